This design comes from an exercise in tuning for small area on the open sky130 flow, not from production work. The RTL was checked by simulation tests, not by an equivalence proof against the original design. Order is by start time. A run may have started before the one above it ended, and the first run may already hold edits. The series may have gaps, and a smaller design here may also do less where the tests do not look. Power and IR drop assume default switching activity.

==> design.v <==
package qspa_pkg;
  parameter INSTRUCTION_WIDTH = 32;
  parameter DATA_WIDTH = 32;
  parameter S0_IDX  = 4'd0;   
  parameter S13_IDX = 4'd13;  
  parameter S14_IDX = 4'd14;  
  parameter S15_IDX = 4'd15;  
  parameter FLAG_ZERO  = 0;
  parameter FLAG_OVF   = 1;
  parameter FLAG_CARRY = 2;
  parameter FLAG_IQ_EMPTY    = 3;
  parameter FLAG_DQ_EMPTY    = 4;
  parameter FLAG_SPARSE_MODE = 5;
  parameter FLAG_LOOP_ACTIVE = 6;
  parameter FLAG_STALL       = 7;
  typedef enum logic [5:0] { 
    NOP     = 6'h00,
    BRANCH  = 6'h01,
    LOOP    = 6'h02,
    HALT    = 6'h03,
    YIELD   = 6'h04,
    ADD_IMM     = 6'h11,
    SUB_IMM     = 6'h12,
    AND_IMM     = 6'h13,
    OR_IMM      = 6'h14,
    CMP_IMM     = 6'h15,
    MOV_IMM     = 6'h16,
    ADD_REG     = 6'h17,
    SUB_REG     = 6'h18,
    AND_REG     = 6'h19,
    OR_REG      = 6'h1A,
    CMP_REG     = 6'h1B,
    MOV_REG     = 6'h1C,
    SHL_IMM     = 6'h1D,
    SHL_REG     = 6'h1E,
    SHR_IMM     = 6'h1F,
    SHR_REG     = 6'h20,
    LCSET_IMM   = 6'h21,
    LCSET_REG   = 6'h22
  } op_t;
  typedef struct packed {
    logic [5:0]  opcode;
    logic [3:0]  vd;
    logic [3:0]  vs1;
    logic [3:0]  vs2;
    logic [13:0] imm14;
  } instr_v_t;
  typedef struct packed {
    logic [5:0]  opcode;
    logic [3:0]  sd;
    logic [3:0]  ss1;
    logic [17:0] imm18;
  } instr_si_t;
  typedef struct packed {
    logic [5:0]  opcode;
    logic [3:0]  sd;
    logic [3:0]  ss1;
    logic [3:0]  ss2;
    logic [13:0] reserved;
  } instr_sr_t;
  typedef struct packed {
    logic [5:0]  opcode;
    logic [3:0]  reserved_qid;
    logic [3:0]  ss1;
    logic [17:0] imm18;
  } instr_c_t;
endpackage
import qspa_pkg::*;
module qsp_regfile (
    input  logic                  clk,
    input  logic                  rst_n,
    input  logic [3:0]            rs1_addr,
    output logic [DATA_WIDTH-1:0] rs1_data,
    input  logic [3:0]            rs2_addr,
    output logic [DATA_WIDTH-1:0] rs2_data,
    input  logic                  we,       
    input  logic [3:0]            rd_addr,  
    input  logic [DATA_WIDTH-1:0] rd_data,  
    input  logic                  flag_zero,
    input  logic                  flag_carry,
    input  logic                  flag_ovf,
    input  logic                  flag_we,   
    output logic [DATA_WIDTH-1:0] status_reg_out
);
    logic [DATA_WIDTH-1:0]  regfile [15:0];  
    always_ff @(posedge clk) begin : write
        if (!rst_n) begin
            for (int i = 0; i < 16; i++) begin
                regfile[i] <= 'b0;
            end
        end else begin
            if (we && rd_addr != S0_IDX) begin
                regfile[rd_addr] <= rd_data;
            end
            if (flag_we) begin
                regfile[S15_IDX][FLAG_ZERO]  <= flag_zero;
                regfile[S15_IDX][FLAG_OVF]   <= flag_ovf;
                regfile[S15_IDX][FLAG_CARRY] <= flag_carry;
            end
        end
    end
    always_comb begin : read
        status_reg_out = regfile[S15_IDX];  
        rs1_data = (rs1_addr == S0_IDX) ? 'b0 : regfile[rs1_addr];
        rs2_data = (rs2_addr == S0_IDX) ? 'b0 : regfile[rs2_addr];
    end
endmodule
import qspa_pkg::*;
module qsp_decode (
    input  logic [INSTRUCTION_WIDTH-1:0] instruction,
    output logic [3:0]                   rs1_addr,
    output logic [3:0]                   rs2_addr,
    output logic [3:0]                   rd_addr,
    output logic                         we,        
    output logic [5:0]                          alu_op,       
    output logic [DATA_WIDTH-1:0]        imm_ext,   
    output logic                         use_imm,    
    output logic                         illegal    
);
    qspa_pkg::instr_v_t  instr_v;
    qspa_pkg::instr_si_t instr_si;
    qspa_pkg::instr_sr_t instr_sr;
    qspa_pkg::instr_c_t  instr_c;
    always_comb begin
        instr_v  = instruction;
        instr_si = instruction;
        instr_sr = instruction;
        instr_c  = instruction;
        alu_op = instruction[31:26]; 
        rs1_addr = 4'b0;
        rs2_addr = 4'b0;
        rd_addr  = 4'b0;
        imm_ext  = 'b0;
        use_imm  = 1'b0;
        we       = 1'b0;
        illegal  = 1'b0;
        case (alu_op)
            ADD_IMM, SHL_IMM, SHR_IMM, LCSET_IMM, SUB_IMM, CMP_IMM, MOV_IMM: begin
                rs1_addr = instr_si.ss1;
                rd_addr  = instr_si.sd;
                imm_ext = $signed(instr_si.imm18);
                use_imm = 1'b1;            
                we = (alu_op != CMP_IMM) && (alu_op != LCSET_IMM);
            end
            ADD_REG, SHL_REG, SHR_REG, LCSET_REG,  SUB_REG, CMP_REG, MOV_REG: begin
                rs1_addr = instr_sr.ss1;
                rs2_addr = instr_sr.ss2;
                rd_addr  = instr_sr.sd;
                use_imm = 1'b0;            
                we = (alu_op != CMP_REG) && (alu_op != LCSET_REG);
            end
            BRANCH, LOOP, HALT, YIELD, NOP: begin
                rs1_addr = instr_c.ss1;
                imm_ext = $signed(instr_c.imm18);  
                use_imm = 1'b1;  
                we      = 1'b0;  
            end
            default: begin
                illegal = 1'b1;  
            end
        endcase
    end
endmodule
import qspa_pkg::*;
module qsp_alu (
    input  logic [5:0]                alu_op,  
    input  logic [DATA_WIDTH-1:0] op1,     
    input  logic [DATA_WIDTH-1:0] op2,     
    output logic [DATA_WIDTH-1:0] result,
    output logic                  flag_zero,
    output logic                  flag_carry,
    output logic                  flag_ovf
);
  logic [DATA_WIDTH-1:0] cmp_result;
  always_comb begin : alu_case
    cmp_result = 'b0;
    case (alu_op)
      ADD_IMM, ADD_REG: begin
        {flag_carry, result} = op1 + op2;  
        flag_ovf = ((op1[DATA_WIDTH-1] == op2[DATA_WIDTH-1]) && (result[DATA_WIDTH-1] != op1[DATA_WIDTH-1]));
        flag_zero = (result == 0);
      end
      SUB_IMM, SUB_REG: begin
        {flag_carry, result} = op1 - op2;  
        flag_ovf = ((op1[DATA_WIDTH-1] != op2[DATA_WIDTH-1]) && (result[DATA_WIDTH-1] != op1[DATA_WIDTH-1]));
        flag_zero = (result == 0);
      end
      AND_IMM, AND_REG: begin
        result = op1 & op2;
        flag_zero = (result == 0);
        flag_carry = 0;  
        flag_ovf = 0;    
      end
      OR_IMM, OR_REG: begin
        result = op1 | op2;
        flag_zero = (result == 0);
        flag_carry = 0;  
        flag_ovf = 0;    
      end
      CMP_IMM, CMP_REG: begin
        {flag_carry, cmp_result} = op1 - op2;  
        flag_ovf = ((op1[DATA_WIDTH-1] != op2[DATA_WIDTH-1]) && (cmp_result[DATA_WIDTH-1] != op1[DATA_WIDTH-1]));
        flag_zero = (cmp_result == 0);
        result = 'b0;  
      end
      MOV_IMM, MOV_REG: begin
        result = op2;  
        flag_zero = (result == 0);
        flag_carry = 0;  
        flag_ovf = 0;    
      end
      SHL_IMM, SHL_REG: begin
        result = op1 << op2[$clog2(DATA_WIDTH)-1:0];  
        flag_zero = (result == 0);
        flag_carry = 0;
        flag_ovf = 0;
      end
      SHR_IMM, SHR_REG: begin
        result = $signed(op1) >>> op2[$clog2(DATA_WIDTH)-1:0]; 
        flag_zero = (result == 0);
        flag_carry = 0;
        flag_ovf = 0;
      end
      LCSET_IMM, LCSET_REG: begin
        result = op1; 
        flag_zero = 0;
        flag_carry = 0;
        flag_ovf = 0;
      end
      default: begin
        result = 'b0;
        flag_zero = 1'b0;
        flag_carry = 1'b0;
        flag_ovf = 1'b0;
      end
    endcase
  end
endmodule
import qspa_pkg::*;
module pipe_reg_dec_iss (
    input  logic                  clk,
    input  logic                  rst,
    input  logic                  stall,  
    input  logic                  flush,  
    input  logic [5:0]                   dec_alu_op,
    input  logic [3:0]            dec_rd_addr,
    input  logic                  dec_we,
    input  logic [DATA_WIDTH-1:0] dec_imm_ext,
    input  logic                  dec_use_imm,
    input  logic [DATA_WIDTH-1:0] dec_rs1_data,
    input  logic [DATA_WIDTH-1:0] dec_rs2_data,
    input  logic [3:0]            dec_rs1_addr,
    input  logic [3:0]            dec_rs2_addr,
    output logic [5:0]                   iss_alu_op,
    output logic [3:0]            iss_rd_addr,
    output logic                  iss_we,
    output logic [DATA_WIDTH-1:0] iss_imm_ext,
    output logic                  iss_use_imm,
    output logic [3:0] iss_rs1_addr,
    output logic [3:0] iss_rs2_addr,
    output logic [DATA_WIDTH-1:0] iss_rs1_data,
    output logic [DATA_WIDTH-1:0] iss_rs2_data
);
    always @(posedge clk) begin
        if (rst) begin
            iss_alu_op    <= NOP;
            iss_rd_addr   <= 'b0;
            iss_we        <= 1'b0;
            iss_imm_ext   <= 'b0;
            iss_use_imm   <= 1'b0;
            iss_rs1_data  <= 'b0;
            iss_rs2_data  <= 'b0;
            iss_rs1_addr  <= 'b0;
            iss_rs2_addr  <= 'b0;
        end else if (flush) begin
            iss_alu_op    <= NOP;
            iss_rd_addr   <= 'b0;
            iss_we        <= 1'b0;
            iss_imm_ext   <= 'b0;
            iss_use_imm   <= 1'b0;
            iss_rs1_data  <= 'b0;
            iss_rs2_data  <= 'b0;
            iss_rs1_addr  <= 'b0;
            iss_rs2_addr  <= 'b0;
        end else if (stall) begin
        end else begin
            iss_alu_op    <= dec_alu_op;
            iss_rd_addr   <= dec_rd_addr;
            iss_we        <= dec_we;
            iss_imm_ext   <= dec_imm_ext;
            iss_use_imm   <= dec_use_imm;
            iss_rs1_data  <= dec_rs1_data;
            iss_rs2_data  <= dec_rs2_data;
            iss_rs1_addr  <= dec_rs1_addr;
            iss_rs2_addr  <= dec_rs2_addr;
        end
    end
endmodule
import qspa_pkg::*;
module pipe_reg_iss_ex (
    input  logic                  clk,
    input  logic                  rst,
    input  logic                  stall,
    input  logic                  flush,
    input  logic [5:0]                   iss_alu_op,
    input  logic [3:0]            iss_rd_addr,
    input  logic                  iss_we,
    input  logic [DATA_WIDTH-1:0] iss_imm_ext,
    input  logic                  iss_use_imm,
    input  logic [DATA_WIDTH-1:0] iss_rs1_data,
    input  logic [DATA_WIDTH-1:0] iss_rs2_data,
    input  logic [3:0]            iss_rs1_addr,
    input  logic [3:0]            iss_rs2_addr,
    output logic [5:0]                   ex_alu_op,
    output logic [3:0]            ex_rd_addr,
    output logic                  ex_we,
    output logic [DATA_WIDTH-1:0] ex_imm_ext,
    output logic                  ex_use_imm,
    output logic [DATA_WIDTH-1:0] ex_rs1_data,
    output logic [DATA_WIDTH-1:0] ex_rs2_data,
    output logic [3:0]            ex_rs1_addr,
    output logic [3:0]            ex_rs2_addr
);
    always @(posedge clk) begin
        if (rst) begin
            ex_alu_op    <= NOP;
            ex_rd_addr   <= 'b0;
            ex_we        <= 1'b0;
            ex_imm_ext   <= 'b0;
            ex_use_imm   <= 1'b0;
            ex_rs1_data  <= 'b0;
            ex_rs2_data  <= 'b0;
            ex_rs1_addr  <= 'b0;
            ex_rs2_addr  <= 'b0;
        end else if (flush) begin
            ex_alu_op    <= NOP;
            ex_rd_addr   <= 'b0;
            ex_we        <= 1'b0;
            ex_imm_ext   <= 'b0;
            ex_use_imm   <= 1'b0;
            ex_rs1_data  <= 'b0;
            ex_rs2_data  <= 'b0;
            ex_rs1_addr  <= 'b0;
            ex_rs2_addr  <= 'b0;
        end else if (stall) begin
        end else begin
            ex_alu_op    <= iss_alu_op;
            ex_rd_addr   <= iss_rd_addr;
            ex_we        <= iss_we;
            ex_imm_ext   <= iss_imm_ext;
            ex_use_imm   <= iss_use_imm;
            ex_rs1_data  <= iss_rs1_data;
            ex_rs2_data  <= iss_rs2_data;
            ex_rs1_addr  <= iss_rs1_addr;
            ex_rs2_addr  <= iss_rs2_addr;
        end
    end
endmodule
import qspa_pkg::*;
module pipe_reg_ex_wb (
    input  logic                  clk,
    input  logic                  rst,
    input  logic                  stall,
    input  logic                  flush,
    input  logic [DATA_WIDTH-1:0] ex_alu_result,
    input  logic [3:0]            ex_rd_addr,
    input  logic                  ex_we,
    input  logic                  ex_flag_zero,
    input  logic                  ex_flag_carry,
    input  logic                  ex_flag_ovf,
    output logic [DATA_WIDTH-1:0] wb_alu_result,
    output logic [3:0]            wb_rd_addr,
    output logic                  wb_we,
    output logic                  wb_flag_zero,
    output logic                  wb_flag_carry,
    output logic                  wb_flag_ovf
);
    always @(posedge clk) begin
        if (rst) begin
            wb_alu_result <= 'b0;
            wb_rd_addr    <= 'b0;
            wb_we         <= 1'b0;
            wb_flag_zero  <= 1'b0;
            wb_flag_carry <= 1'b0;
            wb_flag_ovf   <= 1'b0;
        end else if (flush) begin
            wb_alu_result <= 'b0;
            wb_rd_addr    <= 'b0;
            wb_we         <= 1'b0;
            wb_flag_zero  <= 1'b0;
            wb_flag_carry <= 1'b0;
            wb_flag_ovf   <= 1'b0;
        end else if (stall) begin
        end else begin
            wb_alu_result <= ex_alu_result;
            wb_rd_addr    <= ex_rd_addr;
            wb_we         <= ex_we;
            wb_flag_zero  <= ex_flag_zero;
            wb_flag_carry <= ex_flag_carry;
            wb_flag_ovf   <= ex_flag_ovf;
        end
    end
endmodule
import qspa_pkg::*;
module qsp_core (
    input  logic         clk,
    input  logic         rst_n,
    input  logic [31:0]  instruction,
    output logic [31:0]  status_out,
    output logic         illegal  
);
    logic [5:0]                   dec_alu_op;
    logic [3:0]            dec_rs1_addr, dec_rs2_addr, dec_rd_addr;
    logic [DATA_WIDTH-1:0] dec_imm_ext;
    logic                  dec_we, dec_use_imm;
    logic [DATA_WIDTH-1:0] reg_rs1_data, reg_rs2_data;  
    logic [5:0]                   iss_alu_op;
    logic [3:0]            iss_rs1_addr, iss_rs2_addr, iss_rd_addr;
    logic [DATA_WIDTH-1:0] iss_imm_ext;
    logic                  iss_we, iss_use_imm;
    logic [DATA_WIDTH-1:0] iss_rs1_data, iss_rs2_data;
    logic [5:0]                   ex_alu_op;
    logic [3:0]            ex_rs1_addr, ex_rs2_addr, ex_rd_addr;
    logic [DATA_WIDTH-1:0] ex_imm_ext;
    logic                  ex_we, ex_use_imm;
    logic [DATA_WIDTH-1:0] ex_rs1_data, ex_rs2_data;
    logic [DATA_WIDTH-1:0] alu_result;
    logic [DATA_WIDTH-1:0] alu_op2_final;
    logic                  f_zero, f_carry, f_ovf;
    logic [DATA_WIDTH-1:0] wb_alu_result;
    logic [3:0]            wb_rd_addr;
    logic                  wb_we;
    logic                  wb_flag_zero, wb_flag_carry, wb_flag_ovf;
    logic                  ex_flag_zero, ex_flag_carry, ex_flag_ovf;
    logic [DATA_WIDTH-1:0] fwd_rs1_data;
    logic [DATA_WIDTH-1:0] fwd_rs2_data;
    assign alu_op2_final = ex_use_imm ? ex_imm_ext : fwd_rs2_data;
    qsp_regfile regfile_inst (
        .clk            (clk),
        .rst_n          (rst_n),
        .rs1_addr       (dec_rs1_addr),
        .rs2_addr       (dec_rs2_addr),
        .rs1_data       (reg_rs1_data),
        .rs2_data       (reg_rs2_data),
        .we             (wb_we),
        .rd_addr        (wb_rd_addr),
        .rd_data        (wb_alu_result),
        .flag_zero      (wb_flag_zero),
        .flag_carry     (wb_flag_carry),
        .flag_ovf       (wb_flag_ovf),
        .flag_we        (wb_we),   
        .status_reg_out (status_out)
    );
    qsp_decode decode_inst (
        .instruction (instruction),
        .rs1_addr    (dec_rs1_addr),
        .rs2_addr    (dec_rs2_addr),
        .rd_addr     (dec_rd_addr),
        .we          (dec_we),
        .alu_op      (dec_alu_op),
        .imm_ext     (dec_imm_ext),
        .use_imm     (dec_use_imm),
        .illegal     (illegal)  
    );
    pipe_reg_dec_iss pr_dec_iss (
        .clk          (clk),
        .rst          (!rst_n),
        .stall        (1'b0),  
        .flush        (1'b0),  
        .dec_alu_op   (dec_alu_op),
        .dec_rd_addr  (dec_rd_addr),
        .dec_we       (dec_we),
        .dec_imm_ext  (dec_imm_ext),
        .dec_use_imm  (dec_use_imm),
        .dec_rs1_data (reg_rs1_data),
        .dec_rs2_data (reg_rs2_data),
        .dec_rs1_addr (dec_rs1_addr),
        .dec_rs2_addr (dec_rs2_addr),
        .iss_alu_op   (iss_alu_op),
        .iss_rd_addr  (iss_rd_addr),
        .iss_we       (iss_we),
        .iss_imm_ext  (iss_imm_ext),
        .iss_use_imm  (iss_use_imm),
        .iss_rs1_data (iss_rs1_data),
        .iss_rs2_data (iss_rs2_data),
        .iss_rs1_addr (iss_rs1_addr),
        .iss_rs2_addr (iss_rs2_addr)
    );
    pipe_reg_iss_ex pr_iss_ex (
        .clk          (clk),
        .rst          (!rst_n),
        .stall        (1'b0),  
        .flush        (1'b0),  
        .iss_alu_op   (iss_alu_op),
        .iss_rd_addr  (iss_rd_addr),
        .iss_we       (iss_we),
        .iss_imm_ext  (iss_imm_ext),
        .iss_use_imm  (iss_use_imm),
        .iss_rs1_data (iss_rs1_data),
        .iss_rs2_data (iss_rs2_data),
        .iss_rs1_addr (iss_rs1_addr),
        .iss_rs2_addr (iss_rs2_addr),
        .ex_alu_op    (ex_alu_op),
        .ex_rd_addr   (ex_rd_addr),
        .ex_we        (ex_we),
        .ex_imm_ext   (ex_imm_ext),
        .ex_use_imm   (ex_use_imm),
        .ex_rs1_data  (ex_rs1_data),
        .ex_rs2_data  (ex_rs2_data),
        .ex_rs1_addr  (ex_rs1_addr),
        .ex_rs2_addr  (ex_rs2_addr)
    );
    qsp_alu alu_inst (
        .alu_op       (ex_alu_op),
        .op1      (fwd_rs1_data),
        .op2      (alu_op2_final),
        .result   (alu_result),
        .flag_zero   (f_zero),
        .flag_carry  (f_carry),
        .flag_ovf    (f_ovf)
    );
    pipe_reg_ex_wb pr_ex_wb (
        .clk             (clk),
        .rst             (!rst_n),
        .stall           (1'b0),  
        .flush           (1'b0),  
        .ex_alu_result   (alu_result),
        .ex_rd_addr      (ex_rd_addr),
        .ex_we           (ex_we),
        .ex_flag_zero    (f_zero),
        .ex_flag_carry   (f_carry),
        .ex_flag_ovf     (f_ovf),
        .wb_alu_result   (wb_alu_result),
        .wb_rd_addr      (wb_rd_addr),
        .wb_we           (wb_we),
        .wb_flag_zero    (wb_flag_zero),
        .wb_flag_carry   (wb_flag_carry),
        .wb_flag_ovf     (wb_flag_ovf)
    );
    always_comb begin : forwarding_logic
        fwd_rs1_data = ex_rs1_data;
        fwd_rs2_data = ex_rs2_data;
        if (wb_we && (wb_rd_addr != S0_IDX) && (wb_rd_addr == ex_rs1_addr)) begin
            fwd_rs1_data = wb_alu_result;
        end
        if (wb_we && (wb_rd_addr != S0_IDX) && (wb_rd_addr == ex_rs2_addr)) begin
            fwd_rs2_data = wb_alu_result;
        end
    end
endmodule
==> run.sh <==
#!/bin/bash
# synth_recipe.tcl (not shown) runs the flow's synth.tcl, then flattens the netlist and writes it again
# the make line also repeats each setting of config.mk as NAME=value (left out here)
make -C /OpenROAD-flow-scripts/flow DESIGN_CONFIG=/design/flow/config.mk WORK_HOME=/design/flow/orfs CLKGATE_MAP_FILE= SYNTH_SCRIPT=/design/flow/synth_recipe.tcl finish
==> config.mk <==
export PLATFORM = sky130hd
export DESIGN_NAME = qsp_core
export DESIGN_NICKNAME = qsp_core
export VERILOG_FILES = /design/flow/design.v
export SDC_FILE = /design/flow/constraint.sdc
export NUM_CORES = 4
export LEC_CHECK = 0
export CAP_MARGIN = 20
export CORE_MARGIN = 2
export CORE_UTILIZATION = 40
export SLEW_MARGIN = 20
==> constraint.sdc <==
create_clock -name core_clock -period 7.0 [get_ports {clk}]
set_input_delay 1.4000 -clock core_clock [delete_from_list [all_inputs] [get_ports {clk}]]
set_output_delay 1.4000 -clock core_clock [all_outputs]
set_load 0.01 [all_outputs]
==> metrics.md, run 1 <==
| Metric | Value |
|---|---|
| Outcome | finished clean |
| Worst hold stages | 1 |
| Clk Latency, worst-skew pair | 0.68 ns |
| Synthesis-stage register bit count | 756 |
| DRC | 0 |
| Avg Inst Size Synth | 9.80 µm² |
| Fillers | 10,715 |
| Detail Placement HPWL | 123,000 µm |
| Static leakage | 19.2 nW |
| Adder and majority cell fraction of the synthesized area | 2.98% |
| Top post-synthesis cells by area | edfxtp_1, dfxtp_1, and2_1 |
| Die area | 115,000 µm² |
| Post-route ant nets | 0 |
| CP Launch Type | register |
| Area post-placement | 47,800 µm² |
| Hold Fails Final Rpt | 0 |
| Hold Startpoint | pr_dec_iss.iss_rd_addr[3] |
| Part of the cycle the worst path needs | 94.1% |
| Relative max-transition margin | 20.3% |
| Min Clock Period, post-route | 6.58 ns |
| Fin Setup TNS | 0 ns |
| CTS Buffer Depth | 3 |
| FFs w/ async S/R, synth | 0% |
| Setup Buffers After CTS | 0 |
| Die Height | 339 µm |
| CP Class | register to register |
| Post-synthesis cell area | 45,000 µm² |
| Clock Pin Slew Worst Setup and Hold Paths | 0.07 ns |
| Post-Synth XOR/XNOR Area | 1.32% |
| Max Fclk | 0.152 GHz |
| Sequential power share | 44.1% |
| Synth-to-Final Area Change | 12.7% |
| Core region area | 112,000 µm² |
| First-pass GRT wire length | 262,000 µm |
| Simple-Gate Fraction of Synth Area | 19.2% |
| Final nets | 4,677 |
| Final setup vio count | 0 |
| IO buf count | 66 |
| GRT overflow | 0 |
| Top cell type's share of synthesized area | 34.2% |
| YS warnings | 7 |
| Htree depth | 3 |
| Crit. End Element | register |
| Biggest area consumer among synthesized cells | edfxtp_1 |
| Main synth FF type | edfxtp_1 |
| Final Max Slew Viols | 0 |
| Die X | 339 µm |
| Switching power share of the total | 28.1% |
| Internal power | 8.19 mW |
| Clock Sinks | 756 |
| Combinational share of power | 15.5% |
| FF-to-FF End | pr_ex_wb.wb_flag_zero |
| Worst-Margin Slew | 1.19 ns |
| Routability cong. | 1.02 |
| Share of cells above drive strength 1 | 10.0% |
| Hold Path Class | register to register |
| FF-to-FF setup slack | 0.42 ns |
| Most frequent cells in the layout | and2_1, edfxtp_1, nand2_1 |
| Row count | 123 |
| Final Cell Area | 50,700 µm² |
| Commonest non-fill, non-tap cell in the layout | and2_1 |
| CTS Buf Count | 86 |
| CP required | 7.60 ns |
| Arrival time worst endpoint | 7.18 ns |
| Vias per cell | 6.32 |
| Final clock skew | 0.0353 ns |
| Main combinational cell family by area after synthesis | simple AND/OR/NAND/NOR gates |
| Clock power frac | 40.4% |
| Initial DRC count | 4,903 |
| Reg2reg path depth | 18 |
| EDFF count, synth | 512 |
| Synth Area in Compound Gates | 17.4% |
| Post-Syn Instances | 4,594 |
| NetSw | 3.20 mW |
| Vias in the first global route | 37,411 |
| Mux contribution to synthesized area | 9.56% |
| Final core occ | 45.3% |
| PD cells | 225 nW/µm² |
| VDD IR-drop max | 0.208 mV |
| Cts hold-fix bufs | 0 |
| Initial antenna violation count | 5 |
| Yosys cell types | 94 |
| Critical Path Fanout Max | 8 |
| Worst r2r src | pr_ex_wb.wb_rd_addr[2] |
| Total of max-cap violations | 0 |
| Initial Util | 40.2% |
| IO Count | 67 |
| Largest net degree at the start of global routing | 84 |
| Hold Path Sink | pr_iss_ex.ex_rd_addr[3] |
| Total track usage | 30.7% |
| RSZ-0062 raised after global routing | no |
| # resized after CTS | 0 |
| Seq/Total Area, Yosys | 45.0% |
| CTS tree | built |
| Drt pass-1 iters | 6 |
| Vias | 38,626 |
| Root Buffer | clkbuf_16 |
| Detailed Route WL | 182,000 µm |
| Wire per inst | 29.8 µm |
==> layout make-up <==
cell class | count | area [µm²] | share of cell area [%]
Timing Repair Buffer | 243 | 2140 | 4.22
Inverter | 101 | 382 | 0.752
Tap cell | 1500 | 1880 | 3.70
Clock buffer | 132 | 2540 | 5.01
Antenna cell | 3 | 7.51 | 0.0148
Multi-Input combinational cell | 3349 | 23200 | 45.7
Sequential cell | 756 | 20300 | 39.9
Clock inverter | 28 | 323 | 0.637
==> worst max-delay path, stage by stage (launching register included) <==
cell and delay (ns):
dfxtp_1 0.34, xor2_1 0.19, nor4_4 0.41, and2_2 0.40, mux2i_1 0.12, o21ai_0 0.45, ha_1 0.42, a211oi_1 0.23
o21ai_1 0.12, a221oi_1 0.44, a311o_1 0.42, xor2_1 0.27, nand4_1 0.17, or4b_1 0.56, or4_1 0.50, or4_1 0.47
or4_1 0.39, or4_1 0.41, a31oi_1 0.17
==> Yosys cell counts, drive strengths merged, types with 15 or more instances <==
cell type,number
a31oi,19
xor2,15
o22ai,127
nand3,83
a21o,18
nand4,23
a221oi,48
nand2b,31
a22oi,15
dfxtp,244
a21oi,201
o21a,17
o21bai,17
ha,104
mux2i,305
edfxtp,512
inv,100
nor4,35
o211ai,24
and2,592
nor2b,78
clkbuf,347
a311oi,64
and3,93
nand2,412
a211oi,253
xnor2,53
nor3,39
o221ai,75
o21ai,139
mux4,34
mux2,43
buf,72
nor2,199
==> per-layer routing <==
metal | routed length (µm) | vias up | global-route usage, %
li1 | - | 16861 | -
met1 | 72600 | 19121 | 40.2
met2 | 83600 | 2186 | 49.5
met3 | 16000 | 458 | 4.79
met4 | 9680 | 0 | 15.0
met5 | 0 | - | 0
==> sequential cells by signal (all words and copies together), names as in the netlist, 18 cells and up <==
| signal | flops |
|---|---|
| regfile_inst.regfile | 512 |
| pr_dec_iss.iss_rs1_data | 32 |
| pr_dec_iss.iss_rs2_data | 32 |
| pr_ex_wb.wb_alu_result | 32 |
| pr_iss_ex.ex_rs1_data | 32 |
| pr_iss_ex.ex_rs2_data | 32 |
| pr_dec_iss.iss_imm_ext | 18 |
| pr_iss_ex.ex_imm_ext | 18 |
==> cell families (layout without fill, tap and decap cells) <==
logic type	after synthesis	in the layout
AOI/OAI and AO/OA	1126	1126
xor gates and xnor gates	68	68
adders and majority gates	106	106
buffers and inverters	520	504
DFF	756	756
muxes	382	382
other	1	35
and+or+nand+nor	1635	1635
==> through the flow <==
step	cells	power, mW	setup WS (ns)	hold slack [ns]
after floorplan	4625	6.16	0.296	0.412
after global placement	5948	6.83	0.636	0.414
after detailed placement	5948	6.82	0.596	0.418
after CTS	6108	11.4	0.560	0.429
after global routing	6110	11.7	0.0810	0.438
final	6112	11.4	0.415	0.429
==> worst max-delay path by stage <==
stage                                       from               endpoint  slack (ns)  depth (start not counted)
after floorplan           pr_ex_wb.wb_rd_addr[2]  pr_ex_wb.wb_flag_zero        0.30                         26
after global placement    pr_ex_wb.wb_rd_addr[0]  pr_ex_wb.wb_flag_zero        0.64                         20
after detailed placement  pr_ex_wb.wb_rd_addr[2]  pr_ex_wb.wb_flag_zero        0.60                         18
after CTS                 pr_ex_wb.wb_rd_addr[2]  pr_ex_wb.wb_flag_zero        0.56                         18
after global routing      pr_ex_wb.wb_rd_addr[1]  pr_ex_wb.wb_flag_zero        0.08                         20
final                     pr_ex_wb.wb_rd_addr[2]  pr_ex_wb.wb_flag_zero        0.42                         18
==> power by group through the flow <==
stage | sequential, mW | clock [mW] | combinational [mW]
4_1_cts | 5.02 | 4.64 | 1.72
6_report | 5.02 | 4.61 | 1.77
5_1_grt | 5.03 | 4.80 | 1.86
2_1_floorplan | 5.08 | 0 | 1.08
3_5_place_dp | 5.11 | 0 | 1.71
3_3_place_gp | 5.11 | 0 | 1.72
==> run 2: changes to the inputs <==
==> design.v (replaced) <==
module qsp_regfile (
    input  logic         clk,
    input  logic         rst_n,
    input  logic         we,         
    input  logic [3:0]   rd,
    input  logic [31:0]  wdata,
    input  logic [2:0]   flags,      
    output logic [479:0] regs        
);
    wire [31:0] d = wdata & {32{rst_n}};
    genvar i;
    generate
        for (i = 1; i < 15; i++) begin : g_r
            always_ff @(posedge clk)
                if (!rst_n || (we && rd == i)) regs[32*i-32 +: 32] <= d;
        end
    endgenerate
    always_ff @(posedge clk)
        if (!rst_n || (we && rd == 4'd15)) regs[479:451] <= d[31:3];
    always_ff @(posedge clk)
        if (!rst_n || we) regs[450:448] <= flags & {3{rst_n}};
endmodule
module qsp_core (
    input  logic         clk,
    input  logic         rst_n,
    input  logic [31:0]  instruction,
    output logic [31:0]  status_out,
    output logic         illegal
);
    wire [5:0]  opc = instruction[31:26];
    wire [3:0]  rd  = instruction[25:22];
    wire [3:0]  rs1 = instruction[21:18];
    wire [3:0]  rs2 = instruction[17:14];
    wire [31:0] imm = {{14{instruction[17]}}, instruction[17:0]};
    logic op_add, op_sub, op_mov, op_shl, op_shr, op2_reg;
    always_comb begin
        op_add = 1'b0; op_sub = 1'b0; op_mov = 1'b0; op_shl = 1'b0; op_shr = 1'b0;
        op2_reg = 1'b0; illegal = 1'b0;
        case (opc)
            6'h00, 6'h01, 6'h02, 6'h03, 6'h04,
            6'h15, 6'h1B, 6'h21, 6'h22: ;
            6'h11: op_add = 1'b1;
            6'h17: begin op_add = 1'b1; op2_reg = 1'b1; end
            6'h12: op_sub = 1'b1;
            6'h18: begin op_sub = 1'b1; op2_reg = 1'b1; end
            6'h16: op_mov = 1'b1;
            6'h1C: begin op_mov = 1'b1; op2_reg = 1'b1; end
            6'h1D: op_shl = 1'b1;
            6'h1E: begin op_shl = 1'b1; op2_reg = 1'b1; end
            6'h1F: op_shr = 1'b1;
            6'h20: begin op_shr = 1'b1; op2_reg = 1'b1; end
            default: illegal = 1'b1;
        endcase
    end
    wire we = op_add | op_sub | op_mov | op_shl | op_shr;
    logic        v1, v2, v3;
    logic [3:0]  rd1, rd2, rd3;
    logic [31:0] res1, res2, res3;
    logic        c2, c3, o2, o3;
    logic [479:0] regs;
    qsp_regfile regfile_inst (
        .clk   (clk),
        .rst_n (rst_n),
        .we    (v3),
        .rd    (rd3),
        .wdata (res3),
        .flags ({c3, o3, ~|res3}),
        .regs  (regs)
    );
    assign status_out = regs[479:448];
    wire fwd1 = v1 && (rd1 != 4'd0) && (rd1 == rs1);
    wire fwd2 = v1 && (rd1 != 4'd0) && (rd1 == rs2);
    logic [31:0] rf1, rf2;
    always_comb begin
        rf1 = '0;
        rf2 = '0;
        for (int i = 1; i < 16; i++) begin
            rf1 = rf1 | ({32{rs1 == i}} & regs[32*i-32 +: 32]);
            rf2 = rf2 | ({32{rs2 == i}} & regs[32*i-32 +: 32]);
        end
    end
    wire [31:0] op1  = fwd1 ? res1 : rf1;
    wire [31:0] rv2  = fwd2 ? res1 : rf2;
    wire [31:0] op2  = op2_reg ? rv2 : imm;
    wire [31:0] b = op_sub ? ~op2 : op2;
    wire [32:0] sum = {1'b0, op1} + {1'b0, b} + {32'd0, op_sub};
    logic [31:0] op1_rev, sh_rev;
    always_comb for (int i = 0; i < 32; i++) op1_rev[i] = op1[31-i];
    wire [31:0] shin = op_shl ? op1_rev : op1;
    wire        fill = op_shr & op1[31];
    wire [32:0] shx  = $signed({fill, shin}) >>> op2[4:0];
    wire [31:0] sh   = shx[31:0];
    always_comb for (int i = 0; i < 32; i++) sh_rev[i] = sh[31-i];
    wire [31:0] result = ({32{op_add | op_sub}} & sum[31:0])
                       | ({32{op_mov}} & op2)
                       | ({32{op_shr}} & sh)
                       | ({32{op_shl}} & sh_rev);
    logic as1, sub1, eq1, a1;
    wire  s1  = res1[31];
    wire  co1 = eq1 ? a1 : ~s1;             
    always_ff @(posedge clk) begin
        v1 <= rst_n & we;
        v2 <= rst_n & v1;
        v3 <= rst_n & v2;
        rd1 <= rd;  rd2 <= rd1;  rd3 <= rd2;
        res1 <= result; res2 <= res1; res3 <= res2;
        as1  <= op_add | op_sub;
        sub1 <= op_sub;
        eq1  <= op1[31] == b[31];
        a1   <= op1[31];
        c2 <= as1 & (co1 ^ sub1);
        o2 <= as1 & eq1 & (s1 != a1);
        c3 <= c2;
        o3 <= o2;
    end
endmodule
==> flow/run.sh (new file) <==
#!/bin/bash
# Layout flow: the standard flow (standard.sh) with these changes:
#  - synthesis runs the standard script, except that ABC maps with map.abc,
#    a delay-constrained mapping with area recovery, in place of ORFS's
#    speed script (the flip-flops are mapped before ABC, as in the standard
#    synthesis);
#  - global placement is not timing driven;
#  - ports are buffered with buf_2;
#  - CTS uses clkbuf_16 in clusters of up to 20 sinks, without dummy loads.
# Each step's full log is in orfs/logs/; make's output is in make.log.
set -euo pipefail
W=$(pwd)
sed -e "s|log_cmd abc {\*}\$abc_args|log_cmd abc -script $W/flow/map.abc {*}[lrange \$abc_args 2 end]|" \
  "$FLOW_HOME/scripts/synth.tcl" > "$W/synth_map.tcl"
grep -q "flow/map.abc" "$W/synth_map.tcl"
sed -e "s|source \$::env(SCRIPTS_DIR)/synth.tcl|source $W/synth_map.tcl|" \
  "$W/synth_recipe.tcl" > "$W/synth_recipe_map.tcl"
grep -q "synth_map.tcl" "$W/synth_recipe_map.tcl"
bash standard.sh \
  SYNTH_SCRIPT="$W/synth_recipe_map.tcl" \
  GPL_TIMING_DRIVEN=0 \
  BUFFER_PORTS_ARGS="-buffer_cell sky130_fd_sc_hd__buf_2" \
  CTS_ARGS="-sink_clustering_enable -repair_clock_nets -sink_clustering_size 20 -sink_clustering_max_diameter 100 -buf_list sky130_fd_sc_hd__clkbuf_16 -dont_use_dummy_load" \
  finish > "$W/make.log" 2>&1
==> flow/map.abc (new file) <==
strash
dch
map -D 4000
topo
stime -c
buffer -c
upsize -c -D 4000
dnsize -c -D 4000
==> standard.sh (new file) <==
#!/bin/bash
# synth_recipe.tcl (not shown) runs the flow's synth.tcl, then flattens the netlist and writes it again
# the make line also repeats each setting of config.mk as NAME=value (left out here)
make -C /OpenROAD-flow-scripts/flow DESIGN_CONFIG=/design/flow/config.mk WORK_HOME=/design/flow/orfs CLKGATE_MAP_FILE= SYNTH_SCRIPT=/design/flow/synth_recipe.tcl "${@:-finish}"
--- a/config.mk
+++ b/config.mk
@@ -7,5 +7,6 @@
 export LEC_CHECK = 0
 export CAP_MARGIN = 20
 export CORE_MARGIN = 2
-export CORE_UTILIZATION = 40
+export CORE_UTILIZATION = 55
+export PLACE_DENSITY = 0.65
 export SLEW_MARGIN = 20
removed: run.sh
==> metrics.md, run 2 <==
| Metric | Value |
|---|---|
| Outcome | complete, but fails checks |
| Violated checks | setup timing |
| Htree depth | 2 (-1) |
| DRC | 0 (unchanged) |
| CTS Buf Count | 35 (-59%) |
| Vias | 26,905 (-30%) |
| Count leader, synth | edfxtp_1 |
| Reg2reg path depth | 18 (unchanged) |
| Top cell type's share of synthesized area | 50.0% (+16 points) |
| Synth-to-Final Area Change | 12.7% (about the same) |
| Avg Inst Size Synth | 10.1 µm² (+2.9%) |
| Final clock skew | 0.0461 ns (+0.0109 ns) |
| Cts hold-fix bufs | 0 (unchanged) |
| Post-route ant nets | 0 (unchanged) |
| Worst-Margin Slew | 1.38 ns (+0.194 ns) |
| PnR worst setup slack | -0.00787 ns (-0.423 ns) |
| Post-synth top cells | edfxtp_1, nand2_1, inv_1 |
| Root Buffer | clkbuf_16 |
| IO Count | 67 (unchanged) |
| FF-to-FF setup slack | 0.55 ns (+0.13 ns) |
| CP Class | input pin to register |
| Initial antenna violation count | 5 (unchanged) |
| Vias per cell | 7.26 (+15%) |
| Total of max-cap violations | 0 (unchanged) |
| Clock Sinks | 599 (-21%) |
| CTS tree | built |
| Largest Register | regfile_inst.regs |
| Sequential standard cell area | 16,800 µm² (-17%) |
| Commonest non-fill, non-tap cell in the layout | edfxtp_1 |
| Seq/Total Area, Yosys | 58.2% (+13 points) |
| Part of the cycle the worst path needs | 100% (+6.0 points) |
| Post-Syn Instances | 2,862 (-38%) |
| Detail Placement HPWL | 93,300 µm (-24%) |
| Crit. End Element | register |
| Relative max-transition margin | 6.50% (-14 points) |
| Most frequent cells in the layout | edfxtp_1, nand2_1, inv_1 |
| Final non-filler cell total | 3,706 (-39%) |
| Max reg flops | 480 (-6.3%) |
| Synthesis-stage register bit count | 599 (-21%) |
| Final setup vio count | 2 (+2) |
| Final Cell Area | 32,500 µm² (-36%) |
| Final nets | 3,095 (-34%) |
| Static leakage | 12.2 nW (-37%) |
| IO buf count | 66 (unchanged) |
| CP required | 7.41 ns (-0.19 ns) |
| Biggest area consumer among synthesized cells | edfxtp_1 |
| Initial Util | 55.9% (+16 points) |
| Die area | 54,300 µm² (-53%) |
| Yosys cell types | 48 (-49%) |
| GRT overflow | 0 (unchanged) |
| Total track usage | 45.3% (+15 points) |
| Initial DRC count | 6,141 (+25%) |
| Wire per inst | 33.9 µm (+14%) |
| Die Height | 233 µm (-31%) |
| Clk Latency, worst-skew pair | 0.59 ns (-0.09 ns) |
| Main synth FF type | edfxtp_1 |
| Core region area | 51,600 µm² (-54%) |
| VDD IR-drop max | 0.267 mV (+28%) |
| Final Max Slew Viols | 0 (unchanged) |
| Multi-input logic area | 10,500 µm² (-55%) |
| Worst hold stages | 0 (-1) |
| Fillers | 4,135 (-61%) |
| Hold Path Class | register to register |
| FFs w/ async S/R, synth | 0% (unchanged) |
| Drt pass-1 iters | 7 (+1) |
| Routability cong. | 1.02 (+0.75%) |
| Hold Fails Final Rpt | 0 (unchanged) |
| Top post-synthesis cells by area | edfxtp_1, dfxtp_1, nand2_1 |
| Detailed Route WL | 125,000 µm (-31%) |
| First-pass GRT wire length | 173,000 µm (-34%) |
| Area post-placement | 30,900 µm² (-35%) |
| Max Fclk | 0.143 GHz (-6.0%) |
| CTS Buffer Depth | 3 (unchanged) |
| Min Clock Period, post-route | 7.01 ns (+0.423 ns) |
| PD cells | 244 nW/µm² (+8.6%) |
| YS warnings | 2 (-5) |
| Row count | 83 (-33%) |
| Vias in the first global route | 24,742 (-34%) |
| Share of cells above drive strength 1 | 11.1% (+1.1 points) |
| Post-synthesis cell area | 28,900 µm² (-36%) |
| EDFF count, synth | 480 (-6.3%) |
| Final core occ | 63.0% (+18 points) |
| Die X | 233 µm (-31%) |
| Arrival time worst endpoint | 7.42 ns (+0.24 ns) |
| Largest net degree at the start of global routing | 21 (-75%) |
| Clock Pin Slew Worst Setup and Hold Paths | 0.08 ns (about the same) |
| CP Launch Type | input pin |
| Critical Path Fanout Max | 10 (+2) |
| Post-Place Cells | 3,636 (-39%) |
## run 2: changes by cell type in the layout (fill, tap and decap cells not counted), moves of 74 or more
cell / change
a22oi_1: +83
o22ai_1: -80
o21ai_0: +74
buf_4: -95
mux2i_1: -293
a221oi_1: +96
inv_1: +214
a211oi_1: -243
nor2b_1: -78
and2_1: -589
dfxtp_1: -125
and3_1: -93
## run 2: through the flow
stage	hold WS [ns]	power [mW]	setup TNS, ns	setup slack [ns]
after floorplan	0.310	5.10	0	0.670
after global placement	0.311	5.73	-47.38	-2.54
after detailed placement	0.312	5.78	-44.45	-2.55
after CTS	0.332	7.72	0	0.0117
after global routing	0.339	8.06	-0.246	-0.132
final	0.332	7.93	-0.0111	-0.00787
## run 2: final cells by class
type,instances,area share [%]
buffer,168,2.58
multi-input combinational,1756,32.4
sequential,599,51.7
clock buffer,35,2.69
tap,680,2.62
timing repair buffer,129,3.89
inverter,337,4.09
antenna,2,0.0154
## run 2: power by group
part | internal [mW] | switching [mW] | total [mW]
Clock | 0.895 | 1.16 | 2.05
Combinational | 0.443 | 1.18 | 1.62
Sequential | 4.11 | 0.150 | 4.26
Total | 5.44 | 2.49 | 7.93
## run 2: worst paths after layout
kind | start | endpoint
setup / recovery | instruction[18] | res1[23]
hold / removal | res2[15] | res3[15]
setup reg to reg | rd1[0] | res1[23]
hold reg to reg | res2[15] | res3[15]
## run 2: cell families (layout without fill, tap and decap cells)
group           Yosys count  count (layout)  share of synthesized area (%)
buf+inv                 507             669                           7.01
fa+ha+maj                35              35                           1.54
compound gates          877             877                           20.4
xor+xnor                 48              48                           1.46
mux                      12              12                          0.416
flops                   599             599                           58.2
other cells               0               2                              0
simple gates            784             784                           11.0
## run 2: critical path, stage by stage
cell and delay, ns:
buf_2 0.13, inv_1 0.09, nor2_1 0.07, nand2_2 0.19, clkinvlp_4 0.21, buf_4 0.18
buf_2 0.28, a22oi_1 0.22, nand2_1 0.08, a221oi_1 0.46, nand4_1 0.16, a2111oi_1 1.10
nor2_1 0.52, nand2_1 0.22, nand2_1 0.06, o21ai_0 0.30, mux2i_1 0.17, o21ai_0 0.27
nand2_1 0.17, o211ai_1 0.13, o21ai_0 0.26, a22oi_1 0.46, o221ai_1 0.25
## run 2: per-layer routing
metal	vias to the layer above	part of all wire, %	track usage, %	routed length (µm)
li1	10811	-	-	-
met1	12711	36	62.7	45300
met2	2826	39	62.6	49500
met3	551	18	17.1	22500
met4	6	6.5	21.4	8120
met5	-	0.032	0	40
## run 2: timing repair
action | CTS | global route
setup endpoints to repair | 31 | 15
pin swaps | 3 | 8
gates resized for setup | 100 | 84
setup buffers | 8 | 24
==> run 3: changes to the inputs <==
--- a/design.v
+++ b/design.v
@@ -56,7 +56,7 @@
     logic        v1, v2, v3;
     logic [3:0]  rd1, rd2, rd3;
     logic [31:0] res1, res2, res3;
-    logic        c2, c3, o2, o3;
+    logic        c1, c2, c3, o1, o2, o3;
     logic [479:0] regs;
     qsp_regfile regfile_inst (
         .clk   (clk),
@@ -84,6 +84,7 @@
     wire [31:0] op2  = op2_reg ? rv2 : imm;
     wire [31:0] b = op_sub ? ~op2 : op2;
     wire [32:0] sum = {1'b0, op1} + {1'b0, b} + {32'd0, op_sub};
+    wire        ovf = (op1[31] == b[31]) && (sum[31] != op1[31]);
     logic [31:0] op1_rev, sh_rev;
     always_comb for (int i = 0; i < 32; i++) op1_rev[i] = op1[31-i];
     wire [31:0] shin = op_shl ? op1_rev : op1;
@@ -95,22 +96,15 @@
                        | ({32{op_mov}} & op2)
                        | ({32{op_shr}} & sh)
                        | ({32{op_shl}} & sh_rev);
-    logic as1, sub1, eq1, a1;
-    wire  s1  = res1[31];
-    wire  co1 = eq1 ? a1 : ~s1;             
     always_ff @(posedge clk) begin
         v1 <= rst_n & we;
         v2 <= rst_n & v1;
         v3 <= rst_n & v2;
         rd1 <= rd;  rd2 <= rd1;  rd3 <= rd2;
         res1 <= result; res2 <= res1; res3 <= res2;
-        as1  <= op_add | op_sub;
-        sub1 <= op_sub;
-        eq1  <= op1[31] == b[31];
-        a1   <= op1[31];
-        c2 <= as1 & (co1 ^ sub1);
-        o2 <= as1 & eq1 & (s1 != a1);
-        c3 <= c2;
-        o3 <= o2;
+        c1 <= (op_add & sum[32]) | (op_sub & ~sum[32]);
+        o1 <= (op_add | op_sub) & ovf;
+        c2 <= c1; c3 <= c2;
+        o2 <= o1; o3 <= o2;
     end
 endmodule
==> run.sh (new file) <==
#!/bin/bash
# synth_recipe.tcl (not shown) runs the flow's synth.tcl, then flattens the netlist and writes it again
# the make line also repeats each setting of config.mk as NAME=value (left out here)
make -C /OpenROAD-flow-scripts/flow DESIGN_CONFIG=/design/flow/config.mk WORK_HOME=/design/flow/orfs CLKGATE_MAP_FILE= SYNTH_SCRIPT=/design/flow/synth_recipe.tcl finish
--- a/config.mk
+++ b/config.mk
@@ -7,6 +7,5 @@
 export LEC_CHECK = 0
 export CAP_MARGIN = 20
 export CORE_MARGIN = 2
-export CORE_UTILIZATION = 55
-export PLACE_DENSITY = 0.65
+export CORE_UTILIZATION = 40
 export SLEW_MARGIN = 20
removed: flow/run.sh
removed: flow/map.abc
removed: standard.sh
==> metrics.md, run 3 <==
| Metric | Value |
|---|---|
| First-pass GRT wire length | 217,000 µm (+25%) |
| Commonest non-fill, non-tap cell in the layout | edfxtp_1 |
| FFs w/ async S/R, synth | 0% (unchanged) |
| Area post-placement | 35,100 µm² (+14%) |
| Final core occ | 48.1% (-15 points) |
| Worst hold stages | 0 (unchanged) |
| Hold Startpoint | res2[29] |
| Post-Syn Instances | 2,741 (-4.2%) |
| Post-Place Cells | 3,938 (+8.3%) |
| Vias | 28,873 (+7.3%) |
| GRT overflow | 0 (unchanged) |
| Synth-to-Final Area Change | 19.0% |
| CP max stage delay | 0.45 ns (-0.65 ns) |
| FF-to-FF setup slack | 1.24 ns (+0.69 ns) |
| YS warnings | 2 (unchanged) |
| Initial antenna violation count | 14 (+9) |
| Wire per inst | 38.8 µm (+15%) |
| CP required | 7.53 ns (+0.12 ns) |
| Vias per cell | 7.11 (-2.1%) |
| Final Cell Area | 37,300 µm² (+15%) |
| Avg Inst Size Synth | 11.4 µm² (+13%) |
| Tot Pwr | 9.79 mW (+23%) |
| Simple-Gate Fraction of Synth Area | 10.5% (-0.42 points) |
| Worst r2r src | rd1[1] |
| Post-route ant nets | 0 (unchanged) |
| Synthesis-stage register bit count | 597 (-0.33%) |
| Post-synthesis cell area | 31,300 µm² (+8.5%) |
| PnR worst setup slack | 0.220 ns (+0.227 ns) |
| Relative max-transition margin | 22.1% (+16 points) |
| Clock Pin Slew Worst Setup and Hold Paths | 0.06 ns (-0.02 ns) |
| Slowest cell on the critical path | clkdlybuf4s50_1 |
| Drt pass-1 iters | 8 (+1) |
| Root Buffer | clkbuf_16 |
| Post-Synth XOR/XNOR Area | 1.79% (+0.33 points) |
| Final Max Slew Viols | 0 (unchanged) |
| Htree depth | 3 (+1) |
| Part of the cycle the worst path needs | 96.9% (-3.2 points) |
| Core region area | 77,500 µm² (+50%) |
| Total of max-cap violations | 0 (unchanged) |
| Die Height | 284 µm (+22%) |
| PD cells | 263 nW/µm² (+7.7%) |
| Vias in the first global route | 28,079 (+13%) |
| Final nets | 3,037 (-1.9%) |
| Worst-Margin Slew | 1.16 ns (-0.227 ns) |
| Hold Path Class | register to register |
| Arrival time worst endpoint | 7.31 ns (-0.11 ns) |
| Routability cong. | 1.07 (+4.1%) |
| Static leakage | 13.6 nW (+11%) |
| Main synth FF type | edfxtp_1 |
| Seq/Total Area, Yosys | 53.5% (-4.7 points) |
| DP Worst Slack | -0.425 ns (+2.12 ns) |
| Post-synth top cells | edfxtp_1, a22oi_1, nor2_1 |
| Main combinational cell family by area after synthesis | compound AO/OA/AOI/OAI gates |
| Hold Fails Final Rpt | 0 (unchanged) |
| Final setup vio count | 0 (-2) |
| Max reg flops | 480 (unchanged) |
| CTS Buffer Depth | 3 (unchanged) |
| Clock Sinks | 597 (-0.33%) |
| Biggest area consumer among synthesized cells | edfxtp_1 |
| Total track usage | 38.0% (-7.4 points) |
| Largest net degree at the start of global routing | 47 (+120%) |
| Yosys cell types | 95 (+98%) |
| Share of cells above drive strength 1 | 19.2% (+8.0 points) |
| Max Fclk | 0.147 GHz (+3.4%) |
| Critical Path Fanout Max | 13 (+3) |
| IO buf count | 66 (unchanged) |
| Final non-filler cell total | 4,062 (+9.6%) |
| FF-to-FF End | res1[30] |
| Detail Placement HPWL | 109,000 µm (+17%) |
| VDD IR-drop max | 0.192 mV (-28%) |
| Final clock skew | 0.0314 ns (-0.0147 ns) |
| Clk Latency, worst-skew pair | 0.62 ns (+0.03 ns) |
| CTS Buf Count | 66 (+89%) |
| Largest Register | regfile_inst.regs |
| Row count | 102 (+23%) |
| Adder and majority cell fraction of the synthesized area | 1.46% (-0.081 points) |
| Initial Util | 40.4% (-15 points) |
| Count leader, synth | edfxtp_1 |
| RSZ-0062 raised after global routing | no |
| Crit. End Element | register |
| EDFF count, synth | 480 (unchanged) |
| Outcome | finished clean |
| Hold Path Sink | res3[29] |
| IO Count | 67 (unchanged) |
| Die X | 284 µm (+22%) |
| Mux contribution to synthesized area | 5.56% (+5.1 points) |
| CP Class | input pin to register |
| Most frequent cells in the layout | edfxtp_1, buf_4, a22oi_1 |
| Synth Area in Compound Gates | 22.9% (+2.5 points) |
| CP Launch Type | input pin |
| CTS tree | built |
| DRC | 0 (unchanged) |
| Initial DRC count | 5,537 (-9.8%) |
| Detailed Route WL | 158,000 µm (+26%) |
| Top cell type's share of synthesized area | 46.0% (-3.9 points) |
| Most common cell on crit path | buf_4 |
| Top post-synthesis cells by area | edfxtp_1, dfxtp_1, a22oi_1 |
| Die area | 80,500 µm² (+48%) |
| Reg2reg path depth | 22 (+4) |
| Min Clock Period, post-route | 6.78 ns (-0.227 ns) |
-- run 3: cell types whose count changed in the layout (fill, tap and decap cells not counted), sizes merged, moves of 83 or more --
cell,change
a221oi,-84
buf,+160
inv,-255
mux2i,+85
nand2,-323
nor2,-85
o21ai,-83
-- run 3: per-layer routing --
metal  track usage [%]  wire, µm
met3              12.8     22000
met2              55.8     66400
met5                 0       158
met4              24.4     11900
met1              47.7     57200
-- run 3: cells by family after synthesis --
kind of cell / count (synthesis)
mux: 162
simple gates: 625
buf+inv: 292
compound gates: 965
fa+ha+maj: 36
xor+xnor: 64
flops: 597
-- run 3: worst max-delay path by stage --
stage	start	to	slack [ns]
final	instruction[15]	res1[30]	0.22
after global routing	instruction[15]	res1[30]	0.03
after CTS	instruction[15]	res1[30]	0.14
after detailed placement	instruction[15]	res1[30]	-0.43
after global placement	instruction[15]	res1[30]	-0.39
after floorplan	instruction[15]	res1[29]	0.33
-- run 3: cell type report --
cell class | count | area, µm²
Fill cell | 7014 | 40200
Clock inverter | 32 | 262
Sequential cell | 597 | 16800
Multi-Input combinational cell | 1852 | 13500
Clock buffer | 87 | 1890
Tap cell | 1040 | 1300
Antenna cell | 4 | 10.0
Timing Repair Buffer | 394 | 3310
Inverter | 56 | 210
-- run 3: critical path, delay by kind of cell --
| kind | cells | cell delay (ns) |
|---|---|---|
| AO/OA/AOI/OAI | 14 | 3.44 |
| XOR/XNOR | 1 | 0.12 |
| adder cells (fa/ha/maj) | 1 | 0.23 |
| buffers and inverters | 6 | 1.36 |
| AND/OR/NAND/NOR | 4 | 0.74 |
-- run 3: what timing repair did --
item,4_1_cts,5_1_grt
endpoints found under the setup margin,0,5
hold endpoints to repair,0,0
resized for setup,0,4
hold buffers,0,0
buffers inserted,0,1
-- run 3: report_power, final --
group,leakage [nW],total [mW],internal [mW],switching (mW)
sequential,5.90,4.27,4.08,0.187
combinational,6.68,2.05,0.715,1.33
clock,1.04,3.47,1.99,1.48
-- run 3: through the flow --
step	hold WS [ns]	TNS [ns]
6_report	0.324	0
5_1_grt	0.324	0
4_1_cts	0.321	0
3_5_place_dp	0.312	-1.63
3_3_place_gp	0.310	-1.69
2_1_floorplan	0.310	0
==> run 4: changes to the inputs <==
--- a/design.v
+++ b/design.v
@@ -19,6 +19,33 @@
         if (!rst_n || (we && rd == 4'd15)) regs[479:451] <= d[31:3];
     always_ff @(posedge clk)
         if (!rst_n || we) regs[450:448] <= flags & {3{rst_n}};
+endmodule
+module qsp_aoi222 (
+    input  logic a1, a2, b1, b2, c1, c2,
+    output logic y
+);
+    assign y = ~((a1 & a2) | (b1 & b2) | (c1 & c2));
+endmodule
+module qsp_rdport (
+    input  logic [479:0] regs,      
+    input  logic [14:0]  sel,       
+    output logic [31:0]  q
+);
+    genvar b, g;
+    generate
+        for (b = 0; b < 32; b++) begin : g_bit
+            logic [4:0] y;
+            for (g = 0; g < 5; g++) begin : g_grp
+                qsp_aoi222 u_aoi (
+                    .a1 (sel[3*g]),     .a2 (regs[32*(3*g) + b]),
+                    .b1 (sel[3*g + 1]), .b2 (regs[32*(3*g + 1) + b]),
+                    .c1 (sel[3*g + 2]), .c2 (regs[32*(3*g + 2) + b]),
+                    .y  (y[g])
+                );
+            end
+            assign q[b] = ~&y;
+        end
+    endgenerate
 endmodule
 module qsp_core (
     input  logic         clk,
@@ -56,7 +83,7 @@
     logic        v1, v2, v3;
     logic [3:0]  rd1, rd2, rd3;
     logic [31:0] res1, res2, res3;
-    logic        c1, c2, c3, o1, o2, o3;
+    logic        c2, c3, o2, o3;
     logic [479:0] regs;
     qsp_regfile regfile_inst (
         .clk   (clk),
@@ -70,41 +97,75 @@
     assign status_out = regs[479:448];
     wire fwd1 = v1 && (rd1 != 4'd0) && (rd1 == rs1);
     wire fwd2 = v1 && (rd1 != 4'd0) && (rd1 == rs2);
+    logic [14:0] sel1, sel2;
+    always_comb
+        for (int i = 1; i < 16; i++) begin
+            sel1[i-1] = rs1 == i;
+            sel2[i-1] = rs2 == i;
+        end
     logic [31:0] rf1, rf2;
-    always_comb begin
-        rf1 = '0;
-        rf2 = '0;
-        for (int i = 1; i < 16; i++) begin
-            rf1 = rf1 | ({32{rs1 == i}} & regs[32*i-32 +: 32]);
-            rf2 = rf2 | ({32{rs2 == i}} & regs[32*i-32 +: 32]);
-        end
-    end
+    qsp_rdport rp1 (.regs(regs), .sel(sel1), .q(rf1));
+    qsp_rdport rp2 (.regs(regs), .sel(sel2), .q(rf2));
     wire [31:0] op1  = fwd1 ? res1 : rf1;
     wire [31:0] rv2  = fwd2 ? res1 : rf2;
     wire [31:0] op2  = op2_reg ? rv2 : imm;
     wire [31:0] b = op_sub ? ~op2 : op2;
-    wire [32:0] sum = {1'b0, op1} + {1'b0, b} + {32'd0, op_sub};
-    wire        ovf = (op1[31] == b[31]) && (sum[31] != op1[31]);
+    logic [32:0] sum;
+    logic [31:0] g0, p0;
+    logic [31:0] G, P;
+    logic [32:0] cy;
+    always_comb begin
+        g0 = op1 & b;
+        p0 = op1 ^ b;
+        G = g0; P = p0;
+        for (int d = 1; d < 32; d = d * 2)
+            for (int i = 2*d - 1; i < 32; i += 2*d) begin
+                G[i] = G[i] | (P[i] & G[i-d]);
+                P[i] = P[i] & P[i-d];
+            end
+        for (int d = 8; d >= 1; d = d / 2)
+            for (int i = 3*d - 1; i < 32; i += 2*d) begin
+                G[i] = G[i] | (P[i] & G[i-d]);
+                P[i] = P[i] & P[i-d];
+            end
+        cy[0] = op_sub;
+        for (int i = 0; i < 32; i++) cy[i+1] = G[i] | (P[i] & op_sub);
+        for (int i = 0; i < 32; i++) sum[i] = p0[i] ^ cy[i];
+        sum[32] = cy[32];
+    end
     logic [31:0] op1_rev, sh_rev;
     always_comb for (int i = 0; i < 32; i++) op1_rev[i] = op1[31-i];
     wire [31:0] shin = op_shl ? op1_rev : op1;
     wire        fill = op_shr & op1[31];
-    wire [32:0] shx  = $signed({fill, shin}) >>> op2[4:0];
-    wire [31:0] sh   = shx[31:0];
+    logic [31:0] t1, t2, t3, t4, sh;
+    always_comb begin
+        t4 = op2[4] ? {{16{fill}}, shin[31:16]} : shin;
+        t3 = op2[3] ? {{8{fill}}, t4[31:8]} : t4;
+        t2 = op2[2] ? {{4{fill}}, t3[31:4]} : t3;
+        t1 = op2[1] ? {{2{fill}}, t2[31:2]} : t2;
+        sh = op2[0] ? {fill, t1[31:1]} : t1;
+    end
     always_comb for (int i = 0; i < 32; i++) sh_rev[i] = sh[31-i];
     wire [31:0] result = ({32{op_add | op_sub}} & sum[31:0])
                        | ({32{op_mov}} & op2)
                        | ({32{op_shr}} & sh)
                        | ({32{op_shl}} & sh_rev);
+    logic as1, sub1, eq1, a1;
+    wire  s1  = res1[31];
+    wire  co1 = eq1 ? a1 : ~s1;             
     always_ff @(posedge clk) begin
         v1 <= rst_n & we;
         v2 <= rst_n & v1;
         v3 <= rst_n & v2;
         rd1 <= rd;  rd2 <= rd1;  rd3 <= rd2;
         res1 <= result; res2 <= res1; res3 <= res2;
-        c1 <= (op_add & sum[32]) | (op_sub & ~sum[32]);
-        o1 <= (op_add | op_sub) & ovf;
-        c2 <= c1; c3 <= c2;
-        o2 <= o1; o3 <= o2;
+        as1  <= op_add | op_sub;
+        sub1 <= op_sub;
+        eq1  <= op1[31] == b[31];
+        a1   <= op1[31];
+        c2 <= as1 & (co1 ^ sub1);
+        o2 <= as1 & eq1 & (s1 != a1);
+        c3 <= c2;
+        o3 <= o2;
     end
 endmodule
--- a/config.mk
+++ b/config.mk
@@ -7,5 +7,10 @@
 export LEC_CHECK = 0
 export CAP_MARGIN = 20
 export CORE_MARGIN = 2
-export CORE_UTILIZATION = 40
+export CORE_UTILIZATION = 55
+export CTS_BUF_LIST = sky130_fd_sc_hd__clkbuf_8
+export CTS_CLUSTER_DIAMETER = 60
+export CTS_CLUSTER_SIZE = 15
+export PLACE_DENSITY = 0.65
 export SLEW_MARGIN = 20
+export SYNTH_HIERARCHICAL = 1
==> metrics.md, run 4 <==
| Metric | Value |
|---|---|
| Static leakage | 10.7 nW (-21%) |
| VDD IR-drop max | 0.185 mV (-3.5%) |
| Top post-synthesis cells by area | edfxtp_1, a222oi_1, dfxtp_1 |
| Crit-path cells | clkdlybuf4s50_1 > nand2b_1 > nor2_4 > a222oi_1 > and3_1 > nand3_1 > mux2_2 > ha_1 > nand4_1 > o41ai_1 > o21ai_1 > a31oi_2 > a32oi_1 > buf_4 > o31ai_1 > o21a_1 > or3_1 > a21boi_1 > a211o_1 |
| Area post-placement | 30,400 µm² (-13%) |
| CP required | 7.62 ns (+0.09 ns) |
| Relative max-transition margin | 22.1% (+0.035 points) |
| Detailed Route WL | 104,000 µm (-34%) |
| Max Fclk | 0.157 GHz (+6.7%) |
| Clock Pin Slew Worst Setup and Hold Paths | 0.11 ns (+0.05 ns) |
| Setup Buffers After CTS | 0 (unchanged) |
| Root Buffer | clkbuf_8 |
| FF-to-FF End | res1[31] |
| Seq/Total Area, Yosys | 60.2% (+6.7 points) |
| Final nets | 2,274 (-25%) |
| Wire per inst | 35.8 µm (-7.7%) |
| Outcome | finished clean |
| Tot Pwr | 7.51 mW (-23%) |
| EDFF count, synth | 480 (unchanged) |
| First-pass GRT wire length | 148,000 µm (-32%) |
| Crit. End Element | register |
| Core region area | 50,100 µm² (-35%) |
| Clk Latency, worst-skew pair | 0.72 ns (+0.10 ns) |
| CTS Buf Count | 50 (-24%) |
| Largest Register | regfile_inst.regs |
| Row count | 82 (-20%) |
| Final Max Slew Viols | 0 (unchanged) |
| CP Capture Point | res1[31] |
| Count leader, synth | edfxtp_1 |
| CP Class | input pin to register |
| Hold Fails Final Rpt | 0 (unchanged) |
| Worst path depth | 19 (-27%) |
| Vias per cell | 7.71 (+8.5%) |
| Initial antenna violation count | 0 (-14) |
| Final setup vio count | 0 (unchanged) |
| RSZ-0062 raised after global routing | no |
| Max reg flops | 480 (unchanged) |
| Yosys cell types | 68 (-28%) |
| Drt pass-1 iters | 14 (+6) |
| CTS Buffer Depth | 3 (unchanged) |
| Vias | 22,364 (-23%) |
| Initial DRC count | 5,277 (-4.7%) |
| Die X | 229 µm (-19%) |
| GRT overflow | 0 (unchanged) |
| CTS tree | built |
| # resized after CTS | 0 (unchanged) |
| Cell family with most CP delay | compound AO/OA/AOI/OAI gates |
| Reg2reg path depth | 19 (-14%) |
| Part of the cycle the worst path needs | 90.8% (-6.1 points) |
| Post-synth top cells | edfxtp_1, a222oi_1, mux2i_1 |
| FFs w/ async S/R, synth | 0% (unchanged) |
| Hold Path Class | register to register |
| Final clock skew | 0.0386 ns (+0.00712 ns) |
| Worst r2r src | rd1[1] |
| DP Worst Slack | 0.112 ns (+0.537 ns) |
| Biggest area consumer among synthesized cells | edfxtp_1 |
| Main synth FF type | edfxtp_1 |
| Total track usage | 38.6% (+0.66 points) |
| IO Count | 67 (unchanged) |
| Cts hold-fix bufs | 0 (unchanged) |
| Critical Path Fanout Max | 23 (+10) |
| Share of cells above drive strength 1 | 14.1% (-5.1 points) |
| Critical Path Source | instruction[21] |
| N_diodes | 0 (-4) |
| YS warnings | 8 (+6) |
| Synth-to-Final Area Change | 12.2% |
| CP Launch Type | input pin |
| Routability cong. | 0.953 (-11%) |
| Top cell type's share of synthesized area | 51.7% (+5.6 points) |
| Initial Util | 55.7% (+15 points) |
| Slowest cell on the critical path | nor2_4 |
| DRC | 0 (unchanged) |
| Die Height | 229 µm (-19%) |
| Worst-Margin Slew | 1.17 ns (+0.00894 ns) |
| Commonest non-fill, non-tap cell in the layout | edfxtp_1 |
| Htree depth | 2 (-1) |
| Synthesis-stage register bit count | 599 (+0.34%) |
| Clock Sinks | 599 (+0.34%) |
| Post-route ant nets | 0 (unchanged) |
| Worst hold stages | 0 (unchanged) |
| Fillers | 3,936 (-44%) |
| Largest net degree at the start of global routing | 55 (+17%) |
| Total of max-cap violations | 0 (unchanged) |
| Min Clock Period, post-route | 6.35 ns (-0.428 ns) |
| Post-Syn Instances | 2,056 (-25%) |
| PD cells | 240 nW/µm² (-8.6%) |
| Arrival time worst endpoint | 6.97 ns (-0.34 ns) |
| FF-to-FF setup slack | 1.89 ns (+0.65 ns) |
| Avg Inst Size Synth | 13.6 µm² (+19%) |
| Most frequent cells in the layout | edfxtp_1, a222oi_1, mux2i_1 |
| Vias in the first global route | 21,482 (-23%) |
| Post-synthesis cell area | 27,900 µm² (-11%) |
| IO buf count | 66 (unchanged) |
| Final Cell Area | 31,300 µm² (-16%) |
| PnR worst setup slack | 0.647 ns (+0.428 ns) |
| Crit path buf inv count | 2 (-4) |
| Fin Setup TNS | 0 ns (unchanged) |
| CP max stage delay | 0.89 ns (+0.44 ns) |
| Die area | 52,500 µm² (-35%) |
| Detail Placement HPWL | 68,700 µm (-37%) |
==> run 4: worst min-delay path by stage <==
stage                     startpoint  endpoint
after floorplan                   c2        c3
after global placement        rd2[0]    rd3[0]
after detailed placement      rd2[1]    rd3[1]
after CTS                     rd2[1]    rd3[1]
after global routing          rd2[1]    rd3[1]
final                         rd2[1]    rd3[1]
==> run 4: Yosys stat by module, one instance, submodules excluded <==
| module | area, µm² | cells | flops+latches | copies in the design |
|---|---|---|---|---|
| qsp_regfile | 14800 | 544 | 480 | 1 |
| qsp_core | 9180 | 1064 | 119 | 1 |
| qsp_rdport | 360 | 64 | 0 | 2 |
| qsp_aoi222 | 10.0 | 1 | 0 | 320 |
==> run 4: per-layer routing <==
| metal | track usage (%) | part of all wire, % | up-vias | routed length (µm) |
|---|---|---|---|---|
| li1 | - | - | 9157 | - |
| met5 | 0 | 0 | - | 0 |
| met1 | 51.3 | 36 | 10979 | 37700 |
| met3 | 9.04 | 13 | 370 | 13600 |
| met4 | 22.7 | 7.0 | 0 | 7280 |
| met2 | 58.2 | 44 | 1858 | 45300 |
==> run 4: worst register-to-register path, delay by kind of cell (launching register included) <==
family                     cells  cell delay (ns)
AOI/OAI and AO/OA             10             2.62
xor gates and xnor gates       1             0.13
adders and majority gates      1             0.34
buffers and inverters          2             0.46
DFF                            1             0.44
and+or+nand+nor                5             1.03
==> run 4: kinds of logic after synthesis <==
group / Yosys count / synth area share (%)
compound gates: 588 / 18.0
fa+ha+maj: 35 / 1.57
xor+xnor: 72 / 2.26
buf+inv: 91 / 1.53
simple gates: 454 / 8.25
flops: 599 / 60.2
mux: 217 / 8.17
==> run 4: per-stage QoR <==
stage | hold WS, ns | std cells | utilization [%]
after global routing | 0.322 | 2901 | 62.5
after CTS | 0.326 | 2901 | 62.5
after floorplan | 0.310 | 2056 | -
after detailed placement | 0.312 | 2825 | 60.7
after global placement | 0.311 | 2825 | 60.7
final | 0.319 | 2901 | 62.5
==> run 4: cell type report <==
type | instances | area (µm²) | area share (%)
repair buffers | 175 | 1640 | 5.23
inverters | 13 | 48.8 | 0.156
flip-flops and latches | 599 | 16800 | 53.7
clock buffers | 50 | 688 | 2.20
multi-input cells | 1366 | 11100 | 35.4
clock inverters | 26 | 200 | 0.640
well taps | 672 | 841 | 2.69
==> run 4: report_power, final <==
part / total (mW) / switching (mW) / internal, mW / leakage [nW]
Combinational: 1.36 / 0.877 / 0.478 / 4.30
Clock: 1.93 / 1.21 / 0.722 / 0.496
Sequential: 4.23 / 0.150 / 4.08 / 5.92
Total: 7.51 / 2.23 / 5.28 / 10.7
==> run 5: changes to the inputs <==
==> flow/run.sh (new file) <==
#!/bin/bash
# Layout flow: the standard flow (standard.sh) with these changes:
#  - synthesis runs the standard script, except that ABC maps with map.abc
#    (ABC's &nf mapper with a 4 ns delay target and area recovery) in place
#    of ORFS's speed script; the flip-flops are mapped before ABC, as in the
#    standard synthesis;
#  - ports are buffered with buf_2;
#  - CTS uses clkbuf_8 in clusters of up to 15 sinks, without dummy loads.
# Each step's full log is in orfs/logs/; make's output is in make.log.
set -euo pipefail
W=$(pwd)
sed -e "s|log_cmd abc {\*}\$abc_args|log_cmd abc -script $W/flow/map.abc {*}[lrange \$abc_args 2 end]|" \
  "$FLOW_HOME/scripts/synth.tcl" > "$W/synth_map.tcl"
grep -q "flow/map.abc" "$W/synth_map.tcl"
sed -e "s|source \$::env(SCRIPTS_DIR)/synth.tcl|source $W/synth_map.tcl|" \
  "$W/synth_recipe.tcl" > "$W/synth_recipe_map.tcl"
grep -q "synth_map.tcl" "$W/synth_recipe_map.tcl"
bash standard.sh \
  SYNTH_SCRIPT="$W/synth_recipe_map.tcl" \
  BUFFER_PORTS_ARGS="-buffer_cell sky130_fd_sc_hd__buf_2" \
  CTS_ARGS="-sink_clustering_enable -repair_clock_nets -sink_clustering_size 15 -sink_clustering_max_diameter 60 -buf_list sky130_fd_sc_hd__clkbuf_8 -dont_use_dummy_load" \
  finish > "$W/make.log" 2>&1
==> flow/map.abc (new file) <==
strash
&get -n
&st
&dch
&nf -D 4000
&put
topo
stime -c
buffer -c
upsize -c -D 4000
dnsize -c -D 4000
==> standard.sh (new file) <==
#!/bin/bash
# synth_recipe.tcl (not shown) runs the flow's synth.tcl, then flattens the netlist and writes it again
# the make line also repeats each setting of config.mk as NAME=value (left out here)
make -C /OpenROAD-flow-scripts/flow DESIGN_CONFIG=/design/flow/config.mk WORK_HOME=/design/flow/orfs CLKGATE_MAP_FILE= SYNTH_SCRIPT=/design/flow/synth_recipe.tcl "${@:-finish}"
--- a/config.mk
+++ b/config.mk
@@ -8,9 +8,7 @@
 export CAP_MARGIN = 20
 export CORE_MARGIN = 2
 export CORE_UTILIZATION = 55
-export CTS_BUF_LIST = sky130_fd_sc_hd__clkbuf_8
-export CTS_CLUSTER_DIAMETER = 60
-export CTS_CLUSTER_SIZE = 15
 export PLACE_DENSITY = 0.65
+export SETUP_SLACK_MARGIN = 0.1
 export SLEW_MARGIN = 20
 export SYNTH_HIERARCHICAL = 1
removed: run.sh
==> metrics.md, run 5 <==
| Metric | Value |
|---|---|
| Fin Setup TNS | 0 ns (unchanged) |
| PD cells | 245 nW/µm² (+2.0%) |
| First-pass GRT wire length | 141,000 µm (-4.6%) |
| Total track usage | 38.7% (+0.055 points) |
| Top post-synthesis cells by area | edfxtp_1, a222oi_1, dfxtp_1 |
| Htree depth | 2 (unchanged) |
| Die area | 50,800 µm² (-3.4%) |
| Top cell type's share of synthesized area | 53.5% (+1.8 points) |
| Outcome | finished clean |
| CP required | 7.48 ns (-0.14 ns) |
| Vias | 21,669 (-3.1%) |
| Clk Latency, worst-skew pair | 0.70 ns (-0.02 ns) |
| Initial antenna violation count | 0 (unchanged) |
| Arrival time worst endpoint | 6.96 ns (about the same) |
| Root Buffer | clkbuf_8 |
| PnR worst setup slack | 0.525 ns (-0.123 ns) |
| Detail Placement HPWL | 68,000 µm (-1.0%) |
| Row count | 81 (-1.2%) |
| Largest net degree at the start of global routing | 55 (unchanged) |
| Clock Pin Slew Worst Setup and Hold Paths | 0.10 ns (about the same) |
| Fillers | 3,740 (-5.0%) |
| DP Worst Slack | 0.0405 ns (-0.0713 ns) |
| Detailed Route WL | 98,800 µm (-4.9%) |
| CTS Buf Count | 50 (unchanged) |
| CTS Buffer Depth | 3 (unchanged) |
| M1 wire length | 36,300 µm (-3.9%) |
| Biggest area consumer among synthesized cells | edfxtp_1 |
| Vias per cell | 7.74 (+0.39%) |
| FF-to-FF setup slack | 1.37 ns (-0.52 ns) |
| Share of cells above drive strength 1 | 17.3% (+3.2 points) |
| Final Max Slew Viols | 0 (unchanged) |
| Initial DRC count | 4,811 (-8.8%) |
| N_diodes | 0 (unchanged) |
| Yosys cell types | 56 (-18%) |
| Total of max-cap violations | 0 (unchanged) |
| # resized after CTS | 0 (unchanged) |
| Final clock skew | 0.117 ns (+0.0782 ns) |
| GRT overflow | 0 (unchanged) |
| Setup Buffers After CTS | 0 (unchanged) |
| Commonest non-fill, non-tap cell in the layout | edfxtp_1 |
| Most frequent cells in the layout | edfxtp_1, a222oi_1, buf_4 |
| Synthesis-stage register bit count | 599 (unchanged) |
| Die Height | 225 µm (-1.7%) |
| Avg Inst Size Synth | 13.5 µm² (-0.17%) |
| Die X | 225 µm (-1.7%) |
| Post-synth top cells | edfxtp_1, a222oi_1, dfxtp_1 |
| VDD IR-drop max | 0.181 mV (-1.9%) |
| Static leakage | 10.8 nW (+0.34%) |
| FFs w/ async S/R, synth | 0% (unchanged) |
| Post-Syn Instances | 1,989 (-3.3%) |
| DRC | 0 (unchanged) |
| Final setup vio count | 0 (unchanged) |
| Hold Path Class | register to register |
| IO Count | 67 (unchanged) |
| CP Class | input pin to register |
| Critical Path Fanout Max | 25 (+8.7%) |
| Vias in the first global route | 20,474 (-4.7%) |
| Wire per inst | 35.3 µm (-1.5%) |
| Core region area | 48,600 µm² (-2.8%) |
| Worst-Margin Slew | 1.07 ns (-0.0951 ns) |
| Max Used Layer | met4 |
| EDFF count, synth | 480 (unchanged) |
| WL met3 | 12,700 µm (-6.6%) |
| Final nets | 2,249 (-1.1%) |
| Post-route ant nets | 0 (unchanged) |
| Crit. End Element | register |
| Clock Sinks | 599 (unchanged) |
| Hold Fails Final Rpt | 0 (unchanged) |
| Drt pass-1 iters | 14 (unchanged) |
| IO buf count | 66 (unchanged) |
| Largest Register | regfile_inst.regs |
| Tot Pwr | 7.42 mW (-1.3%) |
| Seq/Total Area, Yosys | 62.4% (+2.1 points) |
| Routability cong. | 1.00 (+5.2%) |
| Part of the cycle the worst path needs | 92.5% (+1.8 points) |
| Relative max-transition margin | 28.0% (+5.9 points) |
| Count leader, synth | edfxtp_1 |
| Max reg flops | 480 (unchanged) |
| Cts hold-fix bufs | 0 (unchanged) |
| Min Clock Period, post-route | 6.48 ns (+0.123 ns) |
| Max Fclk | 0.154 GHz (-1.9%) |
| Met2 Routed Length | 44,200 µm (-2.4%) |
| Synth-to-Final Area Change | 12.4% |
| RSZ-0062 raised after global routing | no |
| YS warnings | 8 (unchanged) |
| Main synth FF type | edfxtp_1 |
| Post-synthesis cell area | 26,900 µm² (-3.4%) |
| Initial Util | 55.4% (-0.33 points) |
| CTS tree | built |
| CP Launch Type | input pin |
[run 5: cell count changes after synthesis, moves of 13 or more]
| cell | change |
|---|---|
| inv_1 | +13 |
| o21ai_1 | -14 |
| nor3_1 | +27 |
| o221ai_1 | +17 |
| o22ai_1 | -15 |
| mux2_2 | -30 |
| a21oi_1 | +29 |
| a31oi_1 | -13 |
| mux2i_1 | -45 |
| buf_2 | -14 |
| nand2_1 | -36 |
| clkbuf_1 | +20 |
| o21ai_0 | +48 |
[run 5: final cells by class]
class | count | area [µm²] | share of cell area [%]
Clock buffer | 50 | 688 | 2.27
Inverter | 27 | 101 | 0.335
Multi-Input combinational cell | 1291 | 10300 | 33.9
Sequential cell | 599 | 16800 | 55.5
Tap cell | 622 | 778 | 2.57
Timing Repair Buffer | 211 | 1640 | 5.43
[run 5: worst paths after layout]
kind,from,end,depth (start not counted)
min,res2[18],res3[18],0
min reg2reg,res2[18],res3[18],0
max,instruction[15],res1[27],21
max reg2reg,rd1[0],res1[27],18
[run 5: routing by layer]
layer | vias up | global-route usage, %
li1 | 8980 | -
met1 | 10624 | 52.7
met2 | 1763 | 59.9
met3 | 302 | 7.30
met4 | 0 | 19.1
met5 | - | 0
[run 5: where the power goes]
group / leakage (nW) / internal (mW) / total [mW] / switching [mW]
Combinational: 4.46 / 0.479 / 1.39 / 0.913
Clock: 0.359 / 0.637 / 1.72 / 1.08
Sequential: 5.93 / 4.14 / 4.31 / 0.166
[run 5: modules after synthesis, one instance, submodules excluded]
module | copies in the design | flops+latches | cell area [µm²] | cells
qsp_regfile | 1 | 480 | 14800 | 547
qsp_core | 1 | 119 | 8200 | 994
qsp_rdport | 2 | 0 | 360 | 64
qsp_aoi222 | 320 | 0 | 10.0 | 1
[run 5: critical path: stages]
cell and delay, ns:
buf_2 0.16, nand2b_2 0.29, nor2_4 0.83, a222oi_1 0.30, nand3_1 0.16, o21ai_0 0.09
o21ai_0 0.29, xnor2_1 0.11, ha_1 0.34, and3_1 0.22, a221o_1 0.35, a31o_2 0.22
a221o_1 0.38, a2111oi_2 0.46, buf_4 0.18, a21boi_0 0.10, o21a_1 0.21, o21a_1 0.18
or3_1 0.30, a32oi_1 0.20, o221ai_1 0.14
[run 5: through the flow]
step,cells,hold slack (ns),cell area [µm²],util (%)
CTS,2800,0.267,30300,62.3
global placement,2750,0.312,29600,60.8
global route,2800,0.268,30300,62.3
floorplan,1989,0.310,27100,-
detailed placement,2750,0.312,29600,60.8
finish,2800,0.266,30300,62.3
[run 5: logic make-up after synthesis]
logic type                 Yosys count  share of synthesized area (%)
and+or+nand+nor                    440                           8.33
DFF                                599                           62.4
buffers and inverters               99                           1.38
AOI/OAI and AO/OA                  626                           19.3
adders and majority gates           35                           1.63
muxes                              141                           5.45
xor gates and xnor gates            49                           1.59
==> run 6: changes to the inputs <==
--- a/flow/run.sh
+++ b/flow/run.sh
@@ -1,7 +1,7 @@
 #!/bin/bash
 # Layout flow: the standard flow (standard.sh) with these changes:
 #  - synthesis runs the standard script, except that ABC maps with map.abc
-#    (ABC's &nf mapper with a 4 ns delay target and area recovery) in place
+#    (ABC's &nf mapper with its delay target relaxed by 30%) in place
 #    of ORFS's speed script; the flip-flops are mapped before ABC, as in the
 #    standard synthesis;
 #  - ports are buffered with buf_2;
==> flow/map.abc (replaced) <==
strash
&get -n
&st
&dch
&nf -R 30
&put
topo
stime -c
buffer -c
upsize -c -D 4000
dnsize -c -D 4000
--- a/config.mk
+++ b/config.mk
@@ -9,6 +9,5 @@
 export CORE_MARGIN = 2
 export CORE_UTILIZATION = 55
 export PLACE_DENSITY = 0.65
-export SETUP_SLACK_MARGIN = 0.1
 export SLEW_MARGIN = 20
 export SYNTH_HIERARCHICAL = 1
==> metrics.md, run 6 <==
| Metric | Value |
|---|---|
| Outcome | finished clean |
| Main synth FF type | edfxtp_1 |
| Relative max-transition margin | 22.7% (-5.3 points) |
| Vias per cell | 7.78 (+0.52%) |
| Final setup vio count | 0 (unchanged) |
| Vias in the first global route | 19,921 (-2.7%) |
| Max reg flops | 480 (unchanged) |
| Fin Setup TNS | 0 ns (unchanged) |
| RSZ-0062 raised after global routing | no |
| Part of the cycle the worst path needs | 87.9% (-4.6 points) |
| Root Buffer | clkbuf_8 |
| Clock Pin Slew Worst Setup and Hold Paths | 0.10 ns (about the same) |
| Routability cong. | 0.972 (-3.1%) |
| Die Height | 224 µm (-0.50%) |
| DRC | 0 (unchanged) |
| Final clock skew | 0.0976 ns (-0.0192 ns) |
| Vias | 21,493 (-0.81%) |
| Core region area | 47,700 µm² (-1.9%) |
| Initial antenna violation count | 4 (+4) |
| Hold Startpoint | res2[29] |
| Sequential standard cell area | 16,800 µm² (unchanged) |
| Share of cells above drive strength 1 | 14.1% (-3.2 points) |
| Total of max-cap violations | 0 (unchanged) |
| Wire per inst | 35.6 µm (+0.92%) |
| Cts hold-fix bufs | 0 (unchanged) |
| Detail Placement HPWL | 66,200 µm (-2.7%) |
| Initial DRC count | 4,971 (+3.3%) |
| Tot Pwr | 7.32 mW (-1.3%) |
| Htree depth | 2 (unchanged) |
| EDFF count, synth | 480 (unchanged) |
| Final nets | 2,218 (-1.4%) |
| CTS tree | built |
| Reg2reg path depth | 20 (+2) |
| Total track usage | 38.4% (-0.31 points) |
| Post-synth top cells | edfxtp_1, a222oi_1, dfxtp_1 |
| Die area | 50,200 µm² (-1.0%) |
| Hold Path Class | register to register |
| CTS Buffer Depth | 3 (unchanged) |
| FF-to-FF setup slack | 1.71 ns (+0.34 ns) |
| CP max stage delay | 0.44 ns (-0.39 ns) |
| Synthesis-stage register bit count | 599 (unchanged) |
| CP Capture Point | res1[19] |
| IO buf count | 66 (unchanged) |
| Row count | 80 (-1.2%) |
| Static leakage | 10.4 nW (-3.7%) |
| Critical Path Source | instruction[15] |
| CP Class | input pin to register |
| Most frequent cells in the layout | edfxtp_1, a222oi_1, dfxtp_1 |
| CP Launch Type | input pin |
| Slowest cell on the critical path | o21ai_0 |
| Commonest non-fill, non-tap cell in the layout | edfxtp_1 |
| Die X | 224 µm (-0.50%) |
| Multi-input logic area | 9970 µm² (-3.0%) |
| Count leader, synth | edfxtp_1 |
| Post-synthesis cell area | 26,700 µm² (-1.0%) |
| Seq/Total Area, Yosys | 63.0% (+0.64 points) |
| YS warnings | 8 (unchanged) |
| Synth-to-Final Area Change | 10.6% |
| Initial Util | 55.8% (+0.47 points) |
| Max Fclk | 0.163 GHz (+5.2%) |
| Largest Register | regfile_inst.regs |
| Min Clock Period, post-route | 6.15 ns (-0.323 ns) |
| CTS Buf Count | 48 (-4.0%) |
| PD cells | 248 nW/µm² (+1.4%) |
| Fillers | 3,732 (-0.21%) |
| Worst r2r src | rd1[0] |
| Yosys cell types | 49 (-13%) |
| CP required | 7.46 ns (-0.02 ns) |
| Post-Syn Instances | 2,004 (+0.75%) |
| Worst-Margin Slew | 1.16 ns (+0.0859 ns) |
| FF-to-FF End | res1[19] |
| IO Count | 67 (unchanged) |
| Setup Buffers After CTS | 0 (unchanged) |
| Crit. End Element | register |
| Avg Inst Size Synth | 13.3 µm² (-1.8%) |
| Clock Sinks | 599 (unchanged) |
| Final Max Slew Viols | 0 (unchanged) |
| Critical Path Fanout Max | 25 (unchanged) |
| Hold Fails Final Rpt | 0 (unchanged) |
| Largest net degree at the start of global routing | 53 (-3.6%) |
| Detailed Route WL | 98,400 µm (-0.41%) |
| FFs w/ async S/R, synth | 0% (unchanged) |
| Post-route ant nets | 0 (unchanged) |
| Biggest area consumer among synthesized cells | edfxtp_1 |
| VDD IR-drop max | 0.152 mV (-16%) |
| Top cell type's share of synthesized area | 54.1% (+0.55 points) |
| Arrival time worst endpoint | 6.61 ns (-0.35 ns) |
| Clk Latency, worst-skew pair | 0.70 ns (about the same) |
| Drt pass-1 iters | 10 (-4) |
| Top post-synthesis cells by area | edfxtp_1, a222oi_1, dfxtp_1 |
| GRT overflow | 0 (unchanged) |
| # resized after CTS | 0 (unchanged) |
| First-pass GRT wire length | 139,000 µm (-1.4%) |
==> run 6: worst min-delay path by stage <==
stage / to / slack, ns / depth (start not counted)
after global placement: res3[6] / 0.31 / 0
after floorplan: c3 / 0.31 / 0
after CTS: res2[20] / 0.28 / 0
after detailed placement: res3[14] / 0.31 / 0
final: res3[29] / 0.28 / 0
after global routing: res3[29] / 0.28 / 0
==> run 6: stage by stage <==
stage	cell area [µm²]	hold WS (ns)	util (%)	setup WS, ns	std cells
floorplan	26700	0.310	-	0.0232	2004
global placement	28800	0.310	60.4	0.387	2714
detailed placement	28800	0.312	60.4	0.381	2714
CTS	29500	0.285	61.7	0.998	2762
global route	29500	0.284	61.7	0.616	2763
finish	29500	0.276	61.7	0.847	2763
==> run 6: metal layers <==
metal	routed length (µm)	up-vias	track usage, %
met5	36	-	0
met4	5730	6	19.1
met3	12900	317	7.92
met2	43600	1831	58.5
met1	36100	10501	52.5
li1	-	8838	-
==> run 6: area by class of cell <==
class                           count  area share, %
Sequential cell                   599           57.0
Multi-Input combinational cell   1307           33.8
Timing Repair Buffer              166           4.01
Tap cell                          615           2.61
Clock buffer                       48           2.24
Inverter                           27          0.344
Antenna cell                        1        0.00849
==> run 6: kinds of logic after synthesis <==
family,share of synthesized area [%]
AOI/OAI and AO/OA,19.2
muxes,4.42
and+or+nand+nor,8.72
adders and majority gates,1.64
buffers and inverters,1.38
xor gates and xnor gates,1.64
DFF,63.0
==> run 6: worst max-delay path, delay by kind of cell <==
kind                       cells  cell delay [ns]
AOI/OAI and AO/OA             10             2.60
xor gates and xnor gates       2             0.23
adders and majority gates      1             0.20
buffers and inverters          3             0.64
and+or+nand+nor                9             1.53
==> run 6: power by group <==
group,internal [mW],leakage (nW),total [mW],switching [mW]
sequential,4.14,5.92,4.31,0.166
clock,0.612,0.345,1.70,1.09
combinational,0.422,4.08,1.31,0.887
==> run 6: per-module statistics from Yosys (local to each module, per instance) <==
module,cells,flip-flops and latches
qsp_rdport,64,0
qsp_regfile,547,480
qsp_aoi222,1,0
qsp_core,1009,119
==> run 7: changes to the inputs <==
--- a/config.mk
+++ b/config.mk
@@ -7,7 +7,7 @@
 export LEC_CHECK = 0
 export CAP_MARGIN = 20
 export CORE_MARGIN = 2
-export CORE_UTILIZATION = 55
-export PLACE_DENSITY = 0.65
+export CORE_UTILIZATION = 65
+export PLACE_DENSITY = 0.75
 export SLEW_MARGIN = 20
 export SYNTH_HIERARCHICAL = 1
==> metrics.md, run 7 <==
| Metric | Value |
|---|---|
| Outcome | finished clean |
| Clk Latency, worst-skew pair | 0.72 ns (+0.02 ns) |
| Arrival time worst endpoint | 6.60 ns (about the same) |
| Final setup vio count | 0 (unchanged) |
| Sequential power share | 58.7% (about the same) |
| Vias | 21,980 (+2.3%) |
| Min Clock Period, post-route | 6.13 ns (-0.0278 ns) |
| Vias per cell | 8.18 (+5.2%) |
| CTS Buf Count | 49 (+2.1%) |
| Largest Register | regfile_inst.regs |
| # resized after CTS | 0 (unchanged) |
| Fillers | 2,695 (-28%) |
| Slowest cell on the critical path | nor2_4 |
| Final non-filler cell total | 2,686 (-2.8%) |
| Clock Sinks | 599 (unchanged) |
| Crit. End Element | register |
| Cts hold-fix bufs | 0 (unchanged) |
| CTS tree | built |
| Die Height | 207 µm (-7.9%) |
| Main synth FF type | edfxtp_1 |
| Static leakage | 10.4 nW (+0.50%) |
| VDD IR-drop max | 0.272 mV (+78%) |
| Worst-Margin Slew | 1.17 ns (+0.00877 ns) |
| PD cells | 249 nW/µm² (about the same) |
| Initial DRC count | 5,355 (+7.7%) |
| Crit-path cells | buf_2 > nand2b_1 > nor2_4 > a222oi_1 > and3_1 > nand3_1 > o21ai_0 > o21ai_0 > xnor2_1 > ha_1 > a21oi_1 > o21ai_0 > a31o_2 > a221oi_1 > nor3_1 > nor2_1 > nand2_1 > and2_1 > o21a_1 > o21a_1 > o31a_1 > a22oi_1 > o221ai_1 |
| Final clock skew | 0.126 ns (+0.0286 ns) |
| Post-Syn Instances | 2,004 (unchanged) |
| Wire per inst | 35.9 µm (+0.69%) |
| CP Launch Type | input pin |
| RSZ-0062 raised after global routing | no |
| Fin Setup TNS | 0 ns (unchanged) |
| CP max stage delay | 0.54 ns (+0.10 ns) |
| Most frequent cells in the layout | edfxtp_1, a222oi_1, dfxtp_1 |
| IO Count | 67 (unchanged) |
| Post-Place Cells | 2,633 (-3.0%) |
| Total track usage | 45.0% (+6.7 points) |
| Vias in the first global route | 20,694 (+3.9%) |
| Global-route met3 utilization | 11.9% (+4.0 points) |
| Core region area | 40,600 µm² (-15%) |
| Relative max-transition margin | 22.2% (-0.49 points) |
| Row count | 74 (-7.5%) |
| Die X | 207 µm (-7.9%) |
| Internal power | 5.20 mW (+0.45%) |
| EDFF count, synth | 480 (unchanged) |
| Total of max-cap violations | 0 (unchanged) |
| Tot Pwr | 7.34 mW (+0.27%) |
| Top post-synthesis cells by area | edfxtp_1, a222oi_1, dfxtp_1 |
| NetSw | 2.14 mW (-0.15%) |
| Post-route ant nets | 0 (unchanged) |
| DRC | 0 (unchanged) |
| CP Class | input pin to register |
| Sequential standard cell area | 16,800 µm² (unchanged) |
| CTS Buffer Depth | 3 (unchanged) |
| Final nets | 2,222 (+0.18%) |
| Share of cells above drive strength 1 | 14.3% (+0.16 points) |
| GR Layer Usage met2 | 67.3% (+8.8 points) |
| Commonest non-fill, non-tap cell in the layout | edfxtp_1 |
| Global-route met1 utilization | 58.9% (+6.4 points) |
| Initial Util | 65.6% (+9.8 points) |
| Avg Inst Size Synth | 13.3 µm² (unchanged) |
| Hold Fails Final Rpt | 0 (unchanged) |
| First-pass GRT wire length | 137,000 µm (-1.6%) |
| Seq/Total Area, Yosys | 63.0% (unchanged) |
| Final Max Slew Viols | 0 (unchanged) |
| Initial antenna violation count | 2 (-2) |
| GRT busiest layer | met2 |
| Yosys cell types | 49 (unchanged) |
| FFs w/ async S/R, synth | 0% (unchanged) |
| Detailed Route WL | 96,300 µm (-2.1%) |
| GRT overflow | 0 (unchanged) |
| Most common cell on crit path | o21ai_0 |
| Drt pass-1 iters | 12 (+2) |
| Root Buffer | clkbuf_8 |
| Htree depth | 2 (unchanged) |
| Clock Pin Slew Worst Setup and Hold Paths | 0.09 ns (about the same) |
| Top cell type's share of synthesized area | 54.1% (unchanged) |
| Critical Path Fanout Max | 13 (-48%) |
| CP required | 7.48 ns (+0.02 ns) |
| Max Fclk | 0.163 GHz (+0.45%) |
| Combinational share of power | 17.9% (about the same) |
| Die area | 42,700 µm² (-15%) |
| Synthesis-stage register bit count | 599 (unchanged) |
| Largest net degree at the start of global routing | 57 (+7.5%) |
| Biggest area consumer among synthesized cells | edfxtp_1 |
| Worst hold slack | 0.228 ns (-0.0482 ns) |
| IO buf count | 66 (unchanged) |
| Setup Buffers After CTS | 0 (unchanged) |
| Clock power frac | 23.4% (about the same) |
| Post-synth top cells | edfxtp_1, a222oi_1, dfxtp_1 |
| Max reg flops | 480 (unchanged) |
| YS warnings | 8 (unchanged) |
| Detail Placement HPWL | 64,700 µm (-2.3%) |
| Routability cong. | 0.996 (+2.5%) |
| Multi-input logic area | 9990 µm² (+0.21%) |
| Switching power share of the total | 29.2% (-0.12 points) |
| Hold Path Class | register to register |
| Synth-to-Final Area Change | 10.8% |
| Post-synthesis cell area | 26,700 µm² (unchanged) |
| Count leader, synth | edfxtp_1 |
| Part of the cycle the worst path needs | 87.5% (-0.40 points) |
## run 7: cell counts after synthesis
Identical to the previous run, type by type.
## run 7: stage by stage
step	worst slack, ns	utilization (%)	instance area (µm²)
after detailed placement	0.465	70.9	28800
after global placement	0.571	70.8	28800
final	0.875	72.7	29500
after floorplan	0.0232	-	26700
after global routing	0.592	72.7	29500
after CTS	1.11	72.6	29500
## run 7: critical path, delay by kind of cell
family / cells / cell delay, ns
XOR/XNOR: 1 / 0.14
buffers and inverters: 1 / 0.33
AO/OA/AOI/OAI: 12 / 2.64
adder cells (fa/ha/maj): 1 / 0.37
AND/OR/NAND/NOR: 8 / 1.72
## run 7: per-module statistics from Yosys (local to each module, per instance)
module,times used,area (µm²)
qsp_regfile,1,14800
qsp_core,1,7930
qsp_rdport,2,360
qsp_aoi222,320,10.0
## run 7: final timing paths
| check | from | end | slack [ns] | cells past startpoint |
|---|---|---|---|---|
| worst min-delay path | res2[11] | res3[11] | 0.23 | 0 |
| worst max-delay path | instruction[14] | res1[27] | 0.87 | 23 |
| worst min register to register | res2[11] | res3[11] | 0.23 | 0 |
| worst max register to register | rd1[1] | res1[27] | 1.41 | 19 |
## run 7: cell families after synthesis
group / after synthesis / share of synthesized area [%]
buffers and inverters: 98 / 1.38
flip-flops: 599 / 63.0
adder cells (fa/ha/maj): 35 / 1.64
multiplexers: 114 / 4.42
XOR/XNOR: 50 / 1.64
AO/OA/AOI/OAI: 636 / 19.2
AND/OR/NAND/NOR: 472 / 8.72
## run 7: per-layer routing
| layer | vias to the layer above | routed length (µm) |
|---|---|---|
| met5 | - | 12 |
| met2 | 2266 | 41900 |
| met4 | 2 | 7680 |
| met3 | 466 | 15200 |
| met1 | 10382 | 31500 |
| li1 | 8864 | - |
## run 7: area by class of cell
class                   instances  area share [%]
diodes                          3          0.0254
inverters                      27           0.343
well taps                     532            2.25
multi-input cells            1307            33.8
clock buffers                  49            2.28
flip-flops and latches        599            56.9
repair buffers                169            4.41
## run 7: power by group through the flow
stage | registers [mW] | logic [mW] | clock network (mW)
6_report | 4.31 | 1.32 | 1.71
5_1_grt | 4.33 | 1.38 | 1.81
4_1_cts | 4.30 | 1.26 | 1.70
3_5_place_dp | 4.38 | 1.26 | 0
3_3_place_gp | 4.36 | 1.24 | 0
2_1_floorplan | 4.33 | 0.765 | 0
==> run 8: changes to the inputs <==
--- a/flow/run.sh
+++ b/flow/run.sh
@@ -5,7 +5,9 @@
 #    of ORFS's speed script; the flip-flops are mapped before ABC, as in the
 #    standard synthesis;
 #  - ports are buffered with buf_2;
-#  - CTS uses clkbuf_8 in clusters of up to 15 sinks, without dummy loads.
+#  - CTS uses clkbuf_8 in clusters of up to 15 sinks, without dummy loads;
+#  - after global routing, gates off the critical paths are downsized
+#    (RECOVER_POWER=100).
 # Each step's full log is in orfs/logs/; make's output is in make.log.
 set -euo pipefail
 W=$(pwd)
@@ -17,6 +19,7 @@
 grep -q "synth_map.tcl" "$W/synth_recipe_map.tcl"
 bash standard.sh \
   SYNTH_SCRIPT="$W/synth_recipe_map.tcl" \
+  RECOVER_POWER=100 \
   BUFFER_PORTS_ARGS="-buffer_cell sky130_fd_sc_hd__buf_2" \
   CTS_ARGS="-sink_clustering_enable -repair_clock_nets -sink_clustering_size 15 -sink_clustering_max_diameter 60 -buf_list sky130_fd_sc_hd__clkbuf_8 -dont_use_dummy_load" \
   finish > "$W/make.log" 2>&1
--- a/config.mk
+++ b/config.mk
@@ -7,7 +7,7 @@
 export LEC_CHECK = 0
 export CAP_MARGIN = 20
 export CORE_MARGIN = 2
-export CORE_UTILIZATION = 65
-export PLACE_DENSITY = 0.75
+export CORE_UTILIZATION = 55
+export PLACE_DENSITY = 0.65
 export SLEW_MARGIN = 20
 export SYNTH_HIERARCHICAL = 1
==> metrics.md, run 8 <==
| Metric | Value |
|---|---|
| Tot Pwr | 7.32 mW (-0.25%) |
| Root Buffer | clkbuf_8 |
| Min Clock Period, post-route | 6.49 ns (+0.360 ns) |
| Commonest non-fill, non-tap cell in the layout | edfxtp_1 |
| Clk Latency, worst-skew pair | 0.69 ns (-0.03 ns) |
| First-pass GRT wire length | 139,000 µm (+1.6%) |
| Arrival time worst endpoint | 6.94 ns (+0.34 ns) |
| Post-synth top cells | edfxtp_1, a222oi_1, dfxtp_1 |
| Worst hold stages | 0 (unchanged) |
| GRT overflow | 0 (unchanged) |
| Clock Pin Slew Worst Setup and Hold Paths | 0.09 ns (about the same) |
| Hold Startpoint | res2[29] |
| Static leakage | 10.1 nW (-2.6%) |
| Post-Place Cells | 2,714 (+3.1%) |
| Adder and majority cell fraction of the synthesized area | 1.64% (unchanged) |
| FF-to-FF End | res1[19] |
| Final non-filler cell total | 2,764 (+2.9%) |
| DRC | 0 (unchanged) |
| Vias per cell | 7.80 (-4.7%) |
| Fillers | 3,768 (+40%) |
| IO Count | 67 (unchanged) |
| Count leader, synth | edfxtp_1 |
| Synthesis-stage register bit count | 599 (unchanged) |
| Final core occ | 61.5% (-11 points) |
| Synth-to-Final Area Change | 10.1% |
| Post-synthesis cell area | 26,700 µm² (unchanged) |
| CP Class | input pin to register |
| Setup Buffers After CTS | 0 (unchanged) |
| Largest net degree at the start of global routing | 53 (-7.0%) |
| Drt pass-1 iters | 14 (+2) |
| Area post-placement | 28,800 µm² (about the same) |
| FF-to-FF setup slack | 1.70 ns (+0.29 ns) |
| Outcome | complete, but fails checks |
| Row count | 80 (+8.1%) |
| Top post-synthesis cells by area | edfxtp_1, a222oi_1, dfxtp_1 |
| Sequential standard cell area | 16,800 µm² (unchanged) |
| Main synth FF type | edfxtp_1 |
| CTS Buf Count | 48 (-2.0%) |
| Total track usage | 38.4% (-6.7 points) |
| Max reg flops | 480 (unchanged) |
| Final Max Slew Viols | 549 (+549) |
| Post-Syn Instances | 2,004 (unchanged) |
| Die X | 224 µm (+8.5%) |
| IO buf count | 66 (unchanged) |
| # resized after CTS | 0 (unchanged) |
| Cts hold-fix bufs | 0 (unchanged) |
| Post-route ant nets | 0 (unchanged) |
| Vias in the first global route | 19,921 (-3.7%) |
| Clock Sinks | 599 (unchanged) |
| Hold Path Class | register to register |
| Main combinational cell family by area after synthesis | compound AO/OA/AOI/OAI gates |
| Worst r2r src | rd1[0] |
| Detail Placement HPWL | 66,200 µm (+2.3%) |
| Final nets | 2,218 (-0.18%) |
| Initial antenna violation count | 4 (+2) |
| Hold Fails Final Rpt | 0 (unchanged) |
| Largest Register | regfile_inst.regs |
| Mux contribution to synthesized area | 4.42% (unchanged) |
| Final clock skew | 0.0961 ns (-0.0300 ns) |
| Initial DRC count | 5,114 (-4.5%) |
| Die area | 50,200 µm² (+18%) |
| Yosys cell types | 49 (unchanged) |
| Final setup vio count | 0 (unchanged) |
| Share of cells above drive strength 1 | 11.5% (-2.8 points) |
| Critical Path Source | instruction[19] |
| Simple-Gate Fraction of Synth Area | 8.72% (unchanged) |
| Final Cell Area | 29,400 µm² (-0.59%) |
| Biggest area consumer among synthesized cells | edfxtp_1 |
| Worst-Margin Slew | 3.11 ns (+1.95 ns) |
| Routability cong. | 0.972 (-2.4%) |
| Total of max-cap violations | 17 (+17) |
| Core region area | 47,700 µm² (+17%) |
| Seq/Total Area, Yosys | 63.0% (unchanged) |
| Synth Area in Compound Gates | 19.2% (unchanged) |
| PD cells | 249 nW/µm² (+0.35%) |
| Detailed Route WL | 98,500 µm (+2.2%) |
| Initial Util | 55.8% (-9.8 points) |
| EDFF count, synth | 480 (unchanged) |
| YS warnings | 8 (unchanged) |
| Avg Inst Size Synth | 13.3 µm² (unchanged) |
| Die Height | 224 µm (+8.5%) |
| CTS tree | built |
| FFs w/ async S/R, synth | 0% (unchanged) |
| Critical Path Fanout Max | 11 (-2) |
| Htree depth | 2 (unchanged) |
| CP required | 7.45 ns (-0.03 ns) |
| CP Capture Point | res1[19] |
| Max Fclk | 0.154 GHz (-5.6%) |
| Post-Synth XOR/XNOR Area | 1.64% (unchanged) |
| Fin Setup TNS | 0 ns (unchanged) |
| Violated checks | capacitance limit, slew limit |
| Reg2reg path depth | 20 (+1) |
| Multi-input logic area | 9960 µm² (-0.26%) |
| CP Launch Type | input pin |
| Wire per inst | 35.6 µm (-0.65%) |
| VDD IR-drop max | 0.151 mV (-44%) |
| Most frequent cells in the layout | edfxtp_1, a222oi_1, dfxtp_1 |
| Vias | 21,555 (-1.9%) |
| RSZ-0062 raised after global routing | no |
| Top cell type's share of synthesized area | 54.1% (unchanged) |
| CTS Buffer Depth | 3 (unchanged) |
| Crit. End Element | register |
| Part of the cycle the worst path needs | 92.7% (+5.1 points) |
| Relative max-transition margin | -108% (-130 points) |
## run 8: critical path, cell delays in order
cell and delay (ns):
buf_2 0.16, nand2b_1 0.30, nor3_1 1.15, buf_4 0.40, a222oi_1 0.13, and3_1 0.18, nand3_1 0.13, mux2_2 0.24
ha_1 0.29, a21o_1 0.21, nand3_1 0.08, nand2_1 0.10, a31o_2 0.30, a221oi_1 0.38, a21boi_0 0.24, buf_4 0.16
nor2b_1 0.07, and2_1 0.17, nand2b_1 0.17, a21oi_1 0.18, xnor2_1 0.08, a22oi_1 0.20, o221ai_1 0.18
## run 8: how the worst min path moves through the flow
| stage | end | slack [ns] |
|---|---|---|
| final | res3[29] | 0.28 |
| after detailed placement | res3[14] | 0.31 |
| after global placement | res3[6] | 0.31 |
| after floorplan | c3 | 0.31 |
| after CTS | res2[20] | 0.28 |
| after global routing | res3[29] | 0.28 |
## run 8: report_power, final
part           internal [mW]  switching, mW  leakage [nW]
clock network          0.612           1.09         0.345
logic                  0.414          0.889          3.86
registers               4.15          0.167          5.92
total                   5.18           2.15          10.1
## run 8: per-stage QoR
step	worst slack (ns)	hold WS (ns)
4_1_cts	0.998	0.285
3_3_place_gp	0.387	0.310
6_report	0.514	0.279
2_1_floorplan	0.0232	0.310
5_1_grt	0.312	0.284
3_5_place_dp	0.381	0.312
## run 8: logic make-up after synthesis
kind of cell | after synthesis
AOI/OAI and AO/OA | 636
xor gates and xnor gates | 50
adders and majority gates | 35
buffers and inverters | 98
DFF | 599
muxes | 114
and+or+nand+nor | 472
## run 8: final cells by class
| class | count | share of cell area [%] |
|---|---|---|
| timing repair buffer | 166 | 3.63 |
| tap | 615 | 2.62 |
| clock buffer | 48 | 2.25 |
| inverter | 27 | 0.345 |
| antenna | 2 | 0.0170 |
| multi-input combinational | 1307 | 33.9 |
| sequential | 599 | 57.2 |
## run 8: metal layers
metal | global-route usage [%] | up-vias | part of all wire (%)
met5 | 0 | - | 0.058
met4 | 19.1 | 6 | 6.0
met3 | 7.92 | 337 | 13
met2 | 58.5 | 1872 | 44
met1 | 52.5 | 10491 | 36
li1 | - | 8849 | -
## run 8: per-module statistics from Yosys, one instance, submodules excluded
module,flip-flops and latches,cell area [µm²],cells,copies in the design
qsp_regfile,480,14800,547,1
qsp_rdport,0,360,64,2
qsp_aoi222,0,10.0,1,320
qsp_core,119,7930,1009,1

## port drivers added, routing unchanged
Ports are ideal in the flow. The routed layouts listed here were re-timed in OpenROAD.
Step 1 assumes that a clkbuf_16 drives the clock port and a buf_2 every other input.
Step 2 also shifts input and output timing later by t, the mid clock arrival at the registers, as if the neighbouring blocks saw the same clock.
a / b / c = ideal / step 1 / step 2; a / b = the first two.
run	t, ns	setup WS [ns]	worst setup path at the end	slew at the worst register clock pin (ns)
run 1	0.742	0.415 / 0.415 / 0.415	register to register	0.07 / 0.07
run 2	0.633	-0.008 / 0.034 / -0.599	input to register	0.10 / 0.10
run 3	0.675	0.220 / 0.266 / -0.409	input to register	0.07 / 0.07
run 4	0.760	0.647 / 0.672 / -0.088	input to register	0.11 / 0.11
run 5	0.700	0.525 / 0.547 / -0.152	input to register	0.10 / 0.10
run 6	0.701	0.847 / 0.813 / 0.112	input to register	0.10 / 0.10
run 7	0.714	0.875 / 0.884 / 0.170	input to register	0.10 / 0.10
run 8	0.697	0.514 / 0.542 / -0.154	input to register	0.10 / 0.10
